Context: an optimization exercise on an open-source flow, tuned for small area. The choices shown serve that exercise and are no tape-out recipe. RTL that was checked went through simulation tests only; none was proved equivalent to the original. Runs are listed by start time; runs that overlapped did not see each other's results, and the first one shown may already differ from the original design. The series may have gaps, and a smaller design here may also do less where the tests do not look. No functional check of the RTL was part of run 4.

$ cat config.mk
export PLATFORM = sky130hd
export DESIGN_NAME = lab5
export DESIGN_NICKNAME = lab5
export VERILOG_FILES = /design/flow/design.v
export SDC_FILE = /design/flow/constraint.sdc
export NUM_CORES = 4
export LEC_CHECK = 0
export CAP_MARGIN = 20
export CORE_MARGIN = 2
export CORE_UTILIZATION = 40
export SLEW_MARGIN = 20
$ cat constraint.sdc
create_clock -name core_clock -period 10.0 [get_ports {clk}]
set_input_delay 2.0000 -clock core_clock [delete_from_list [all_inputs] [get_ports {clk}]]
set_output_delay 2.0000 -clock core_clock [all_outputs]
set_load 0.01 [all_outputs]
$ cat design.v
module bcdcnv(
    input [3:0] nmber,
    output [6:0] svnseg
);
reg [6:0] seg;
always @(nmber)
    begin
        case (nmber)  
            0 : seg = 7'b1000000;
            1 : seg = 7'b1111001;
            2 : seg = 7'b0100100;
            3 : seg = 7'b0110000;
            4 : seg = 7'b0011001;
            5 : seg = 7'b0010010;
            6 : seg = 7'b0100000;
            7 : seg = 7'b1111000;
            8 : seg = 7'b0000000;
            9 : seg = 7'b0010000;
            default : seg = 7'b1111111; 
        endcase
    end
assign svnseg = seg;
endmodule
module secgen (
    input clk,
    input rst,
    output sec
);
parameter CLKCONST = 5000;  
reg [25:0] temp;  
wire tmpzr;
assign tmpzr = temp == 0;
always_ff @(posedge clk) begin
    if (rst)
    temp <= CLKCONST;  
    else if (tmpzr)
    temp <= CLKCONST;
    else
    temp <= temp - 1;
end
assign sec = tmpzr;
endmodule
module afsm (
    input clk,
    input rst,
    input sec,
    output rled0, gled0, yled0,  
    output [3:0] hex0n,  
    output rled1, gled1, yled1,  
    output [3:0] hex1n  
);
parameter WAY1 = 2'b00;  
parameter WAY2 = 2'b01;
parameter CHR1 = 2'b11;
parameter CHR2 = 2'b10;
wire chr1half, chr2half;
wire chr1done, chr2done;
reg [1:0] state;
wire stateisway1;
assign stateisway1 = state == WAY1;
wire stateisway2;
assign stateisway2 = state == WAY2;
wire stateischr1;
assign stateischr1 = state == CHR1;
wire stateischr2;
assign stateischr2 = state == CHR2;
always_ff @(posedge clk) begin
    if(rst)
    state <= WAY1;
    else
        if(stateisway1)
        state <= chr1half? CHR1 : WAY1;
        else if(stateischr1)
        state <= chr1done? WAY2 : CHR1;       
        else if(stateisway2)
        state <= chr2half? CHR2 : WAY2;
        else if(stateischr2)
        state <= chr2done? WAY1 : CHR2;
        else
        state <= state; 
end
reg [3:0] cntdwn; 
always_ff @(posedge clk) begin
    if(rst)
    cntdwn <= 9;
    else
    if(chr1done|chr2done)
    cntdwn <= 9;
    else if(sec)
    cntdwn <= cntdwn - 1;
end
assign chr1done = cntdwn == 0;
assign chr2done = chr1done;
assign chr1half = cntdwn == 3;
assign chr2half = chr1half;
assign gled0 = stateisway1;  
assign rled0 = stateisway2 | stateischr2;  
assign yled0 = stateischr1;  
assign hex0n = stateisway1? cntdwn - 4 : cntdwn;
assign gled1 = stateisway2;  
assign rled1 = stateisway1 | stateischr1;  
assign yled1 = stateischr2;  
assign hex1n = stateisway2? cntdwn - 4 : cntdwn;  
endmodule
module mfsm (
    input clk,
    input rst,
    input sec,
    input chrtsw,
    output rled0, gled0, yled0,  
    output [3:0] hex0n,  
    output rled1, gled1, yled1,  
    output [3:0] hex1n  
);
parameter WAY1 = 2'b00;  
parameter WAY2 = 2'b01;
parameter CHR1 = 2'b11;
parameter CHR2 = 2'b10;
wire chr1done, chr2done;
reg [1:0] state;
wire stateisway1;
assign stateisway1 = state == WAY1;
wire stateisway2;
assign stateisway2 = state == WAY2;
wire stateischr1;
assign stateischr1 = state == CHR1;
wire stateischr2;
assign stateischr2 = state == CHR2;
always_ff @(posedge clk) begin
    if(rst)
    state <= chrtsw? WAY1 : WAY2;
    else
        if(stateisway1)
        state <= (chrtsw&sec)? CHR1 : WAY1;
        else if(stateischr1)
        state <= (chr1done)? WAY2 : CHR1;       
        else if(stateisway2)
        state <= (!chrtsw&sec)? CHR2 : WAY2; 
        else if(stateischr2)
        state <= (chr2done&sec)? WAY1 : CHR2;
        else
        state <= state; 
end
reg [1:0] cntdwn; 
always_ff @(posedge clk) begin
    if(rst)
    cntdwn <= 2'd3;
    else if(sec)
    cntdwn <= (stateischr1 | stateischr2)? cntdwn-1 : 3;
end
assign chr1done = cntdwn == 2'b0;
assign chr2done = chr1done;
assign gled0 = stateisway1;  
assign rled0 = stateisway2 | stateischr2;  
assign yled0 = stateischr1;  
assign hex0n = (stateisway1 | stateisway2)? 4'd9 : cntdwn;  
assign gled1 = stateisway2;  
assign rled1 = stateisway1 | stateischr1;  
assign yled1 = stateischr2;  
assign hex1n = (stateisway1 | stateisway2)? 4'd9 : cntdwn;  
endmodule
module lcddisp(
  input clk,
  input rst,
  output reg lcd_e, lcd_rs,
  output reg [7:0] data
);
parameter EHIGH = 100;
parameter CHARLEN = 200;
integer j;
reg [7:0] Datas;
always @(*) begin
  case (j)
  1  : Datas =  8'h38;   	 
  2  : Datas =  8'h0C;   	 
  3  : Datas =  8'h06;   	 
  4  : Datas =  8'h01;   	 
  5  : Datas =  8'h80;   	 
  6  : Datas =  8'h54;   	 
  7  : Datas =  8'h68;   	 
  8  : Datas =  8'h69;   	 
  9  : Datas =  8'h20;   	 
  10 : Datas =  8'h4E;   	 
  11 : Datas =  8'h67;   	 
  12 : Datas =  8'h68;   	 
  13 : Datas =  8'h69;   	 
  14 : Datas =  8'h65;   	 
  15 : Datas =  8'h6D;   	 
  16 : Datas =  8'h20;   	 
  17 : Datas =  8'h35;   	 
  18 : Datas =  8'hC0;    
  19 : Datas =  8'h42;   	 
  20 : Datas =  8'h4D;   	 
  21 : Datas =  8'h44;   	 
  22 : Datas =  8'h54;   	 
  23 : Datas =  8'h20;   	 
  24 : Datas =  8'h44;   	 
  25 : Datas =  8'h48;   	 
  26 : Datas =  8'h42;   	 
  27 : Datas =  8'h4B;   	 
  default : Datas = 8'h00;
  endcase
end
integer i; 
always @(posedge clk) begin
  if (rst) begin
  i = 0; j = 1;
  lcd_e = 0; lcd_rs = 0;
  data = 8'h00;
  end
  else begin
  if (i <= EHIGH) begin
  i = i + 1; lcd_e = 1;
  data = Datas;
  end
  else if (i > EHIGH & i < CHARLEN) begin
  i = i + 1; lcd_e = 0;
  end
  else if (i == CHARLEN) begin
  j = j + 1; i = 0;
  end
  else i = 0;
  if (j <= 5 )
    lcd_rs = 0;  
  else if (j > 5 & j< 18)
    lcd_rs = 1;   
  else if (j == 18)
    lcd_rs = 0;
  else if (j > 27) begin 
    lcd_rs = 1;
    j = 5;
    end
  else
   lcd_rs = 1;
  end
end
endmodule
module lab5 (
    input clk,
    input rst,
    input masw,  
    input chrtsw,  
    output lcdrs, lcdrw, lcden,  
    output [7:0] lcddata,
    output rled0, gled0, yled0,  
    output [6:0] hex0,  
    output rled1, gled1, yled1,  
    output [6:0] hex1,  
    output [3:0] hex1nmo,
	output sectest
);
lcddisp ilcddisp (clk,rst,lcden,lcdrs,lcddata);
assign lcdrw = 0;
wire rled0a, rled0m;
assign rled0 = masw? rled0a : rled0m;
wire gled0a, gled0m;
assign gled0 = masw? gled0a : gled0m;
wire yled0a, yled0m;
assign yled0 = masw? yled0a : yled0m;
wire [6:0] hex0a, hex0m;
assign hex0 = masw? hex0a : hex0m;
wire rled1a, rled1m;
assign rled1 = masw? rled1a : rled1m;
wire gled1a, gled1m;
assign gled1 = masw? gled1a : gled1m;
wire yled1a, yled1m;
assign yled1 = masw? yled1a : yled1m;
wire [6:0] hex1a, hex1m;
assign hex1 = masw? hex1a : hex1m;
wire sec;
wire [3:0] hex0na,hex1na;
afsm iafsm (
    clk,
    rst,
	sec,
    rled0a, gled0a, yled0a,  
    hex0na,  
    rled1a, gled1a, yled1a,  
    hex1na  
);
wire [3:0] hex0nm;
wire [3:0] hex1nm;
assign hex1nmo = hex1nm;
mfsm imfsm (
    clk,
    rst,
    sec,
    chrtsw, 
    rled0m, gled0m, yled0m,  
    hex0nm,  
    rled1m, gled1m, yled1m,  
    hex1nm  
);
bcdcnv ibcdcnv1 (hex0na,hex0a);
bcdcnv ibcdcnv2 (hex1na,hex1a);
bcdcnv ibcdcnv3 (hex0nm,hex0m);
bcdcnv ibcdcnv4 (hex1nm,hex1m);
secgen isecgen (clk,rst,sec);
assign sectest = sec;
endmodule
$ cat run.sh
#!/bin/bash
# synth_recipe.tcl (not shown) runs the flow's synth.tcl, then flattens the netlist and writes it again
# the make line also repeats each setting of config.mk as NAME=value (left out here)
make -C /OpenROAD-flow-scripts/flow DESIGN_CONFIG=/design/flow/config.mk WORK_HOME=/design/flow/orfs CLKGATE_MAP_FILE= SYNTH_SCRIPT=/design/flow/synth_recipe.tcl finish
==> run_results.csv, run 1 <==
group,metric,value,unit
setup_path,cpPeakStageDelay,730,ps
clock_network,cts_tree,"yes",
worst_hold_path,hold_start,"ilcddisp.data[6]$_SDFFE_PP0P_",
synth,synthAdderAreaFrac,4.99,%
detailed_routing,vias,6133,
global_routing,gr-max-usage-layer,"met2",
synth,synth_seq_cells,118,
global_routing,grt_pass1_vias,5590,
synth,synth_top_family_by_area,"simple AND/OR/NAND/NOR gates",
setup_path,reg2reg_slack,5120,ps
setup_path,end_kind,"output port",
clock_network,cts_sinks,118,
clock_network,cts-root-buf,"clkbuf_16",
synth,synth_top_area_share,33.1,%
global_routing,grt_max_degree,41,
setup_path,critPathLaunchType,"input port",
placement,dp_hpwl,11200,microns
placement,port_buffers,37,
worst_hold_path,hold_path_class,"reg2reg",
synth,synth_cell_type_count,77,
global_routing,grtUsageTotal,18.0,%
worst_hold_path,min_to,"ilcddisp.data[6]$_SDFFE_PP0P_",
outcome,outcome,"no timing/DRC/antenna violations",
synth,synth_top_cell_by_area,"dfxtp_1",
sta,finalHoldViolations,0,
sta,fin_skew,14.7,ps
synth,synth-simple-area-share,30.9,%
worst_hold_path,hold_depth,2,
synth,synth_compound_area_share,12.6,%
detailed_routing,antenna_left,0,
synth,synthFlopType,"dfxtp_1",
floorplan,chipHeight,136,microns
layout,areaGrowthSynthToFinish,15.0,%
detailed_routing,first_iter_violations,439,
global_routing,gr-usage-met3,3.69,%
floorplan,num_rows,48,
setup_path,r2r_start,"ilcddisp.j[0]$_SDFF_PP1_",
placement,gp_congestion,0.819,
global_routing,grt_pass1_wl,27000,microns
layout,mostFrequentLayoutCell,"nor2_1",
sta,relSlewSlack,35.9,%
clock_network,clkLatencyLatePin,420,ps
sta,post-route-period-util,58.9,%
setup_path,crit_arrival,3890,ps
synth,syn_inst,900,
clock_network,cts_buffers,17,
setup_path,reg2regPathDepth,17,
floorplan,coreArea,17200,sq um
sta,setup_viol,0,
floorplan,ioPinCount,40,
setup_path,critPathMaxFanout,19,
sta,min_period,5890,ps
synth,async_reset_ff_share,0,%
global_routing,gr-total-overflow,0,
setup_path,path_cells,"clkdlybuf4s50_1, nor2_1, nand3_1, o21ai_0, clkdlybuf4s50_1",
sta,finalMaxSlewViolations,0,
synth,synth_xor_area_share,11.5,%
clock_network,hold_buffers,0,
detailed_routing,wire_per_inst,13.9,microns
sta,setup-tns-final,0,ps
synth,synth_mux_area_share,1.23,%
setup_path,path_class,"in2out",
sta,rsz0062_at_grt,"false",
detailed_routing,drc,0,
clock_network,h-tree-depth,4,
global_routing,antenna_found_initial,0,
setup_path,crit_top_cell,"clkdlybuf4s50_1",
clock_network,clk_pin_slew,60,ps
synth,synth_area,7010,sq um
synth,seq_area_frac_synth,34.0,%
sta,holdWs,449,ps
global_routing,use_met1,25.3,%
clock_network,cts_setup_buffers,0,
clock_network,cts_resized,0,
detailed_routing,first_pass_iters,6,
setup_path,crit_required,8000,ps
synth,synth_edf_count,2,
layout,nNetsFinal,944,
sta,worstMarginPinSlew,955,ps
synth,synthTopCellsByArea,"dfxtp_1 33%, nor2_1 8.1%, xnor2_1 5.6%, xor2_1 5.6%, ha_1 5.0%",
layout,diodes,0,
synth,yosys_warnings,5,
placement,placed_cell_area,7480,sq um
layout,final_cell_mix,"152 x nor2_1, 116 x dfxtp_1, 77 x nand2_1, 45 x xor2_1, 45 x xnor2_1",
layout,drive_gt1_share,6.70,%
detailed_routing,wirelength,16000,microns
floorplan,die_w,136,microns
flow_run,maxCapViolations,0,
layout,final_area,8070,sq um
floorplan,dieArea,18600,sq um
clock_network,cts_buffer_depth,2,
global_routing,met2_usage,27.2,%
sta,fmax,170,MHz
detailed_routing,via_per_inst,5.33,
synth,synth_area_per_cell,7.79,sq um
floorplan,start_util,40.7,%
setup_path,critPathSlowestCell,"clkdlybuf4s50_1",
worst max path at each step:
stage	startpoint	end	slack, ps
global route	masw	hex1[0]	3920
finish	masw	hex1[0]	4110
detailed placement	masw	hex0[3]	4080
global placement	masw	hex0[0]	4150
CTS	masw	hex0[3]	4090
floorplan	masw	hex0[1]	5090
logic make-up (layout without fill, tap and decap cells):
| logic type | Yosys count | in the layout |
|---|---|---|
| and+or+nand+nor | 435 | 435 |
| AOI/OAI and AO/OA | 139 | 139 |
| DFF | 118 | 118 |
| xor gates and xnor gates | 91 | 91 |
| buffers and inverters | 80 | 104 |
| adders and majority gates | 28 | 28 |
| muxes | 8 | 8 |
| other | 1 | 2 |
layout make-up:
cell class,instances,area [sq um]
clock buffers,17,425
fillers,1724,9170
flip-flops and latches,118,2380
clock inverters,15,163
multi-input cells,703,4300
inverters,32,120
repair buffers,40,393
well taps,225,282
metal layers:
metal / part of all wire, % / vias up / wire length (microns)
li1: - / 3173 / -
met1: 52 / 2818 / 8300
met2: 43 / 124 / 6860
met3: 3.6 / 18 / 582
met4: 1.3 / 0 / 211
met5: 0 / - / 0
cell usage after synthesis (5+ instances only):
| cell type | instances |
|---|---|
| or2_2 | 5 |
| dfxtp_1 | 116 |
| nor4_1 | 29 |
| a211oi_1 | 7 |
| nand2b_1 | 7 |
| xor2_1 | 45 |
| nand4_1 | 21 |
| nor3_1 | 26 |
| nand3_1 | 44 |
| xnor2_1 | 45 |
| inv_1 | 30 |
| o21ai_0 | 31 |
| o211ai_1 | 7 |
| and2_1 | 6 |
| nand2_1 | 77 |
| and3_1 | 15 |
| or4_1 | 7 |
| nor2_1 | 152 |
| ha_1 | 28 |
| mux2_2 | 5 |
| or3_1 | 12 |
| a21oi_1 | 41 |
| and4_1 | 7 |
| a21boi_0 | 5 |
| buf_2 | 11 |
| clkbuf_1 | 33 |
| a21o_1 | 6 |
stage by stage:
step	setup WS (ps)	util, %	instances
floorplan	5090	-	901
global placement	4150	43.4	1118
detailed placement	4080	43.4	1118
CTS	4090	46.8	1150
global route	3920	46.8	1150
finish	4110	46.8	1150
critical path, delay by kind of cell:
kind	cells	cell delay (ps)
compound gates	1	130
buf+inv	2	1290
simple gates	2	470
registers in the layout (all words and copies together) (netlist names), named ones only:
name,flops
ilcddisp.lcd_rs,1
ilcddisp.j,32
imfsm.state,2
isecgen.temp,26
iafsm.state,2
ilcddisp.lcd_e,1
ilcddisp.i,32
iafsm.cntdwn,4
imfsm.cntdwn,2
ilcddisp.data,8
Power of run 1 is not shown: the default activity estimate is doubtful for this run.
==> run 2: changes to the inputs <==
==> design.v (replaced) <==
module bcdcnv(
    input [3:0] nmber,
    output reg [6:0] svnseg
);
always @(*) begin
    case (nmber)
        0 : svnseg = 7'b1000000;
        1 : svnseg = 7'b1111001;
        2 : svnseg = 7'b0100100;
        3 : svnseg = 7'b0110000;
        4 : svnseg = 7'b0011001;
        5 : svnseg = 7'b0010010;
        6 : svnseg = 7'b0100000;
        7 : svnseg = 7'b1111000;
        8 : svnseg = 7'b0000000;
        9 : svnseg = 7'b0010000;
        default : svnseg = 7'b1111111;
    endcase
end
endmodule
module secgen (
    input clk,
    input rst,
    output sec
);
localparam [12:0] S0   = 13'h1fff;
localparam [12:0] SEND = 13'h127d;
reg [12:0] lfsr;
assign sec = lfsr == SEND;
always_ff @(posedge clk) begin
    if (rst | sec)
        lfsr <= S0;
    else
        lfsr <= {lfsr[11:0], lfsr[12] ^ lfsr[3] ^ lfsr[2] ^ lfsr[0]};
end
endmodule
module afsm (
    input clk,
    input rst,
    input sec,
    output side,
    output chr,
    output [3:0] hex0n,
    output [3:0] hex1n
);
reg s, c;
reg [3:0] cntdwn;
wire done = cntdwn == 4'd0;
wire half = cntdwn == 4'd3;
always_ff @(posedge clk) begin
    if (rst) begin
        s <= 1'b0; c <= 1'b0;
    end else if (c) begin
        if (done) begin c <= 1'b0; s <= ~s; end
    end else if (half)
        c <= 1'b1;
end
always_ff @(posedge clk) begin
    if (rst | done)
        cntdwn <= 4'd9;
    else if (sec)
        cntdwn <= cntdwn - 4'd1;
end
assign side = s;
assign chr = c;
assign hex0n = (~s & ~c) ? cntdwn - 4'd4 : cntdwn;
assign hex1n = ( s & ~c) ? cntdwn - 4'd4 : cntdwn;
endmodule
module mfsm (
    input clk,
    input rst,
    input sec,
    input chrtsw,
    output side,
    output chr,
    output [3:0] hexn
);
reg s, c;
reg [1:0] cntdwn;
wire done = cntdwn == 2'd0;
always_ff @(posedge clk) begin
    if (rst) begin
        s <= ~chrtsw; c <= 1'b0;
    end else if (c) begin
        if (done & (~s | sec)) begin c <= 1'b0; s <= ~s; end
    end else if (sec & (chrtsw ^ s))
        c <= 1'b1;
end
always_ff @(posedge clk) begin
    if (rst)
        cntdwn <= 2'd3;
    else if (sec)
        cntdwn <= c ? cntdwn - 2'd1 : 2'd3;
end
assign side = s;
assign chr = c;
assign hexn = c ? {2'b00, cntdwn} : 4'd9;
endmodule
module lcddisp(
  input clk,
  input rst,
  output lcd_e, lcd_rs,
  output [7:0] data
);
reg [7:0] ic;
reg [4:0] jd;
wire i0 = ic == 8'd99;
always_ff @(posedge clk) begin
  if (rst)
    ic <= 8'd99;
  else if (i0)
    ic <= 8'd155;
  else
    ic <= ic + 8'd1;
end
always_ff @(posedge clk) begin
  if (rst)
    jd <= 5'd0;
  else if (i0)
    jd <= (jd == 5'd27) ? 5'd5 : jd + 5'd1;
end
wire [7:0] Datas =
  (jd == 5'd1) ? 8'h38 :
  (jd == 5'd2) ? 8'h0C :
  (jd == 5'd3) ? 8'h06 :
  (jd == 5'd4) ? 8'h01 :
  (jd == 5'd5) ? 8'h80 :
  (jd == 5'd6) ? 8'h54 :
  (jd == 5'd7) ? 8'h68 :
  (jd == 5'd8) ? 8'h69 :
  (jd == 5'd9) ? 8'h20 :
  (jd == 5'd10) ? 8'h4E :
  (jd == 5'd11) ? 8'h67 :
  (jd == 5'd12) ? 8'h68 :
  (jd == 5'd13) ? 8'h69 :
  (jd == 5'd14) ? 8'h65 :
  (jd == 5'd15) ? 8'h6D :
  (jd == 5'd16) ? 8'h20 :
  (jd == 5'd17) ? 8'h35 :
  (jd == 5'd18) ? 8'hC0 :
  (jd == 5'd19) ? 8'h42 :
  (jd == 5'd20) ? 8'h4D :
  (jd == 5'd21) ? 8'h44 :
  (jd == 5'd22) ? 8'h54 :
  (jd == 5'd23) ? 8'h20 :
  (jd == 5'd24) ? 8'h44 :
  (jd == 5'd25) ? 8'h48 :
  (jd == 5'd26) ? 8'h42 :
  (jd == 5'd27) ? 8'h4B :
  8'h00;
assign data = Datas;
assign lcd_e = ic[7];
wire cmd_cur  = (jd >= 5'd1 && jd <= 5'd5) || jd == 5'd18;
wire cmd_next = (jd <= 5'd4) || jd == 5'd17;
assign lcd_rs = i0 ? ~cmd_next : ~cmd_cur;
endmodule
module lab5 (
    input clk,
    input rst,
    input masw,  
    input chrtsw,  
    output lcdrs, lcdrw, lcden,  
    output [7:0] lcddata,
    output rled0, gled0, yled0,  
    output [6:0] hex0,  
    output rled1, gled1, yled1,  
    output [6:0] hex1,  
    output [3:0] hex1nmo,
    output sectest
);
lcddisp ilcddisp (clk, rst, lcden, lcdrs, lcddata);
assign lcdrw = 1'b0;
wire sec;
secgen isecgen (clk, rst, sec);
assign sectest = sec;
wire sa, ca, sm, cm;
wire [3:0] hex0na, hex1na, hexnm;
afsm iafsm (clk, rst, sec, sa, ca, hex0na, hex1na);
mfsm imfsm (clk, rst, sec, chrtsw, sm, cm, hexnm);
assign hex1nmo = hexnm;
wire s = masw ? sa : sm;
wire c = masw ? ca : cm;
assign gled0 = ~s & ~c;
assign yled0 = ~s &  c;
assign rled0 =  s;
assign gled1 =  s & ~c;
assign yled1 =  s &  c;
assign rled1 = ~s;
bcdcnv ibcdcnv0 (masw ? hex0na : hexnm, hex0);
bcdcnv ibcdcnv1 (masw ? hex1na : hexnm, hex1);
endmodule
==> run 2 against run 1 <==
Final area down 59%. Flip-flop and latch count down 82. Clock skew fell by 12 ps. Core utilization is 1.3 points higher. Global-route usage fell by 0.39 points. Worst setup slack worse by 740 ps. Critical path depth grew 1. Non-clock buffer count shrank 1. Synthesized area shrank 60%. Critical path type unchanged. Largest cell class unchanged. Highest routed layer unchanged.
==> run_results.csv, run 2 <==
group,metric,value,unit
outcome,outcome,"no timing/DRC/antenna violations",
detailed_routing,via_per_inst,5.29,
synth,synth_mux_area_share,4.61,%
worst_hold_path,hold_start,"ilcddisp.ic[0]$_SDFF_PP1_",
synth,synthFlopType,"dfxtp_1",
global_routing,gr-total-overflow,0,
setup_path,r2r_start,"ilcddisp.jd[4]$_SDFFE_PP0P_",
synth,syn_inst,373,
layout,fill_cells,705,
floorplan,dieArea,7750,sq um
synth,yosys_warnings,5,
synth,synth_top_cell_by_area,"dfxtp_1",
sta,holdWs,420,ps
detailed_routing,vias,2598,
synth,synth_seq_cells,36,
floorplan,num_rows,30,
sta,setup-tns-final,0,ps
sta,finalMaxSlewViolations,0,
clock_network,cts_buffers,5,
sta,relSlewSlack,35.4,%
setup_path,reg2regPathDepth,4,
global_routing,antenna_found_initial,0,
sta,post-route-period-util,66.3,%
flow_run,maxCapViolations,0,
clock_network,cts_setup_buffers,0,
sta,rsz0062_at_grt,"false",
synth,synth_top_area_share,24.8,%
synth,synth_area_per_cell,7.57,sq um
sta,min_period,6630,ps
clock_network,cts_resized,0,
floorplan,die_w,88.0,microns
clock_network,clkLatencyLatePin,280,ps
setup_path,critPathMaxFanout,15,
sta,worstMarginPinSlew,967,ps
floorplan,ioPinCount,40,
layout,reg_top3,"isecgen.lfsr: 13 flops, ilcddisp.ic: 8 flops, ilcddisp.jd: 5 flops",
synth,synth_xor_area_share,4.61,%
synth,synth_edf_count,1,
detailed_routing,first_iter_violations,127,
global_routing,grt_pass1_vias,2386,
placement,gp_congestion,0.844,
global_routing,grt_pass1_wl,11100,microns
synth,synth-simple-area-share,29.1,%
floorplan,coreArea,6830,sq um
layout,diodes,0,
setup_path,reg2reg_slack,7890,ps
global_routing,grt_max_degree,36,
sta,fin_skew,2.71,ps
synth,synth_area,2830,sq um
floorplan,chipHeight,88.0,microns
detailed_routing,first_pass_iters,4,
worst_hold_path,hold_path_class,"reg2reg",
layout,top_register,"isecgen.lfsr",
clock_network,cts_sinks,36,
synth,synthTopCellsByArea,"dfxtp_1 25%, ha_1 7.1%, a21oi_1 6.4%, nor2_1 5.4%, nand2_1 4.0%",
setup_path,critPathLaunchType,"input port",
clock_network,cts-root-buf,"clkbuf_8",
floorplan,start_util,41.4,%
setup_path,crit_arrival,4630,ps
synth,synth_compound_area_share,21.7,%
synth,synth_top_family_by_area,"simple AND/OR/NAND/NOR gates",
setup_path,crit_required,8000,ps
synth,seq_area_frac_synth,25.9,%
synth,synthAdderAreaFrac,7.09,%
detailed_routing,antenna_left,0,
layout,mostFrequentLayoutCell,"nor2_1",
layout,nNetsFinal,415,
sta,setup_viol,0,
layout,largest_reg_flops,13,
layout,areaGrowthSynthToFinish,16.2,%
layout,final_cell_mix,"41 x nor2_1, 36 x a21oi_1, 36 x clkdlybuf4s50_1, 35 x dfxtp_1, 30 x nand2_1",
detailed_routing,drc,0,
setup_path,end_kind,"output port",
clock_network,cts_buffer_depth,2,
clock_network,h-tree-depth,2,
setup_path,worstReg2RegEnd,"ilcddisp.jd[4]$_SDFFE_PP0P_",
synth,synth_common_cells,"41 x nor2_1, 36 x a21oi_1, 35 x dfxtp_1, 30 x nand2_1, 19 x o21ai_0",
detailed_routing,wirelength,6320,microns
synth,async_reset_ff_share,0,%
clock_network,hold_buffers,0,
global_routing,grtUsageTotal,17.6,%
placement,port_buffers,37,
sta,finalHoldViolations,0,
layout,drive_gt1_share,8.61,%
worst_hold_path,hold_depth,1,
worst_hold_path,min_to,"ilcddisp.ic[0]$_SDFF_PP1_",
setup_path,path_class,"in2out",
clock_network,cts_tree,"yes",
sta,fmax,151,MHz
placement,dp_hpwl,4340,microns
layout,fin_util,48.1,%
clock_network,clk_pin_slew,70,ps
synth,synth_cell_type_count,69,
detailed_routing,wire_per_inst,12.9,microns
synth,yosysMostFrequentCell,"nor2_1",
-- run 2: changes by cell type in the layout (fill, tap and decap cells not counted), moves of 20 or more --
cell,delta
xnor2_1,-37
nor4_1,-27
nor2_1,-111
dfxtp_1,-81
xor2_1,-40
nand2_1,-47
nand4_1,-20
nand3_1,-29
-- run 2: worst max-delay path, stage by stage --
cell and delay, ps:
clkdlybuf4s50_1 840, mux2i_1 510, ha_1 330, mux2_2 260
a21oi_1 140, clkdlybuf4s50_1 550
-- run 2: how the worst max path moves through the flow --
stage,startpoint,end,slack (ps),cells after the start
after floorplan,masw,hex1[3],4590,5
after global placement,masw,hex1[3],3420,6
after detailed placement,masw,hex1[3],3370,6
after CTS,masw,hex1[3],3350,6
after global routing,masw,hex1[3],3200,6
final,masw,hex1[3],3370,6
-- run 2: final cells by class --
cell class | count | area, sq um | share of cell area, %
multi-input combinational | 294 | 1900 | 58.0
sequential | 36 | 731 | 22.3
timing repair buffer | 39 | 380 | 11.6
tap | 96 | 120 | 3.66
clock buffer | 6 | 72.6 | 2.21
inverter | 19 | 71.3 | 2.17
clock inverter | 1 | 5.00 | 0.152
-- run 2: kinds of logic after synthesis --
kind of cell,count (synthesis)
compound gates,96
xor+xnor,14
fa+ha+maj,16
buf+inv,44
flops,36
mux,12
other cells,1
simple gates,154
-- run 2: through the flow --
stage | cell area, sq um | instances | setup WS [ps]
after CTS | 3290 | 491 | 3350
after detailed placement | 3210 | 484 | 3370
after floorplan | 2830 | 374 | 4590
after global routing | 3280 | 491 | 3200
after global placement | 3210 | 484 | 3420
final | 3280 | 491 | 3370
-- run 2: routing by layer --
layer  wire, microns  GRT usage, %  up-vias
li1                -             -     1354
met5               0             0        -
met3             232          3.96        7
met1            3060          24.1     1183
met4              70          4.41        0
met2            2950          28.1       54
Power of run 2 is not shown: the default activity estimate is doubtful for this run.
==> run 3: changes to the inputs <==
==> flow/run.sh (new file) <==
#!/bin/bash
# Own layout flow: the standard synthesis, then the combinational logic
# between the standard synthesis's registers is re-mapped with a stronger ABC
# script (registers, their names and cell types untouched; the result is
# proven equivalent to the standard netlist, else the standard netlist is
# kept), then the standard layout steps from floorplan to finish.
set -uo pipefail
W=$(pwd)
F=$W/flow
PLAT=${FLOW_PLATFORM:-sky130hd}
LIB=$FLOW_HOME/platforms/$PLAT/lib/sky130_fd_sc_hd__tt_025C_1v80.lib
YOSYS=$FLOW_HOME/../tools/install/yosys/bin/yosys
[ -x "$YOSYS" ] || YOSYS=yosys
# IO buffers: the smallest buffer instead of the default pick
export BUFFER_PORTS_ARGS="-buffer_cell sky130_fd_sc_hd__buf_1"

bash standard.sh synth > $W/std_synth.log 2>&1 || { echo "standard synth failed"; exit 1; }
R=$W/orfs/results/$PLAT/lab5/base
cp $R/1_2_yosys.v $W/std_1_2_yosys.v
SEQ=$(grep -o "sky130_fd_sc_hd__[a-z0-9_]*" $W/std_1_2_yosys.v | sort -u | grep -E "__(df|edf|sdf|sedf|dl|conb)" | tr '\n' ' ')

SCRIPTS=(
 "+strash;&get,-n;&deepsyn,-T,30,-S,1;&put;&get,-n;&dch,-f;&nf,-R,1000;&put"
 "+strash;&get,-n;&deepsyn,-T,30,-S,2;&put;&get,-n;&dch,-f;&nf,-R,1000;&put"
 "+strash;&get,-n;&deepsyn,-T,30,-S,3;&put;&get,-n;&dch,-f;&nf,-R,1000;&put"
 "+strash;dc2;dc2;&get,-n;&syn2;&dch,-f;&nf,-R,1000;&put"
)
for k in 0 1 2 3; do
  mkdir -p $W/resyn$k
  cat > $W/resyn$k/map.ys <<EOS
read_liberty -ignore_miss_func $LIB
blackbox $SEQ
read_verilog $W/std_1_2_yosys.v
hierarchy -top lab5
flatten -noscopeinfo
rename -hide w:_*_.*
hierarchy -top lab5
opt_clean
abc -liberty $LIB -dont_use *probe* -dont_use *lpflow* -script "${SCRIPTS[$k]}"
splitnets
opt_clean -purge
hilomap -singleton -hicell sky130_fd_sc_hd__conb_1 HI -locell sky130_fd_sc_hd__conb_1 LO
insbuf -buf sky130_fd_sc_hd__buf_4 A X
tee -o $W/resyn$k/stat.txt stat -liberty $LIB
write_verilog -noattr -nohex -nodec $W/resyn$k/net.v
EOS
  cat > $W/resyn$k/eq.ys <<EOS
read_liberty -ignore_miss_func $LIB
read_verilog $W/std_1_2_yosys.v
rename lab5 gold
read_verilog $W/resyn$k/net.v
rename lab5 gate
hierarchy -check
flatten -noscopeinfo gold gate
opt_clean
equiv_make gold gate equiv
hierarchy -top equiv
equiv_simple -seq 2
equiv_induct
equiv_status -assert
EOS
  ( cd $W/resyn$k && timeout 600 $YOSYS -q map.ys > $W/resyn$k/map.log 2>&1 \
    && timeout 600 $YOSYS eq.ys > $W/resyn$k/eq.log 2>&1 && touch $W/resyn$k/ok ) &
done
wait
BEST=""; BA=""
for k in 0 1 2 3; do
  [ -f $W/resyn$k/ok ] || continue
  A=$(grep "Chip area" $W/resyn$k/stat.txt | awk '{print $NF}')
  echo "candidate $k area $A" | tee -a $W/resyn.log
  if [ -z "$BA" ] || awk "BEGIN{exit !($A < $BA)}"; then BA=$A; BEST=$k; fi
done
if [ -n "$BEST" ]; then
  echo "using candidate $BEST ($BA)" | tee -a $W/resyn.log
  cp $W/resyn$BEST/net.v $R/1_2_yosys.v
  touch $R/1_2_yosys.v
else
  echo "no candidate passed; keeping the standard netlist" | tee -a $W/resyn.log
fi
bash standard.sh > $W/std_finish.log 2>&1 || { echo "standard layout failed"; tail -30 $W/std_finish.log; exit 1; }
==> standard.sh (new file) <==
#!/bin/bash
# synth_recipe.tcl (not shown) runs the flow's synth.tcl, then flattens the netlist and writes it again
# the make line also repeats each setting of config.mk as NAME=value (left out here)
make -C /OpenROAD-flow-scripts/flow DESIGN_CONFIG=/design/flow/config.mk WORK_HOME=/design/flow/orfs CLKGATE_MAP_FILE= SYNTH_SCRIPT=/design/flow/synth_recipe.tcl "${@:-finish}"
removed: run.sh
==> run 3 against run 2 <==
Flip-flop and latch count unchanged. Worst setup slack improved by 630 ps. Clock skew increased by 9.2 ps. Core utilization increased by 0.65 points. Die area decreased by 35%. Critical endpoint is now hex1[4].
==> run_results.csv, run 3 <==
group,metric,value,unit
global_routing,grtUsageTotal,16.3,%
floorplan,num_rows,24,
clock_network,clk_pin_slew,70,ps
detailed_routing,antenna_left,0,
sta,fin_skew,11.9,ps
detailed_routing,drc,0,
layout,mostFrequentLayoutCell,"nor2_1",
clock_network,cts-root-buf,"clkbuf_8",
floorplan,die_w,71.1,microns
placement,dp.cells,328,
clock_network,cts_resized,0,
placement,gp_congestion,0.820,
sta,fmax,167,MHz
sta,worstMarginPinSlew,907,ps
layout,drive_gt1_share,3.52,%
synth,syn_inst,237,
synth,synth_area,1800,sq um
detailed_routing,first_iter_violations,52,
sta,rsz0062_at_grt,"false",
synth,synth_area_per_cell,7.59,sq um
detailed_routing,vias,1758,
layout,largest_reg_flops,13,
detailed_routing,first_pass_iters,4,
setup_path,path_class,"in2out",
sta,min_period,6000,ps
global_routing,grt_pass1_vias,1513,
flow_run,maxCapViolations,0,
layout,diodes,0,
layout,final_cell_mix,"40 x nor2_1, 37 x buf_1, 35 x dfxtp_1, 25 x nand2_1, 17 x o21ai_0",
placement,port_buffers,37,
sta,setup-tns-final,0,ps
sta,post-route-period-util,60.0,%
detailed_routing,wire_per_inst,11.7,microns
sta,setup_viol,0,
sta,finalMaxSlewViolations,0,
detailed_routing,via_per_inst,5.23,
setup_path,crit_arrival,4000,ps
detailed_routing,wirelength,3930,microns
sta,relSlewSlack,39.4,%
clock_network,h-tree-depth,2,
layout,nNetsFinal,287,
sta,finalHoldViolations,0,
global_routing,grt_max_degree,31,
placement,dp_hpwl,2840,microns
setup_path,reg2reg_slack,7570,ps
setup_path,crit_required,8000,ps
floorplan,chipHeight,71.1,microns
clock_network,cts_buffers,5,
global_routing,gr-total-overflow,0,
floorplan,coreArea,4350,sq um
floorplan,ioPinCount,40,
global_routing,antenna_found_initial,0,
clock_network,cts_setup_buffers,0,
global_routing,grt_pass1_wl,6690,microns
clock_network,cts_sinks,36,
worst_hold_path,hold_path_class,"reg2reg",
clock_network,cts_tree,"yes",
setup_path,critPathLaunchType,"input port",
clock_network,clkLatencyLatePin,290,ps
layout,top_register,"isecgen.lfsr",
floorplan,dieArea,5050,sq um
clock_network,cts_buffer_depth,2,
floorplan,start_util,41.3,%
clock_network,hold_buffers,0,
synth,yosys_warnings,5,
setup_path,end_kind,"output port",
layout,reg_top3,"isecgen.lfsr: 13 flops, ilcddisp.ic: 8 flops, ilcddisp.jd: 5 flops",
setup_path,critPathMaxFanout,15,
layout,layoutNonFillerInstCount,336,
layout,areaGrowthSynthToFinish,17.9,%
outcome,outcome,"no timing/DRC/antenna violations",
[run 3: cell type report]
cell class                 count  area (sq um)
clock buffer                   6          93.8
fill                         434          2230
sequential                    36           731
inverter                      13          48.8
clock inverter                 2          12.5
tap                           52          65.1
multi-input combinational    188          1020
timing repair buffer          39           154
[run 3: routing by layer]
layer	GRT usage, %	share of wire, %
met5	0	0
met2	25.1	43
met4	6.92	1.7
met3	4.13	4.4
met1	21.7	51
[run 3: critical path, cell delays in order]
cell,delay [ps]
buf_1,450
nor2_1,100
a21oi_1,490
nor2_1,110
nand2_1,120
o211ai_1,100
and2_0,160
a31oi_1,230
nand2_1,80
buf_1,150
[run 3: final timing paths]
kind	start	end	cells past startpoint
worst max register to register	ilcddisp.ic[0]$_SDFF_PP1_	ilcddisp.jd[4]$_SDFFE_PP0P_	9
worst min-delay path	ilcddisp.ic[0]$_SDFF_PP1_	ilcddisp.ic[0]$_SDFF_PP1_	1
worst min register to register	ilcddisp.ic[0]$_SDFF_PP1_	ilcddisp.ic[0]$_SDFF_PP1_	1
worst max-delay path	masw	hex1[4]	10
[run 3: through the flow]
stage          util (%)  hold WS [ps]  setup WS, ps  cell area, sq um
2_1_floorplan         -           404          4690              1800
3_3_place_gp       46.3           425          4060              2010
3_5_place_dp       46.3           430          3980              2010
4_1_cts            48.7           445          4000              2120
5_1_grt            48.7           465          3710              2120
6_report           48.7           442          4000              2120
Power of run 3 is not shown: the default activity estimate is doubtful for this run.
==> run 4: changes to the inputs <==
==> design.v (replaced) <==
module bcdcnv(
    input [3:0] nmber,
    output reg [6:0] svnseg
);
always @(*) begin
    case (nmber)
        0 : svnseg = 7'b1000000;
        1 : svnseg = 7'b1111001;
        2 : svnseg = 7'b0100100;
        3 : svnseg = 7'b0110000;
        4 : svnseg = 7'b0011001;
        5 : svnseg = 7'b0010010;
        6 : svnseg = 7'b0100000;
        7 : svnseg = 7'b1111000;
        8 : svnseg = 7'b0000000;
        9 : svnseg = 7'b0010000;
        default : svnseg = 7'b1111111;
    endcase
end
endmodule
module secgen (
    input clk,
    input rst,
    output sec
);
localparam [12:0] S0   = 13'h1fff;
localparam [12:0] SEND = 13'h127d;
reg [12:0] lfsr;
assign sec = lfsr == SEND;
always_ff @(posedge clk) begin
    if (rst | sec)
        lfsr <= S0;
    else
        lfsr <= {lfsr[11:0], lfsr[12] ^ lfsr[3] ^ lfsr[2] ^ lfsr[0]};
end
endmodule
module afsm (
    input clk,
    input rst,
    input sec,
    output side,
    output chr,
    output [3:0] hex0n,
    output [3:0] hex1n
);
localparam [3:0] W3 = 4'd15;
reg s;
reg [3:0] p;
wire c = ~p[3] & ~p[2];
always_ff @(posedge clk) begin
    if (rst) begin
        s <= 1'b0; p <= 4'd9;
    end else if (p == W3)
        p <= 4'd3;
    else if (p == 4'd0) begin
        p <= 4'd9; s <= ~s;
    end else if (sec)
        p <= (p == 4'd4) ? W3 : p - 4'd1;
end
wire [3:0] red   = (p == W3) ? 4'd3 : p;
wire [3:0] green = (c | p == W3) ? p : p - 4'd4;
assign side = s;
assign chr = c;
assign hex0n = s ? red : green;
assign hex1n = s ? green : red;
endmodule
module mfsm (
    input clk,
    input rst,
    input sec,
    input chrtsw,
    output side,
    output chr,
    output [3:0] hexn
);
reg s, c;
reg [1:0] cnt;
always_ff @(posedge clk) begin
    if (rst) begin
        s <= ~chrtsw; c <= 1'b0; cnt <= 2'd1;
    end else if (c) begin
        if (cnt == 2'd0 && (~s | sec)) begin
            c <= 1'b0; s <= ~s; cnt <= 2'd1;
        end else if (sec)
            cnt <= cnt - 2'd1;
    end else if (sec & (chrtsw ^ s)) begin
        c <= 1'b1; cnt <= 2'd3;
    end
end
assign side = s;
assign chr = c;
assign hexn = {~c, 1'b0, cnt};
endmodule
module lcddisp(
  input clk,
  input rst,
  output lcd_e, lcd_rs,
  output [7:0] data
);
reg [6:0] st;
reg e;
wire tc = st == 7'd19;
wire i0 = tc & ~e;
always_ff @(posedge clk) begin
  if (rst) begin
    st <= 7'd19; e <= 1'b0;
  end else if (tc) begin
    st <= e ? 7'd3 : 7'd1; e <= ~e;
  end else
    st <= {st[5:0], st[6] ^ st[0]};
end
reg [4:0] jd;
always_ff @(posedge clk) begin
  if (rst)
    jd <= 5'd30;
  else if (i0)
    jd <= (jd == 5'd25) ? 5'd3 : jd + 5'd1;
end
wire [9:0] tab =
  (jd == 5'd0) ? {8'h0C, 1'b1, 1'b1} :   
  (jd == 5'd1) ? {8'h06, 1'b1, 1'b1} :   
  (jd == 5'd2) ? {8'h01, 1'b1, 1'b1} :   
  (jd == 5'd3) ? {8'h80, 1'b1, 1'b0} :   
  (jd == 5'd4) ? {8'h54, 1'b0, 1'b0} :   
  (jd == 5'd5) ? {8'h68, 1'b0, 1'b0} :   
  (jd == 5'd6) ? {8'h69, 1'b0, 1'b0} :   
  (jd == 5'd7) ? {8'h20, 1'b0, 1'b0} :   
  (jd == 5'd8) ? {8'h4E, 1'b0, 1'b0} :   
  (jd == 5'd9) ? {8'h67, 1'b0, 1'b0} :   
  (jd == 5'd10) ? {8'h68, 1'b0, 1'b0} :   
  (jd == 5'd11) ? {8'h69, 1'b0, 1'b0} :   
  (jd == 5'd12) ? {8'h65, 1'b0, 1'b0} :   
  (jd == 5'd13) ? {8'h6D, 1'b0, 1'b0} :   
  (jd == 5'd14) ? {8'h20, 1'b0, 1'b0} :   
  (jd == 5'd15) ? {8'h35, 1'b0, 1'b1} :   
  (jd == 5'd16) ? {8'hC0, 1'b1, 1'b0} :   
  (jd == 5'd17) ? {8'h42, 1'b0, 1'b0} :   
  (jd == 5'd18) ? {8'h4D, 1'b0, 1'b0} :   
  (jd == 5'd19) ? {8'h44, 1'b0, 1'b0} :   
  (jd == 5'd20) ? {8'h54, 1'b0, 1'b0} :   
  (jd == 5'd21) ? {8'h20, 1'b0, 1'b0} :   
  (jd == 5'd22) ? {8'h44, 1'b0, 1'b0} :   
  (jd == 5'd23) ? {8'h48, 1'b0, 1'b0} :   
  (jd == 5'd24) ? {8'h42, 1'b0, 1'b0} :   
  (jd == 5'd25) ? {8'h4B, 1'b0, 1'b0} :   
  (jd == 5'd30) ? {8'h00, 1'b0, 1'b1} :   
  (jd == 5'd31) ? {8'h38, 1'b1, 1'b1} :   
  10'd0;
wire [7:0] rom = tab[9:2];
wire cmd_cur = tab[1];
wire cmd_next = tab[0];
assign data = rom;
assign lcd_e = e;
assign lcd_rs = ~(i0 ? cmd_next : cmd_cur);
endmodule
module lab5 (
    input clk,
    input rst,
    input masw,  
    input chrtsw,  
    output lcdrs, lcdrw, lcden,  
    output [7:0] lcddata,
    output rled0, gled0, yled0,  
    output [6:0] hex0,  
    output rled1, gled1, yled1,  
    output [6:0] hex1,  
    output [3:0] hex1nmo,
    output sectest
);
lcddisp ilcddisp (clk, rst, lcden, lcdrs, lcddata);
assign lcdrw = 1'b0;
wire sec;
secgen isecgen (clk, rst, sec);
assign sectest = sec;
wire sa, ca, sm, cm;
wire [3:0] hex0na, hex1na, hexnm;
afsm iafsm (clk, rst, sec, sa, ca, hex0na, hex1na);
mfsm imfsm (clk, rst, sec, chrtsw, sm, cm, hexnm);
assign hex1nmo = hexnm;
wire s = masw ? sa : sm;
wire c = masw ? ca : cm;
assign gled0 = ~s & ~c;
assign yled0 = ~s &  c;
assign rled0 =  s;
assign gled1 =  s & ~c;
assign yled1 =  s &  c;
assign rled1 = ~s;
bcdcnv ibcdcnv0 (masw ? hex0na : hexnm, hex0);
bcdcnv ibcdcnv1 (masw ? hex1na : hexnm, hex1);
endmodule
--- a/flow/run.sh
+++ b/flow/run.sh
@@ -14,4 +14,6 @@
 # IO buffers: the smallest buffer instead of the default pick
 export BUFFER_PORTS_ARGS="-buffer_cell sky130_fd_sc_hd__buf_1"
+# clock tree: small clock buffers, sinks in few clusters, no dummy loads
+export CTS_ARGS="-sink_clustering_enable -repair_clock_nets -buf_list {sky130_fd_sc_hd__clkbuf_2 sky130_fd_sc_hd__clkbuf_4 sky130_fd_sc_hd__clkbuf_8} -root_buf sky130_fd_sc_hd__clkbuf_4 -sink_clustering_size 40 -sink_clustering_max_diameter 300 -dont_use_dummy_load"
 
 bash standard.sh synth > $W/std_synth.log 2>&1 || { echo "standard synth failed"; exit 1; }
==> run 4 against run 3 <==
Clock skew is 8.8 ps higher. Critical path type unchanged. Hold slack worse by 3.2 ps. First-iteration DRC count is 67% higher. Flip-flop and latch count is 1 lower. Still clean.
==> run_results.csv, run 4 <==
group,metric,value,unit
outcome,outcome,"no timing/DRC/antenna violations",
placement,place_ws,4260,ps
setup_path,critPathSlowestCell,"mux2i_1",
sta,relSlewSlack,29.1,%
layout,mostFrequentLayoutCell,"buf_1",
placement,gp_congestion,0.864,
global_routing,gr-usage-met3,5.96,%
detailed_routing,via_per_inst,5.39,
layout,reg_top3,"isecgen.lfsr: 13 flops, ilcddisp.st: 7 flops, ilcddisp.jd: 5 flops",
global_routing,grt_pass1_wl,6380,microns
synth,syn_inst,222,
layout,areaGrowthSynthToFinish,14.6,%
layout,fill_cells,424,
setup_path,crit_required,8000,ps
clock_network,cts_setup_buffers,0,
setup_path,end_kind,"output port",
detailed_routing,first_iter_violations,87,
detailed_routing,vias,1703,
setup_path,path_class,"in2out",
layout,multi_input_area,967,sq um
layout,diodes,0,
sta,rsz0062_at_grt,"false",
clock_network,cts_resized,0,
layout,largest_reg_flops,13,
setup_path,crit_arrival,3800,ps
clock_network,hold_buffers,0,
global_routing,grt_max_degree,30,
clock_network,cts_buffer_depth,2,
sta,post-route-period-util,58.0,%
detailed_routing,wire_per_inst,11.9,microns
setup_path,cpPeakStageDelay,430,ps
global_routing,antenna_found_initial,0,
setup_path,crit_buf_inv,2,
detailed_routing,first_pass_iters,4,
floorplan,coreArea,4060,sq um
layout,ff_latch_area,711,sq um
synth,synth_area_per_cell,7.71,sq um
layout,final_cell_mix,"37 x buf_1, 34 x nand2_1, 34 x dfxtp_1, 22 x nor2_1, 17 x o21ai_0",
global_routing,gr-total-overflow,0,
setup_path,worst_path_dominant_cell_family,"compound AO/OA/AOI/OAI gates",
flow_run,maxCapViolations,0,
layout,fin_util,48.4,%
sta,holdWs,439,ps
setup_path,critPathLaunchType,"input port",
setup_path,reg2reg_slack,8070,ps
worst_hold_path,hold_path_class,"reg2reg",
synth,synth_area,1710,sq um
global_routing,met2_usage,24.4,%
clock_network,h-tree-depth,2,
global_routing,grtUsageTotal,16.0,%
clock_network,clk_pin_slew,110,ps
placement,dp_hpwl,2620,microns
detailed_routing,wirelength,3750,microns
sta,fmax,173,MHz
setup_path,critPathMaxFanout,11,
placement,port_buffers,37,
floorplan,die_w,69.4,microns
sta,worst_slack,4200,ps
detailed_routing,antenna_left,0,
setup_path,path_cells,"buf_1, mux2i_1, a21oi_1, o221ai_1, o211ai_1, o21ai_0, o21ai_0, buf_1",
layout,top_register,"isecgen.lfsr",
floorplan,start_util,42.2,%
layout,nNetsFinal,272,
sta,min_period,5800,ps
synth,yosys_warnings,5,
clock_network,cts_buffers,5,
floorplan,chipHeight,69.4,microns
floorplan,dieArea,4820,sq um
sta,finalHoldViolations,0,
sta,setup_viol,0,
layout,drive_gt1_share,2.63,%
clock_network,clkLatencyLatePin,330,ps
sta,fin_skew,20.7,ps
sta,setup-tns-final,0,ps
detailed_routing,drc,0,
floorplan,num_rows,23,
clock_network,cts_sinks,35,
global_routing,grt_pass1_vias,1442,
sta,worstMarginPinSlew,1050,ps
floorplan,ioPinCount,40,
global_routing,gr-max-usage-layer,"met2",
clock_network,cts_tree,"yes",
global_routing,use_met1,21.5,%
sta,finalMaxSlewViolations,0,
clock_network,cts-root-buf,"clkbuf_4",
-- run 4: cell count changes in the layout (fill, tap and decap cells not counted), sizes merged, moves of 3 or more --
cell,change
a31oi,-6
clkinv,-6
nand2,+9
nand2b,+4
nand3,+8
nand3b,-3
nand4,+4
nor2,-18
nor3,-9
-- run 4: per-layer routing --
metal,part of all wire [%],wire (microns),vias up
met4,1.1,40,0
met5,0,0,-
li1,-,-,881
met3,4.7,175,4
met1,51,1910,773
met2,43,1620,45
-- run 4: cell type report --
class / count / area share (%)
multi-input cells: 179 / 49.3
flip-flops and latches: 35 / 36.2
clock buffers: 5 / 1.91
inverters: 8 / 1.53
repair buffers: 39 / 7.84
well taps: 50 / 3.19
-- run 4: path summary, 6_finish.rpt --
path / from / end / depth (start not counted)
max reg2reg: ilcddisp.st[2]$_SDFF_PP0_ / ilcddisp.jd[2]$_SDFFE_PP1P_ / 6
min reg2reg: isecgen.lfsr[11]$_SDFF_PP1_ / isecgen.lfsr[12]$_SDFF_PP1_ / 1
min: isecgen.lfsr[11]$_SDFF_PP1_ / isecgen.lfsr[12]$_SDFF_PP1_ / 1
max: masw / hex1[5] / 8
-- run 4: metrics by stage --
step / cell area, sq um / std cells
global route: 1960 / 316
CTS: 1960 / 316
detailed placement: 1920 / 311
finish: 1960 / 316
global placement: 1920 / 311
floorplan: 1720 / 223
Power of run 4 is not shown: the default activity estimate is doubtful for this run.
==> run 5: changes to the inputs <==
--- a/design.v
+++ b/design.v
@@ -76,10 +76,14 @@
 reg s, c;
 reg [1:0] cnt;
+wire back = c & (cnt == 2'd0) & (~s | sec);
+always_ff @(posedge clk) begin
+    s <= rst ? ~chrtsw : s ^ back;
+end
 always_ff @(posedge clk) begin
     if (rst) begin
-        s <= ~chrtsw; c <= 1'b0; cnt <= 2'd1;
+        c <= 1'b0; cnt <= 2'd1;
     end else if (c) begin
-        if (cnt == 2'd0 && (~s | sec)) begin
-            c <= 1'b0; s <= ~s; cnt <= 2'd1;
+        if (back) begin
+            c <= 1'b0; cnt <= 2'd1;
         end else if (sec)
             cnt <= cnt - 2'd1;
--- a/flow/run.sh
+++ b/flow/run.sh
@@ -22,11 +22,11 @@
 SEQ=$(grep -o "sky130_fd_sc_hd__[a-z0-9_]*" $W/std_1_2_yosys.v | sort -u | grep -E "__(df|edf|sdf|sedf|dl|conb)" | tr '\n' ' ')
 
-SCRIPTS=(
- "+strash;&get,-n;&deepsyn,-T,30,-S,1;&put;&get,-n;&dch,-f;&nf,-R,1000;&put"
- "+strash;&get,-n;&deepsyn,-T,30,-S,2;&put;&get,-n;&dch,-f;&nf,-R,1000;&put"
- "+strash;&get,-n;&deepsyn,-T,30,-S,3;&put;&get,-n;&dch,-f;&nf,-R,1000;&put"
- "+strash;dc2;dc2;&get,-n;&syn2;&dch,-f;&nf,-R,1000;&put"
-)
-for k in 0 1 2 3; do
+SCRIPTS=()
+for sd in 1 2 3 4 5 6 7; do
+  SCRIPTS+=("+strash;&get,-n;&deepsyn,-T,60,-S,$sd;&put;&get,-n;&dch,-f;&nf,-R,1000;&put")
+done
+SCRIPTS+=("+strash;dc2;dc2;&get,-n;&syn2;&dch,-f;&nf,-R,1000;&put")
+NC=${#SCRIPTS[@]}
+for k in $(seq 0 $((NC-1))); do
   mkdir -p $W/resyn$k
   cat > $W/resyn$k/map.ys <<EOS
@@ -64,8 +64,9 @@
   ( cd $W/resyn$k && timeout 600 $YOSYS -q map.ys > $W/resyn$k/map.log 2>&1 \
     && timeout 600 $YOSYS eq.ys > $W/resyn$k/eq.log 2>&1 && touch $W/resyn$k/ok ) &
+  if (( k % 4 == 3 )); then wait; fi
 done
 wait
 BEST=""; BA=""
-for k in 0 1 2 3; do
+for k in $(seq 0 $((NC-1))); do
   [ -f $W/resyn$k/ok ] || continue
   A=$(grep "Chip area" $W/resyn$k/stat.txt | awk '{print $NF}')
==> run 5 against run 4 <==
Still clean on timing, DRC and antenna. Via count shrank 5.9%. First-iteration DRC count rose by 10%. Critical path depth rose by 3. Clock skew down 0.70 ps. Clock-buffer cell count stayed put. Flip-flop and latch count unchanged. Cell count decreased by 3.5%. Final area is 0.51% lower. Wire length decreased by 3.4%. Synthesized area fell by 0.15%. Non-clock buffer count decreased by 1.
==> run_results.csv, run 5 <==
group,metric,value,unit
outcome,outcome,"no timing/DRC/antenna violations",
global_routing,grt_pass1_wl,6190,microns
sta,rsz0062_at_grt,"false",
detailed_routing,wire_per_inst,11.9,microns
worst_hold_path,hold_start,"isecgen.lfsr[10]$_SDFF_PP1_",
floorplan,die_w,69.4,microns
global_routing,antenna_found_initial,0,
sta,post-route-period-util,60.6,%
setup_path,r2r_start,"ilcddisp.st[5]$_SDFF_PP0_",
flow_run,maxCapViolations,0,
sta,setup_viol,0,
detailed_routing,first_iter_violations,96,
setup_path,crit_arrival,4060,ps
global_routing,grt_max_degree,33,
setup_path,reg2reg_slack,7860,ps
clock_network,cts-root-buf,"clkbuf_4",
synth,synth_area,1710,sq um
synth,yosys_warnings,5,
worst_hold_path,hold_path_class,"reg2reg",
setup_path,path_class,"in2out",
sta,min_period,6060,ps
clock_network,cts_buffer_depth,2,
placement,port_buffers,37,
detailed_routing,via_per_inst,5.26,
setup_path,crit_required,8000,ps
clock_network,h-tree-depth,2,
synth,syn_inst,212,
clock_network,cts_tree,"yes",
detailed_routing,first_pass_iters,4,
sta,holdWs,448,ps
clock_network,cts_sinks,35,
clock_network,cts_buffers,5,
layout,largest_reg_flops,13,
setup_path,end_kind,"output port",
sta,worstMarginPinSlew,674,ps
floorplan,start_util,42.1,%
floorplan,ioPinCount,40,
placement,gp_congestion,0.802,
floorplan,chipHeight,69.4,microns
clock_network,cts_setup_buffers,0,
clock_network,cts_resized,0,
sta,finalMaxSlewViolations,0,
detailed_routing,drc,0,
detailed_routing,antenna_left,0,
sta,fin_skew,20.0,ps
layout,mostFrequentLayoutCell,"buf_1",
layout,areaGrowthSynthToFinish,14.2,%
clock_network,hold_buffers,0,
layout,fin_util,48.1,%
setup_path,reg2regPathDepth,7,
layout,final_cell_mix,"37 x buf_1, 35 x dfxtp_1, 23 x nor2_1, 20 x nand2_1, 15 x o21ai_0",
detailed_routing,wirelength,3620,microns
floorplan,num_rows,23,
placement,dp_hpwl,2590,microns
sta,setup-tns-final,0,ps
worst_hold_path,hold_depth,1,
setup_path,critPathMaxFanout,13,
clock_network,clk_pin_slew,100,ps
clock_network,clkLatencyLatePin,330,ps
layout,diodes,0,
layout,reg_top3,"isecgen.lfsr: 13 flops, ilcddisp.st: 7 flops, ilcddisp.jd: 5 flops",
layout,drive_gt1_share,2.35,%
worst_hold_path,min_to,"isecgen.lfsr[11]$_SDFF_PP1_",
sta,fmax,165,MHz
floorplan,dieArea,4810,sq um
layout,top_register,"isecgen.lfsr",
global_routing,grtUsageTotal,15.4,%
sta,finalHoldViolations,0,
global_routing,grt_pass1_vias,1355,
setup_path,worstReg2RegEnd,"ilcddisp.jd[4]$_SDFFE_PP1P_",
setup_path,critPathLaunchType,"input port",
layout,nNetsFinal,261,
synth,synth_area_per_cell,8.06,sq um
detailed_routing,vias,1603,
global_routing,gr-total-overflow,0,
floorplan,coreArea,4060,sq um
sta,relSlewSlack,54.6,%
## run 5: worst max-delay path, stage by stage
cell and delay [ps]:
buf_1 380, mux2i_1 390, nand2_1 80, o21ai_0 170
xor2_1 250, a21oi_1 60, nor2_1 120, nand2b_1 130
o21ai_0 130, o21ai_0 170, buf_1 170
## run 5: worst max path at each step
stage | from | end | slack (ps) | depth (start not counted)
after floorplan | masw | hex0[5] | 4420 | 9
after global placement | masw | hex0[5] | 4020 | 11
after detailed placement | masw | hex0[5] | 3940 | 11
after CTS | masw | hex0[5] | 3930 | 11
after global routing | masw | hex0[5] | 3610 | 11
final | masw | hex0[5] | 3940 | 11
## run 5: layout make-up
class | instances | area, sq um
Sequential cell | 35 | 701
Clock buffer | 5 | 37.5
Multi-Input combinational cell | 168 | 971
Inverter | 9 | 33.8
Fill cell | 416 | 2110
Tap cell | 50 | 62.6
Timing Repair Buffer | 38 | 146
## run 5: per-layer routing
metal / part of all wire, % / wire length, microns / GRT usage [%] / vias to the layer above
met5: 0 / 0 / 0 / -
met4: 1.3 / 48 / 4.58 / 0
met3: 4.7 / 169 / 4.65 / 6
met2: 41 / 1500 / 22.8 / 35
met1: 53 / 1900 / 21.6 / 722
li1: - / - / - / 840
## run 5: stage by stage
stage,setup WS [ps],instances,cell area [sq um]
6_report,3940,305,1950
5_1_grt,3610,305,1950
4_1_cts,3930,305,1950
3_5_place_dp,3940,300,1910
3_3_place_gp,4020,300,1910
2_1_floorplan,4420,213,1710
Power of run 5 is not shown: the default activity estimate is doubtful for this run.
==> run 6: changes to the inputs <==
--- a/design.v
+++ b/design.v
@@ -24,13 +24,14 @@
     output sec
 );
-localparam [12:0] S0   = 13'h1fff;
-localparam [12:0] SEND = 13'h127d;
+localparam [12:0] S0   = 13'h0dc1;
+localparam [12:0] SEND = 13'h1a6b;
+localparam [12:0] MASK = 13'h167f;
 reg [12:0] lfsr;
-assign sec = lfsr == SEND;
+assign sec = (lfsr & MASK) == (SEND & MASK);
 always_ff @(posedge clk) begin
     if (rst | sec)
         lfsr <= S0;
     else
-        lfsr <= {lfsr[11:0], lfsr[12] ^ lfsr[3] ^ lfsr[2] ^ lfsr[0]};
+        lfsr <= {lfsr[11:0], lfsr[12] ^ lfsr[0]};
 end
 endmodule
@@ -48,16 +49,18 @@
 reg [3:0] p;
 wire c = ~p[3] & ~p[2];
+wire is_w3 = p[3] & p[2];
+wire is_4 = p[2] & ~p[1] & ~p[0];
 always_ff @(posedge clk) begin
     if (rst) begin
         s <= 1'b0; p <= 4'd9;
-    end else if (p == W3)
+    end else if (is_w3)
         p <= 4'd3;
     else if (p == 4'd0) begin
         p <= 4'd9; s <= ~s;
     end else if (sec)
-        p <= (p == 4'd4) ? W3 : p - 4'd1;
+        p <= is_4 ? W3 : p - 4'd1;
 end
-wire [3:0] red   = (p == W3) ? 4'd3 : p;
-wire [3:0] green = (c | p == W3) ? p : p - 4'd4;
+wire [3:0] red   = is_w3 ? 4'd3 : p;
+wire [3:0] green = (c | is_w3) ? p : p - 4'd4;
 assign side = s;
 assign chr = c;
@@ -104,13 +107,13 @@
 reg [6:0] st;
 reg e;
-wire tc = st == 7'd19;
+wire tc = (st & 7'd79) == 7'd15;
 wire i0 = tc & ~e;
 always_ff @(posedge clk) begin
   if (rst) begin
-    st <= 7'd19; e <= 1'b0;
+    st <= 7'd47; e <= 1'b0;
   end else if (tc) begin
-    st <= e ? 7'd3 : 7'd1; e <= ~e;
+    st <= e ? 7'd126 : 7'd127; e <= ~e;
   end else
-    st <= {st[5:0], st[6] ^ st[0]};
+    st <= {st[5:0], st[6] ^ st[3]};
 end
 reg [4:0] jd;
@@ -119,5 +122,5 @@
     jd <= 5'd30;
   else if (i0)
-    jd <= (jd == 5'd25) ? 5'd3 : jd + 5'd1;
+    jd <= (jd[4] & jd[3] & ~jd[1] & jd[0]) ? 5'd3 : jd + 5'd1;   
 end
 wire [9:0] tab =
==> run 6 against run 5 <==
Hold slack got worse by 24 ps. Sequential share of layout area rose by 0.92 points. Via count fell by 0.69%. Highest routed layer unchanged. Core utilization fell by 0.53 points. Worst setup slack got worse by 80 ps.
==> run_results.csv, run 6 <==
group,metric,value,unit
layout,mostFrequentLayoutCell,"buf_1",
setup_path,crit_required,8000,ps
clock_network,hold_buffers,0,
sta,rsz0062_at_grt,"false",
clock_network,cts_buffer_depth,2,
setup_path,reg2regPathDepth,6,
flow_run,maxCapViolations,0,
clock_network,clk_pin_slew,100,ps
synth,syn_inst,211,
global_routing,grt_max_degree,24,
placement,dp_hpwl,2520,microns
setup_path,path_class,"in2out",
global_routing,grtUsageTotal,15.9,%
floorplan,chipHeight,68.4,microns
sta,setup-tns-final,0,ps
clock_network,cts_sinks,35,
placement,port_buffers,37,
worst_hold_path,hold_depth,2,
placement,gp_congestion,0.857,
setup_path,crit_arrival,4150,ps
layout,nNetsFinal,260,
sta,worstMarginPinSlew,721,ps
detailed_routing,vias,1592,
floorplan,die_w,68.4,microns
global_routing,grt_pass1_vias,1292,
sta,min_period,6150,ps
sta,relSlewSlack,51.9,%
setup_path,path_cells,"buf_1, nand2_1, o22ai_1, clkinv_1, nor2_1, o2bb2ai_1, o21a_1, nor2b_1, buf_1",
detailed_routing,first_pass_iters,5,
global_routing,grt_pass1_wl,5610,microns
detailed_routing,first_iter_violations,56,
floorplan,num_rows,23,
clock_network,cts_tree,"yes",
floorplan,ioPinCount,40,
setup_path,crit_top_cell,"buf_1",
sta,finalMaxSlewViolations,0,
floorplan,start_util,41.5,%
sta,fin_skew,13.8,ps
worst_hold_path,hold_path_class,"reg2reg",
clock_network,cts_setup_buffers,0,
setup_path,critPathMaxFanout,11,
global_routing,gr-total-overflow,0,
detailed_routing,wire_per_inst,11.7,microns
layout,top_register,"isecgen.lfsr",
detailed_routing,via_per_inst,5.24,
clock_network,h-tree-depth,2,
layout,diodes,0,
synth,yosys_warnings,5,
setup_path,critPathLaunchType,"input port",
layout,drive_gt1_share,2.36,%
setup_path,critPathSlowestCell,"o22ai_1",
layout,largest_reg_flops,13,
setup_path,end_kind,"output port",
clock_network,cts_buffers,5,
clock_network,cts-root-buf,"clkbuf_4",
detailed_routing,antenna_left,0,
outcome,outcome,"no timing/DRC/antenna violations",
synth,synth_area_per_cell,7.87,sq um
layout,areaGrowthSynthToFinish,14.6,%
setup_path,cpPeakStageDelay,590,ps
layout,fill_cells,415,
clock_network,clkLatencyLatePin,330,ps
sta,post-route-period-util,61.5,%
clock_network,cts_resized,0,
layout,final_cell_mix,"37 x buf_1, 35 x dfxtp_1, 34 x nor2_1, 17 x nand2_1",
detailed_routing,wirelength,3560,microns
sta,finalHoldViolations,0,
sta,setup_viol,0,
synth,synth_area,1660,sq um
sta,fmax,163,MHz
floorplan,coreArea,4000,sq um
detailed_routing,drc,0,
global_routing,antenna_found_initial,0,
layout,reg_top3,"isecgen.lfsr: 13 flops, ilcddisp.st: 7 flops, ilcddisp.jd: 5 flops",
floorplan,dieArea,4680,sq um
-- run 6: changes by cell type in the layout (fill, tap and decap cells not counted), sizes merged, moves of 4 or more --
cell   previous run  this run
a31oi             1         5
o21a              2         6
nor2             23        34
nand3             8         4
-- run 6: final cells by class --
class	count	area [sq um]	share of cell area (%)
flip-flops and latches	35	701	36.8
inverters	10	37.5	1.97
multi-input cells	166	918	48.3
clock buffers	5	37.5	1.97
well taps	50	62.6	3.29
repair buffers	38	146	7.69
-- run 6: critical path, delay by kind of cell --
family / cells / cell delay, ps
AO/OA/AOI/OAI: 3 / 950
AND/OR/NAND/NOR: 3 / 580
buffers and inverters: 3 / 610
-- run 6: final timing paths --
| kind | start | to | slack (ps) |
|---|---|---|---|
| setup / recovery | masw | hex1[0] | 3850 |
| hold / removal | ilcddisp.st[4]$_SDFF_PP0_ | ilcddisp.st[5]$_SDFF_PP1_ | 420 |
| setup reg to reg | isecgen.lfsr[10]$_SDFF_PP1_ | iafsm.p[3]$_SDFFE_PP1P_ | 8120 |
| hold reg to reg | ilcddisp.st[4]$_SDFF_PP0_ | ilcddisp.st[5]$_SDFF_PP1_ | 420 |
-- run 6: stage by stage --
stage          util [%]  instances  area (sq um)  setup slack [ps]  hold WS [ps]
2_1_floorplan         -        212          1660              4470           390
4_1_cts            47.6        304          1900              3880           429
3_5_place_dp       46.6        299          1870              3890           401
3_3_place_gp       46.6        299          1870              3990           395
5_1_grt            47.6        304          1900              3580           447
6_report           47.6        304          1900              3850           424
-- run 6: layer usage --
metal	vias up	track usage [%]	share of wire [%]
met5	-	0	0
li1	840	-	-
met1	707	22.3	51
met4	0	4.50	1.0
met3	5	4.93	5.7
met2	40	23.3	42
Power of run 6 is not shown: the default activity estimate is doubtful for this run.
==> run 7: changes to the inputs <==
--- a/flow/run.sh
+++ b/flow/run.sh
@@ -22,16 +22,23 @@
 SEQ=$(grep -o "sky130_fd_sc_hd__[a-z0-9_]*" $W/std_1_2_yosys.v | sort -u | grep -E "__(df|edf|sdf|sedf|dl|conb)" | tr '\n' ' ')
 
+# Round r maps the best netlist so far (the standard one at first) again with
+# 8 scripts, 4 at a time; each result must be proven equivalent to the
+# standard netlist to count.
+IN=$W/std_1_2_yosys.v
+BEST_NET=""; BA=""
+for r in 1 2; do
 SCRIPTS=()
 for sd in 1 2 3 4 5 6 7; do
-  SCRIPTS+=("+strash;&get,-n;&deepsyn,-T,60,-S,$sd;&put;&get,-n;&dch,-f;&nf,-R,1000;&put")
+  SCRIPTS+=("+strash;&get,-n;&deepsyn,-T,60,-S,$((sd + 10 * r));&put;&get,-n;&dch,-f;&nf,-R,1000;&put")
 done
 SCRIPTS+=("+strash;dc2;dc2;&get,-n;&syn2;&dch,-f;&nf,-R,1000;&put")
 NC=${#SCRIPTS[@]}
 for k in $(seq 0 $((NC-1))); do
-  mkdir -p $W/resyn$k
-  cat > $W/resyn$k/map.ys <<EOS
+  D=$W/resyn$r.$k
+  mkdir -p $D
+  cat > $D/map.ys <<EOS
 read_liberty -ignore_miss_func $LIB
 blackbox $SEQ
-read_verilog $W/std_1_2_yosys.v
+read_verilog $IN
 hierarchy -top lab5
 flatten -noscopeinfo
@@ -44,12 +51,12 @@
 hilomap -singleton -hicell sky130_fd_sc_hd__conb_1 HI -locell sky130_fd_sc_hd__conb_1 LO
 insbuf -buf sky130_fd_sc_hd__buf_4 A X
-tee -o $W/resyn$k/stat.txt stat -liberty $LIB
-write_verilog -noattr -nohex -nodec $W/resyn$k/net.v
+tee -o $D/stat.txt stat -liberty $LIB
+write_verilog -noattr -nohex -nodec $D/net.v
 EOS
-  cat > $W/resyn$k/eq.ys <<EOS
+  cat > $D/eq.ys <<EOS
 read_liberty -ignore_miss_func $LIB
 read_verilog $W/std_1_2_yosys.v
 rename lab5 gold
-read_verilog $W/resyn$k/net.v
+read_verilog $D/net.v
 rename lab5 gate
 hierarchy -check
@@ -62,19 +69,21 @@
 equiv_status -assert
 EOS
-  ( cd $W/resyn$k && timeout 600 $YOSYS -q map.ys > $W/resyn$k/map.log 2>&1 \
-    && timeout 600 $YOSYS eq.ys > $W/resyn$k/eq.log 2>&1 && touch $W/resyn$k/ok ) &
+  ( cd $D && timeout 600 $YOSYS -q map.ys > $D/map.log 2>&1 \
+    && timeout 600 $YOSYS eq.ys > $D/eq.log 2>&1 && touch $D/ok ) &
   if (( k % 4 == 3 )); then wait; fi
 done
 wait
-BEST=""; BA=""
 for k in $(seq 0 $((NC-1))); do
-  [ -f $W/resyn$k/ok ] || continue
-  A=$(grep "Chip area" $W/resyn$k/stat.txt | awk '{print $NF}')
-  echo "candidate $k area $A" | tee -a $W/resyn.log
-  if [ -z "$BA" ] || awk "BEGIN{exit !($A < $BA)}"; then BA=$A; BEST=$k; fi
+  D=$W/resyn$r.$k
+  [ -f $D/ok ] || continue
+  A=$(grep "Chip area" $D/stat.txt | awk '{print $NF}')
+  echo "round $r candidate $k area $A" | tee -a $W/resyn.log
+  if [ -z "$BA" ] || awk "BEGIN{exit !($A < $BA)}"; then BA=$A; BEST_NET=$D/net.v; fi
 done
-if [ -n "$BEST" ]; then
-  echo "using candidate $BEST ($BA)" | tee -a $W/resyn.log
-  cp $W/resyn$BEST/net.v $R/1_2_yosys.v
+[ -n "$BEST_NET" ] && IN=$BEST_NET
+done
+if [ -n "$BEST_NET" ]; then
+  echo "using $BEST_NET ($BA)" | tee -a $W/resyn.log
+  cp $BEST_NET $R/1_2_yosys.v
   touch $R/1_2_yosys.v
 else
==> run 7 against run 6 <==
Clock-buffer cell count unchanged. Hold slack got worse by 19 ps. Synthesized area decreased by 0.53%. Sequential share of layout area increased by 0.32 points. Die area decreased by 0.50%. Maximum frequency about the same. Cell count decreased by 3.0%. Synthesized cell count decreased by 3.8%. Global-route usage increased by 0.12 points.
==> run_results.csv, run 7 <==
group,metric,value,unit
setup_path,cp-startpoint,"masw",
layout,drive_gt1_share,2.04,%
sta,finalMaxSlewViolations,0,
floorplan,die_w,68.3,microns
layout,largest_reg_flops,13,
global_routing,antenna_found_initial,0,
global_routing,gr-total-overflow,0,
flow_run,maxCapViolations,0,
worst_hold_path,hold_path_class,"reg2reg",
layout,final_cell_mix,"37 x buf_1, 35 x dfxtp_1, 20 x nand2_1, 19 x nor2_1, 15 x o21ai_0",
setup_path,path_class,"in2out",
clock_network,cts_tree,"yes",
setup_path,reg2reg_slack,8020,ps
detailed_routing,via_per_inst,5.20,
detailed_routing,first_iter_violations,120,
clock_network,clk_pin_slew,100,ps
synth,yosys_warnings,5,
sta,fin_skew,17.5,ps
clock_network,cts_setup_buffers,0,
setup_path,r2r_start,"isecgen.lfsr[1]$_SDFF_PP0_",
global_routing,grt_pass1_wl,5610,microns
setup_path,crit_required,8000,ps
setup_path,critPathMaxFanout,10,
detailed_routing,antenna_left,0,
floorplan,num_rows,23,
clock_network,cts_buffer_depth,2,
detailed_routing,wire_per_inst,11.6,microns
setup_path,crit_buf_inv,2,
sta,relSlewSlack,47.7,%
placement,port_buffers,37,
setup_path,crit_cells,10,
detailed_routing,first_pass_iters,4,
outcome,outcome,"no timing/DRC/antenna violations",
layout,fill_cells,421,
global_routing,grt_pass1_vias,1276,
clock_network,cts_sinks,35,
clock_network,cts_buffers,5,
sta,worstMarginPinSlew,785,ps
synth,synth_area,1650,sq um
placement,dp_hpwl,2410,microns
floorplan,start_util,41.3,%
setup_path,critPathSlowestCell,"nor2_1",
clock_network,cts-root-buf,"clkbuf_4",
global_routing,grtUsageTotal,16.0,%
detailed_routing,wirelength,3410,microns
detailed_routing,vias,1534,
setup_path,worst_path_dominant_cell_family,"simple AND/OR/NAND/NOR gates",
sta,fmax,163,MHz
layout,nNetsFinal,251,
global_routing,grt_max_degree,22,
sta,setup_viol,0,
synth,syn_inst,203,
floorplan,chipHeight,68.3,microns
sta,setup-tns-final,0,ps
setup_path,crit_arrival,4150,ps
placement,gp_congestion,0.736,
setup_path,end_kind,"output port",
layout,areaGrowthSynthToFinish,14.2,%
setup_path,cpPeakStageDelay,440,ps
sta,holdWs,404,ps
setup_path,endpoint,"hex0[0]",
synth,synth_area_per_cell,8.14,sq um
sta,post-route-period-util,61.5,%
layout,top_register,"isecgen.lfsr",
setup_path,critPathLaunchType,"input port",
clock_network,clkLatencyLatePin,340,ps
floorplan,coreArea,4000,sq um
clock_network,hold_buffers,0,
sta,min_period,6150,ps
setup_path,reg2regPathDepth,7,
floorplan,ioPinCount,40,
floorplan,dieArea,4660,sq um
layout,mostFrequentLayoutCell,"buf_1",
sta,rsz0062_at_grt,"false",
setup_path,path_cells,"buf_1, o21ai_0, nor2_1, nor2_1, nand2_1, a22oi_1, or2_0, o21a_1, and2_0, buf_1",
layout,reg_top3,"isecgen.lfsr: 13 flops, ilcddisp.st: 7 flops, ilcddisp.jd: 5 flops",
clock_network,h-tree-depth,2,
layout,diodes,0,
setup_path,worstReg2RegEnd,"iafsm.p[3]$_SDFFE_PP1P_",
sta,finalHoldViolations,0,
detailed_routing,drc,0,
clock_network,cts_resized,0,
## run 7: cell types whose count changed in the layout (fill, tap and decap cells not counted), moves of 3 or more
cell,delta
nor3_1,-3
and2_0,+5
nand2_1,+3
mux2i_1,+4
a31oi_1,-3
nand3_1,+4
a211oi_1,-4
nor4_1,+3
o21a_1,-4
nor2_1,-15
## run 7: metrics by stage
stage / util [%] / cells / setup WS [ps] / cell area [sq um]
3_3_place_gp: 46.2 / 290 / 4000 / 1850
3_5_place_dp: 46.2 / 290 / 3910 / 1850
4_1_cts: 47.2 / 295 / 3890 / 1890
2_1_floorplan: - / 204 / 4290 / 1660
6_report: 47.2 / 295 / 3850 / 1890
5_1_grt: 47.2 / 295 / 3620 / 1890
## run 7: how the worst min path moves through the flow
stage,slack [ps],from,endpoint,depth (start not counted)
finish,400,ilcddisp.st[5]$_SDFF_PP1_,ilcddisp.st[6]$_SDFF_PP0_,2
global route,440,ilcddisp.st[5]$_SDFF_PP1_,ilcddisp.st[6]$_SDFF_PP0_,2
CTS,420,ilcddisp.st[5]$_SDFF_PP1_,ilcddisp.st[6]$_SDFF_PP0_,2
detailed placement,400,isecgen.lfsr[7]$_SDFF_PP1_,isecgen.lfsr[8]$_SDFF_PP1_,1
global placement,390,ilcddisp.st[4]$_SDFF_PP0_,ilcddisp.st[5]$_SDFF_PP1_,2
floorplan,390,isecgen.lfsr[7]$_SDFF_PP1_,isecgen.lfsr[8]$_SDFF_PP1_,1
## run 7: worst min-delay path, delay by kind of cell, from the launching register on
kind            cells  cell delay [ps]
flops               1              310
buf+inv             1               30
compound gates      1               40
## run 7: layout make-up
class / instances / area [sq um] / share of cell area (%)
Clock buffer: 5 / 37.5 / 1.99
Timing Repair Buffer: 37 / 139 / 7.36
Multi-Input combinational cell: 159 / 913 / 48.4
Inverter: 9 / 33.8 / 1.79
Tap cell: 50 / 62.6 / 3.32
Sequential cell: 35 / 701 / 37.1
## run 7: routing by layer
metal	vias up	routed length, microns	track usage (%)
li1	811	-	-
met1	679	1760	20.7
met5	-	0	0
met3	7	175	3.78
met2	37	1390	23.9
met4	0	80	10.0
Power of run 7 is not shown: the default activity estimate is doubtful for this run.
==> run 8: changes to the inputs <==
--- a/flow/run.sh
+++ b/flow/run.sh
@@ -22,15 +22,15 @@
 SEQ=$(grep -o "sky130_fd_sc_hd__[a-z0-9_]*" $W/std_1_2_yosys.v | sort -u | grep -E "__(df|edf|sdf|sedf|dl|conb)" | tr '\n' ' ')
 
-# Round r maps the best netlist so far (the standard one at first) again with
+# Round r (1..3) maps the best netlist so far (the standard one at first) again with
 # 8 scripts, 4 at a time; each result must be proven equivalent to the
 # standard netlist to count.
 IN=$W/std_1_2_yosys.v
 BEST_NET=""; BA=""
-for r in 1 2; do
+for r in 1 2 3; do
 SCRIPTS=()
 for sd in 1 2 3 4 5 6 7; do
   SCRIPTS+=("+strash;&get,-n;&deepsyn,-T,60,-S,$((sd + 10 * r));&put;&get,-n;&dch,-f;&nf,-R,1000;&put")
 done
-SCRIPTS+=("+strash;dc2;dc2;&get,-n;&syn2;&dch,-f;&nf,-R,1000;&put")
+SCRIPTS+=("+strash;&get,-n;&dch,-f;&nf,-R,1000;&put;strash;&get,-n;&dch,-f;&nf,-R,1000,-a;&put")
 NC=${#SCRIPTS[@]}
 for k in $(seq 0 $((NC-1))); do
==> run 8 against run 7 <==
Hold slack did not move. Maximum frequency did not move. Wire length did not move. Synthesized cell count did not move. Die area did not move. Flip-flop and latch count did not move. Synthesized area did not move. Global-route usage did not move. Worst setup slack did not move. Clock skew did not move. Highest routed layer unchanged. Clock-buffer cell count did not move.
==> run_results.csv, run 8 <==
group,metric,value,unit
outcome,outcome,"no timing/DRC/antenna violations",
floorplan,start_util,41.3,%
worst_hold_path,hold_start,"ilcddisp.st[5]$_SDFF_PP1_",
global_routing,use_met1,20.7,%
clock_network,hold_buffers,0,
layout,areaGrowthSynthToFinish,14.2,%
sta,finalHoldViolations,0,
setup_path,r2r_start,"isecgen.lfsr[1]$_SDFF_PP0_",
setup_path,crit_required,8000,ps
placement,gp_congestion,0.736,
global_routing,gr-total-overflow,0,
floorplan,die_w,68.3,microns
detailed_routing,drc,0,
global_routing,grt_max_degree,22,
setup_path,critPathMaxFanout,10,
global_routing,gr-max-usage-layer,"met2",
sta,finalMaxSlewViolations,0,
floorplan,coreArea,4000,sq um
sta,relSlewSlack,47.7,%
layout,final_cell_mix,"37 x buf_1, 35 x dfxtp_1, 20 x nand2_1, 19 x nor2_1, 15 x o21ai_0",
floorplan,dieArea,4660,sq um
detailed_routing,first_iter_violations,120,
setup_path,reg2regPathDepth,7,
global_routing,grtUsageTotal,16.0,%
layout,drive_gt1_share,2.04,%
sta,post-route-period-util,61.5,%
clock_network,cts_buffers,5,
layout,largest_reg_flops,13,
sta,min_period,6150,ps
clock_network,clkLatencyLatePin,340,ps
clock_network,cts_tree,"yes",
detailed_routing,vias,1534,
global_routing,grt_pass1_vias,1276,
sta,setup_viol,0,
detailed_routing,first_pass_iters,4,
setup_path,cpPeakStageDelay,440,ps
setup_path,path_cells,"buf_1, o21ai_0, nor2_1, nor2_1, nand2_1, a22oi_1, or2_0, o21a_1, and2_0, buf_1",
detailed_routing,via_per_inst,5.20,
clock_network,cts_sinks,35,
clock_network,cts_buffer_depth,2,
floorplan,num_rows,23,
layout,mostFrequentLayoutCell,"buf_1",
layout,nNetsFinal,251,
sta,fmax,163,MHz
floorplan,ioPinCount,40,
clock_network,cts_resized,0,
floorplan,chipHeight,68.3,microns
setup_path,cp-startpoint,"masw",
setup_path,critPathSlowestCell,"nor2_1",
placement,dp_hpwl,2410,microns
layout,reg_top3,"isecgen.lfsr: 13 flops, ilcddisp.st: 7 flops, ilcddisp.jd: 5 flops",
worst_hold_path,hold_path_class,"reg2reg",
layout,diodes,0,
sta,rsz0062_at_grt,"false",
clock_network,cts-root-buf,"clkbuf_4",
sta,worstMarginPinSlew,785,ps
flow_run,maxCapViolations,0,
global_routing,grt_pass1_wl,5610,microns
synth,syn_inst,203,
synth,synth_area_per_cell,8.14,sq um
layout,fill_cells,421,
global_routing,gr-usage-met3,3.78,%
setup_path,crit_arrival,4150,ps
detailed_routing,antenna_left,0,
sta,setup-tns-final,0,ps
setup_path,path_class,"in2out",
clock_network,clk_pin_slew,100,ps
worst_hold_path,min_to,"ilcddisp.st[6]$_SDFF_PP0_",
sta,fin_skew,17.5,ps
clock_network,cts_setup_buffers,0,
global_routing,met2_usage,23.9,%
global_routing,antenna_found_initial,0,
worst_hold_path,hold_depth,2,
synth,synth_area,1650,sq um
synth,yosys_warnings,5,
setup_path,end_kind,"output port",
setup_path,reg2reg_slack,8020,ps
setup_path,worstReg2RegEnd,"iafsm.p[3]$_SDFFE_PP1P_",
setup_path,critPathLaunchType,"input port",
layout,top_register,"isecgen.lfsr",
placement,port_buffers,37,
detailed_routing,wire_per_inst,11.6,microns
clock_network,h-tree-depth,2,
detailed_routing,wirelength,3410,microns
[run 8: cell counts in the layout (fill, tap and decap cells not counted)]
Identical to the previous run, type by type.
[run 8: area by class of cell]
| type | count | area (sq um) | share of cell area, % |
|---|---|---|---|
| clock buffers | 5 | 37.5 | 1.99 |
| repair buffers | 37 | 139 | 7.36 |
| flip-flops and latches | 35 | 701 | 37.1 |
| inverters | 9 | 33.8 | 1.79 |
| multi-input cells | 159 | 913 | 48.4 |
| well taps | 50 | 62.6 | 3.32 |
[run 8: metal layers]
metal	wire, microns	up-vias
li1	-	811
met1	1760	679
met2	1390	37
met3	175	7
met4	80	0
met5	0	-
[run 8: worst max-delay path: cells and delay by family]
family	cells	cell delay (ps)
AOI/OAI and AO/OA	3	520
buffers and inverters	2	450
and+or+nand+nor	5	1160
[run 8: worst max-delay path by stage]
stage | cells after the start | to | slack, ps
2_1_floorplan | 9 | hex1[4] | 4290
3_3_place_gp | 11 | hex1[4] | 4000
3_5_place_dp | 11 | hex1[4] | 3910
4_1_cts | 11 | hex1[4] | 3890
5_1_grt | 11 | hex1[4] | 3620
6_report | 10 | hex0[0] | 3850
[run 8: through the flow]
step / hold slack, ps / area (sq um) / utilization [%] / cells / worst slack [ps]
global placement: 394 / 1850 / 46.2 / 290 / 4000
finish: 404 / 1890 / 47.2 / 295 / 3850
floorplan: 390 / 1660 / - / 204 / 4290
global route: 438 / 1890 / 47.2 / 295 / 3620
CTS: 416 / 1890 / 47.2 / 295 / 3890
detailed placement: 399 / 1850 / 46.2 / 290 / 3910
Power of run 8 is not shown: the default activity estimate is doubtful for this run.

## static timing again, ports no longer ideal
The flow's constraints put no driver on any port. The routed layouts listed below were extracted and timed again, unchanged, in two steps.
Step 1 sets driving cells, clkbuf_16 on the clock port and buf_2 on the other inputs (assumed; they add their load-dependent delay and slew).
Step 2 also shifts input and output timing later by t, the mid clock arrival at the registers, as if the neighbouring blocks saw the same clock.
a / b / c = ideal ports / drivers / drivers and shift; a / b = the first two.
run	t, ns	setup slack, ns	worst hold slack (ns)	pins driven straight from the clock port
run 1	0.460	4.109 / 4.085 / 4.085	0.449 / 0.449 / 0.449	1
run 2	0.309	3.371 / 3.346 / 3.346	0.420 / 0.420 / 0.420	1
run 3	0.314	4.001 / 3.972 / 3.972	0.442 / 0.442 / 0.442	1
run 4	0.342	4.203 / 4.180 / 4.180	0.439 / 0.439 / 0.439	1
run 5	0.339	3.935 / 3.912 / 3.912	0.448 / 0.448 / 0.448	1
run 6	0.340	3.855 / 3.829 / 3.829	0.424 / 0.424 / 0.424	1
run 7	0.353	3.849 / 3.823 / 3.823	0.404 / 0.404 / 0.404	1
run 8	0.353	3.849 / 3.823 / 3.823	0.404 / 0.404 / 0.404	1
After both steps setup and hold are still met in every run listed. For run 3, which loses most, drivers alone change the setup slack by -0.029 ns; drivers and shift together by -0.029 ns.
